From an optimization exercise on the open Yosys and OpenROAD flow, aimed at small area; shortcuts taken in it are not production practice. At most, simulation tests tie the RTL to the original design; equivalence was not proved. Order is by start time. A run may have started before the one above it ended, and the first run may already hold edits. Not every run is shown, and edits may drop behaviour that the tests do not exercise. The RTL of run 9 was laid out without a check of its function.

==> flow/design.v <==
module control(clk, rst, finish, value, able, direc, clea, led, to_fin, state,twice_play);
input clk;
input rst;
input [3:0] value;
input finish;
output reg able;
output reg direc;
output reg clea;
output reg to_fin;
output reg twice_play;
output reg [5:0] led;
output reg [2:0] state;
parameter [7:0] initi = 8'b00000001;
parameter [7:0] recording = 8'b00000010;
parameter [7:0] record_pause = 8'b00000100;
parameter [7:0] record_finish = 8'b00001000;
parameter [7:0] playing = 8'b00010000;
parameter [7:0] play_pause = 8'b00100000;
parameter [7:0] move_forward = 8'b01000000;
parameter [7:0] move_backward = 8'b10000000;
reg [7:0] next_state;
wire [7:0] current_state = next_state;
parameter [3:0] i_on = 4'b0001; 
parameter [3:0] i_pause = 4'b0010; 
parameter [3:0] i_clear = 4'b0011; 
parameter [3:0] i_back = 4'b0100; 
reg valid_val;
always@(posedge clk) 
begin
	if(rst)
	begin
		next_state <= initi;
		valid_val = 0;
	end
	else
	begin
	if(value == 4'b1111)
		valid_val = 0; 
	case(current_state)
	initi: 
	begin
		if(value == i_on && valid_val == 0)
		begin
			next_state <= recording;
			valid_val = 1;
		end
	end
	recording: 
	begin
		if(value == i_on && valid_val == 0 )
		begin
			next_state <= record_finish;
			valid_val = 1;
		end
		else if(value == i_pause && valid_val == 0)
		begin
			next_state <= record_pause;
			valid_val = 1;
		end
	end
	record_pause: 
	begin
		if(value == i_on || value == i_pause && valid_val == 0)
		begin
			next_state <= recording;
			valid_val = 1;
		end
	end
	record_finish: 
	begin
		if(value == i_on && valid_val == 0)
		begin
			next_state <= playing;
			valid_val = 1;
		end
		else if(value == i_clear || value == i_back && valid_val == 0)
		begin
			next_state <= initi;
			valid_val = 1;
		end
	end	
	playing: 
	begin
		if(finish == 1 || value == i_on && valid_val == 0)
		begin
			next_state <= record_finish;
			valid_val = 1;
		end
		else if(value == i_pause && valid_val == 0)
		begin
			next_state <= play_pause;
			valid_val = 1;
		end
		else if(value == i_clear && valid_val == 0)
		begin
			next_state <= move_forward;
			valid_val =1;
		end
		else if(value == i_back && valid_val == 0)
		begin
			next_state <= move_backward;
			valid_val =1;
		end
	end
	play_pause: 
	begin
		if(value == i_on || value == i_pause && valid_val == 0)
		begin
			next_state <= playing;
			valid_val = 1;
		end
	end
	move_forward: 
	begin
		if(value == i_on && valid_val ==0)
		begin
			next_state <= playing;
			valid_val = 1;
		end
		else if(finish == 1 && valid_val == 0)
		begin
			next_state <= record_finish;
			valid_val =1;
		end
	end
	move_backward: 
	begin
		if(value == i_on && valid_val ==0)
		begin
			next_state <= playing;
			valid_val = 1;
		end
		else if(finish == 1 && valid_val == 0)
		begin
			next_state <= record_finish;
			valid_val =1;
		end
	end
	default:
		next_state <= initi;
	endcase
	end
end
always@(posedge clk) 
begin
	if(rst)
	begin
		state <= 3'b000;
		able <= 0;
		direc <= 0;
		clea <= 1;
		to_fin <= 0;
		twice_play <= 0;
	end
	else
	case(current_state)
	initi:
	begin
		state <= 3'b000;		 
		able <= 0;				 
		direc <= 0;				 
		clea <= 1;				 
		to_fin <= 0;				 
		twice_play <= 0;			 
	end
	recording:
	begin
		state <= 3'b001;
		able <= 1;
		direc <= 0;
		clea <= 0;
		to_fin <= 0;
		twice_play <= 0;
	end
	record_pause:
	begin
		state <= 3'b010;
		able <= 0;
		direc <= 0;
		clea <= 0;
		to_fin <= 0;
		twice_play <= 0;
	end
	record_finish:
	begin
		state <= 3'b011;
		able <= 0;
		direc <= 0;
		clea <= 0;
		to_fin <= 1;
		twice_play <= 0;
	end
	playing:
	begin
		state <= 3'b100;
		able <= 1;
		direc <= 1;
		clea <= 0;
		to_fin <= 0;
		twice_play <= 0;
	end
	play_pause:
	begin
		state <= 3'b101;
		able <= 0;
		direc <= 1;
		clea <= 0;
		to_fin <= 0;
		twice_play <= 0;
	end
	move_forward:
	begin
		state <= 3'b110;
		able <= 1;
		direc <= 1;
		clea <= 0;
		to_fin <= 0;
		twice_play <= 1;
	end
	move_backward:
	 begin
		state <= 3'b111;
		able <= 1;
		direc <= 0;
		clea <= 0;
		to_fin <= 0;
		twice_play <= 1;
	end
	default:
	begin
		state <= 3'b111;
		able <= 0;
		direc <= 0;
		clea <= 0;
		to_fin <= 0;
		twice_play <= 0;
	end
	endcase
end
always@(posedge clk)
begin
	if(rst)
		led <= 6'b000001;
	else
	case(current_state)
	initi: begin
			led <= 6'b000001;
			end
	recording: begin
			led <= 6'b000010;
			end
	record_pause:begin
			led <= 6'b000100;
			end
	record_finish:	begin
			led <= 6'b001000;
				end
	playing: begin
			led <= 6'b010000;
				end
	play_pause: begin
			led <= 6'b100000;
				end
	move_forward:begin
			led <= 6'b110000;
				end
	move_backward:begin
			led <= 6'b111000;
            end					
	default:
		begin 
			led <= 6'b111111;
		end 	
	endcase
end
endmodule
module timer(rst, tick, able, direc, clk1, clear, to_fin, play_twice, minute1, minute0, second1, second0, finish);
input able;
input direc;
input clk1;
input rst;
input tick; 
input clear;
input to_fin;
input play_twice;
output reg [3:0] minute1;
output reg [3:0] minute0;
output reg [3:0] second1;
output reg [3:0] second0;
output reg finish;
reg [7:0] minute;
reg [7:0] second;
reg [15:0] lasttime;
always@(posedge clk1)
begin	
	if(rst == 1 || tick == 1 && clear == 1)
	begin
		lasttime = 0;
		minute = 0;
		second = 0;
		finish <= 0;
	end
	else if(tick == 1)
	begin
		if(able == 0)
		begin
			finish <= 0;
			if(to_fin == 1)
			begin
				minute = lasttime/100;
				second = lasttime - minute*100;
			end
		end
		else if(able == 1 && finish == 0)
		begin
			if(direc == 0 && play_twice == 0)
			begin
				if(second < 59)
					second = second + 1;
				else if(second == 59)
				begin
					second = 0;
					minute = minute + 1;
				end
				lasttime = minute*100+second;
			end
			else if(direc == 0 && play_twice == 1)
			begin
				if(lasttime == minute*100 + second )
					finish <= 1;
				else if(second == 59)
				begin
					second = 0;
					minute = minute + 1;
				end
				else
					second = second + 1;
			end
			else if(direc == 1)
			begin
				if(minute == 0 && second == 0)
				begin
					finish <= 1;
					minute = lasttime/100;
					second = lasttime - minute*100;
				end
				else if(second == 0)
				begin
					second = 59;
					minute = minute - 1;
				end
				else 
					second = second - 1;
			end
		end
	end
end
always@(*)
begin
	minute1 = minute/10;
	minute0 = minute-10*minute1;
end
always@(*)
begin
	second1 = second/10;
	second0 = second-10*second1;
end
endmodule
module recorder(clk, rst, key, tick, state, led, able, direc, clea, to_fin,
                twice_play, finish, minute1, minute0, second1, second0);
input clk;
input rst;
input [3:0] key;
input tick;
output [2:0] state;
output [5:0] led;
output able;
output direc;
output clea;
output to_fin;
output twice_play;
output finish;
output [3:0] minute1;
output [3:0] minute0;
output [3:0] second1;
output [3:0] second0;
control u_control(.clk(clk), .rst(rst), .finish(finish), .value(key), .able(able),
                  .direc(direc), .clea(clea), .led(led), .to_fin(to_fin),
                  .state(state), .twice_play(twice_play));
timer u_timer(.rst(rst), .tick(tick), .able(able), .direc(direc), .clk1(clk),
              .clear(clea), .to_fin(to_fin), .play_twice(twice_play),
              .minute1(minute1), .minute0(minute0), .second1(second1),
              .second0(second0), .finish(finish));
endmodule
==> flow/run.sh <==
#!/bin/bash
# synth_recipe.tcl (not shown) runs the flow's synth.tcl, then flattens the netlist and writes it again
# the make line also repeats each setting of config.mk as NAME=value (left out here)
make -C /OpenROAD-flow-scripts/flow DESIGN_CONFIG=/design/flow/config.mk WORK_HOME=/design/flow/orfs CLKGATE_MAP_FILE= SYNTH_SCRIPT=/design/flow/synth_recipe.tcl finish
==> flow/config.mk <==
export PLATFORM = sky130hd
export DESIGN_NAME = recorder
export DESIGN_NICKNAME = recorder
export VERILOG_FILES = /design/flow/design.v
export SDC_FILE = /design/flow/constraint.sdc
export NUM_CORES = 4
export LEC_CHECK = 0
export CAP_MARGIN = 20
export CORE_MARGIN = 2
export CORE_UTILIZATION = 40
export SLEW_MARGIN = 20
==> flow/constraint.sdc <==
create_clock -name core_clock -period 12.0 [get_ports {clk}]
set_input_delay 2.4000 -clock core_clock [delete_from_list [all_inputs] [get_ports {clk}]]
set_output_delay 2.4000 -clock core_clock [all_outputs]
set_load 0.01 [all_outputs]
==> results.toml, run 1 <==
[status]
status = "finished clean"

[setup_path]
worstPathMaxFanout = 19
r2r-end = "u_timer.second[7]"
timing.rr.start = "u_timer.lasttime[13]"
crit_arrival_ns = 7.98
regToRegSetupSlack_ns = 2.53
crit_path_start = "u_timer.minute[4]"
worstSetupStartpointType = "register"
path_class = "register to output port"
required_ns = 9.60
worst-r2r-cell-count = 34
end_kind = "output port"

[drt]
wl_met3_mm = 1.155
drt_iter0_drc = 782
vias = 9302
ant_nets = 0
top_layer_used = "met4"
wl_per_cell_microns = 16.40
wl_met1_mm = 12.67
wl_met2_mm = 11.97
drc = 0
avgViaCountPerCell = 5.847
dr.pass1.iters = 5
routed_wl_mm = 26.09

[finish]
nets = 1394
drive_above_1_share_pct = 5.346
num_antenna_cells = 0
syn2layout_area_growth_pct = 7.318

[timing]
fin_tns_setup_ns = 0
relSlewSlack_pct = 30.43
max_freq_ghz = 0.09630
hold_viol = 0
fin_crit_ns = 10.38
fin_worst_skew_ns = 0.01174
rsz0062_at_grt = "no"
worst_pin_slew_ns = 1.034
setup_viol = 0
slew_violations = 0
period_share_pct = 86.53

[synthesis]
yosysTopAreaCellShare_pct = 13.80
syn_area_per_cell_sq_um = 7.394
syn_inst = 1288
synth_cell_types = 101
ys_warn_count = 2
yosys.area.top_type = "ha_1"
synth_edf_count = 0
ys_seq_area_share_pct = 11.77
synth-main-ff-cell = "dfxtp_1"
synth.area.top_cells = "ha_1 14%, dfxtp_1 12%, xnor2_1 7.0%"
syn-cell-area_sq_um = 9523
async_flop_share_pct = 0
synth-seq-cells = 56

[clock_tree]
postCtsHoldBufs = 0
tritoncts = "built"
clk_pin_slew_ns = 0.08
cts_sinks = 56
clock_latency_ns = 0.31
root_buffer = "clkbuf_16"
cts_buffers = 5
htreeDepth = 2
post_cts_resized = 0
postCtsSetupBuffers = 0
clock_path_buffers = 2

[worst_hold_path]
hold_end = "u_control.next_state[2]"
min_from = "u_control.next_state[2]"
whs_path_depth = 2
min_path_type = "register to register"

[global_routing]
grt_overflow = 0
grt.total_usage_pct = 21.17
grt_start_max_net_pins = 33
grt_pass1_vias = 8545
antenna_found_initial = 0
grt_pass1_wl_mm = 43.55

[placed_design]
gp_congestion = 0.9022
dpl.hpwl_mm = 20.13
port-buffer-count = 37

[floorplanning]
rows = 56
start_util_pct = 40.69
io_pins = 38
coreArea_sq_um = 23400
die_w_microns = 158.3
die_h_microns = 158.3
dieArea_sq_um = 25060

[run]
maxCapViolCount = 0
## state kept, by name (all words and copies together), names as in the netlist
name and flops:
u_timer.lasttime 16, u_control.next_state 8, u_timer.minute 8, u_timer.second 8
u_control.led 6, u_control.state 3, u_control.able 1, u_control.clea 1
u_control.direc 1, u_control.to_fin 1, u_control.twice_play 1, u_control.valid_val 1
u_timer.finish 1
## through the flow
stage          setup WS, ns  cell area [sq um]  hold slack, ns  util [%]  cells
3_5_place_dp          1.982              10030          0.4872     42.84   1583
5_1_grt              0.8375              10220          0.5183     43.67   1591
4_1_cts               1.589              10220          0.5001     43.67   1591
2_1_floorplan         3.155               9523          0.4532         -   1288
6_report              1.616              10220          0.4959     43.67   1591
3_3_place_gp          2.097              10030          0.4703     42.84   1583
## kinds of logic after synthesis
family | count (synthesis) | synth area share (%)
XOR/XNOR | 105 | 10.21
adder cells (fa/ha/maj) | 119 | 16.44
flip-flops | 56 | 11.77
multiplexers | 17 | 1.813
AND/OR/NAND/NOR | 429 | 22.09
AO/OA/AOI/OAI | 411 | 31.02
buffers and inverters | 151 | 6.661
## worst max-delay path: stages, from the launching register on
cell and delay (ns):
dfxtp_1 0.73, inv_1 0.30, ha_1 0.27, nand2b_1 0.11, o21ai_0 0.11, xnor2_1 0.71
a21oi_1 0.27, and2_1 0.27, a2111oi_0 0.66, and2_1 0.27, a21oi_1 0.14, and2_1 0.22
or2_2 0.32, a2111oi_0 0.36, and3_1 0.23, o311ai_0 0.14, or2_2 0.40, inv_1 0.11
ha_1 0.23, nand2_1 0.06, o21ai_0 0.09, nand4_1 0.17, ha_1 0.17, inv_1 0.05
fa_1 0.37, xor2_1 0.18, xnor2_1 0.18, clkdlybuf4s50_1 0.55
## per-layer routing
metal	track usage (%)	vias up
li1	-	4670
met1	30.22	4376
met2	35.11	230
met3	1.551	26
met4	4.204	0
met5	0	-
## Yosys cell counts, drive strengths merged (5+ instances only)
| cell | instances |
|---|---|
| nand4 | 11 |
| a211o | 5 |
| and2 | 15 |
| ha | 105 |
| mux2i | 15 |
| buf | 17 |
| a41oi | 5 |
| a22oi | 12 |
| o21bai | 8 |
| a21boi | 7 |
| a221oi | 8 |
| nor2 | 123 |
| o21a | 16 |
| a21oi | 94 |
| or2 | 10 |
| a2111oi | 10 |
| nor2b | 17 |
| nor3b | 5 |
| dfxtp | 56 |
| o31ai | 12 |
| nor3 | 38 |
| clkbuf | 52 |
| xnor2 | 79 |
| xor2 | 26 |
| nand2b | 18 |
| o22ai | 15 |
| nand2 | 108 |
| o311ai | 11 |
| a31oi | 14 |
| or3 | 8 |
| nand3b | 6 |
| o211ai | 12 |
| inv | 81 |
| nor4 | 10 |
| fa | 11 |
| a21o | 27 |
| o21ai | 72 |
| a211oi | 29 |
| and3 | 16 |
| nand3 | 35 |
## cells in the final DEF, fill, tap and decap left out, types with 12 or more instances in the layout
master / instances
ha_1: 105
nor2b_1: 17
xnor2_1: 76
nand2b_1: 18
and2_1: 15
dfxtp_1: 56
o21ai_0: 62
xor2_1: 25
mux2i_1: 15
a22oi_1: 12
inv_1: 81
clkdlybuf4s50_1: 37
nor3_1: 37
a31oi_1: 13
and3_1: 16
a21oi_1: 93
o21a_1: 15
a211oi_1: 27
o22ai_1: 14
a21o_1: 27
nand3_1: 33
nor2_1: 122
nand2_1: 108
## how the worst max path moves through the flow
stage          depth (start not counted)          to
2_1_floorplan                         31  minute0[3]
3_3_place_gp                          27  minute0[3]
3_5_place_dp                          27  minute0[3]
4_1_cts                               27  minute0[3]
5_1_grt                               26  minute0[3]
6_report                              27  minute0[3]
## final cells by class
class                           count  area [sq um]
Inverter                           82         307.8
Sequential cell                    56          1121
Multi-Input combinational cell   1081          7767
Tap cell                          319         399.1
Clock inverter                      3         68.82
Clock buffer                        5         125.1
Timing Repair Buffer               45         430.4
Fill cell                        2470         13180
Power of run 1 is not shown: the default activity estimate is doubtful for this run.
==> inputs of run 2 (changes only) <==
==> flow/design.v (replaced) <==
module control(clk, rst, finish, value, st);
input clk;
input rst;
input [3:0] value;
input finish;
output reg [2:0] st;
reg [2:0] cur;
reg [2:0] nxt;
reg valid_val;
reg tr;
wire v  = valid_val & (value != 4'b1111);
wire k1 = value == 4'd1;
wire k2 = value == 4'd2;
wire k3 = value == 4'd3;
wire k4 = value == 4'd4;
always @(*) begin
	nxt = cur;
	tr = 1'b0;
	case (cur)
	3'd0: if (k1 && !v) begin nxt = 3'd1; tr = 1'b1; end
	3'd1: if (k1 && !v) begin nxt = 3'd3; tr = 1'b1; end
	      else if (k2 && !v) begin nxt = 3'd2; tr = 1'b1; end
	3'd2: if (k1 || k2 && !v) begin nxt = 3'd1; tr = 1'b1; end
	3'd3: if (k1 && !v) begin nxt = 3'd4; tr = 1'b1; end
	      else if (k3 || k4 && !v) begin nxt = 3'd0; tr = 1'b1; end
	3'd4: if (finish || k1 && !v) begin nxt = 3'd3; tr = 1'b1; end
	      else if (k2 && !v) begin nxt = 3'd5; tr = 1'b1; end
	      else if (k3 && !v) begin nxt = 3'd6; tr = 1'b1; end
	      else if (k4 && !v) begin nxt = 3'd7; tr = 1'b1; end
	3'd5: if (k1 || k2 && !v) begin nxt = 3'd4; tr = 1'b1; end
	default: if (k1 && !v) begin nxt = 3'd4; tr = 1'b1; end
	         else if (finish && !v) begin nxt = 3'd3; tr = 1'b1; end
	endcase
end
always @(posedge clk) begin
	if (rst) begin
		cur <= 3'd0;
		valid_val <= 1'b0;
		st <= 3'd0;
	end else begin
		cur <= nxt;
		valid_val <= v | tr;
		st <= cur;
	end
end
endmodule
module timer(clk, rst, tick, st, minute1, minute0, second1, second0, finish);
input clk;
input rst;
input tick;
input [2:0] st;
output [3:0] minute1;
output [3:0] minute0;
output [3:0] second1;
output [3:0] second0;
output reg finish;
reg [4:0] mt;
reg [3:0] mu;
reg [2:0] st_;
reg [3:0] su;
reg [4:0] lmt;
reg [3:0] lmu;
reg [2:0] lst;
reg [3:0] lsu;
assign minute1 = mt[3:0];
assign minute0 = mu;
assign second1 = {1'b0, st_};
assign second0 = su;
wire su9 = su[3] & su[0];
wire st5 = st_[2] & st_[0];
wire mwrap = mt[4] & mt[3] & mt[0] & mu[2] & mu[0];
wire mu9 = mu[3] & mu[0];
wire [3:0] i_su = su9 ? 4'd0 : su + 4'd1;
wire [2:0] i_st = su9 ? (st5 ? 3'd0 : st_ + 3'd1) : st_;
wire cs = su9 & st5;
wire [3:0] i_mu = cs ? ((mu9 | mwrap) ? 4'd0 : mu + 4'd1) : mu;
wire [4:0] i_mt = (cs & mu9) ? mt + 5'd1 : (cs & mwrap) ? 5'd0 : mt;
wire su0 = su == 4'd0;
wire st0 = st_ == 3'd0;
wire mu0 = mu == 4'd0;
wire [3:0] d_su = su0 ? 4'd9 : su - 4'd1;
wire [2:0] d_st = su0 ? (st0 ? 3'd5 : st_ - 3'd1) : st_;
wire bs = su0 & st0;
wire [3:0] d_mu = bs ? (mu0 ? 4'd9 : mu - 4'd1) : mu;
wire [4:0] d_mt = (bs & mu0) ? mt - 5'd1 : mt;
wire zero = su0 & st0 & mu0 & (mt == 5'd0);
wire same = {mt, mu, st_, su} == {lmt, lmu, lst, lsu};
always @(posedge clk) begin
	if (rst || tick && st == 3'd0) begin
		{mt, mu, st_, su} <= 16'd0;
		{lmt, lmu, lst, lsu} <= 16'd0;
		finish <= 1'b0;
	end else if (tick) begin
		case (st)
		3'd2, 3'd5: finish <= 1'b0;
		3'd3: begin
			finish <= 1'b0;
			{mt, mu, st_, su} <= {lmt, lmu, lst, lsu};
		end
		3'd1: if (!finish) begin
			{mt, mu, st_, su} <= {i_mt, i_mu, i_st, i_su};
			{lmt, lmu, lst, lsu} <= {i_mt, i_mu, i_st, i_su};
		end
		3'd7: if (!finish) begin
			if (same)
				finish <= 1'b1;
			else
				{mt, mu, st_, su} <= {i_mt, i_mu, i_st, i_su};
		end
		default: if (!finish) begin  
			if (zero) begin
				finish <= 1'b1;
				{mt, mu, st_, su} <= {lmt, lmu, lst, lsu};
			end else
				{mt, mu, st_, su} <= {d_mt, d_mu, d_st, d_su};
		end
		endcase
	end
end
endmodule
module recorder(clk, rst, key, tick, state, led, able, direc, clea, to_fin,
                twice_play, finish, minute1, minute0, second1, second0);
input clk;
input rst;
input [3:0] key;
input tick;
output [2:0] state;
output reg [5:0] led;
output able;
output direc;
output clea;
output to_fin;
output twice_play;
output finish;
output [3:0] minute1;
output [3:0] minute0;
output [3:0] second1;
output [3:0] second0;
wire [2:0] st;
control u_control(.clk(clk), .rst(rst), .finish(finish), .value(key), .st(st));
timer u_timer(.clk(clk), .rst(rst), .tick(tick), .st(st),
              .minute1(minute1), .minute0(minute0), .second1(second1),
              .second0(second0), .finish(finish));
assign state = st;
assign able = (st == 3'd1) | st[2] & (st[1] | ~st[0]);
assign direc = st[2] & ~(st[1] & st[0]);
assign clea = st == 3'd0;
assign to_fin = st == 3'd3;
assign twice_play = st[2] & st[1];
always @(*) begin
	case (st)
	3'd0: led = 6'b000001;
	3'd1: led = 6'b000010;
	3'd2: led = 6'b000100;
	3'd3: led = 6'b001000;
	3'd4: led = 6'b010000;
	3'd5: led = 6'b100000;
	3'd6: led = 6'b110000;
	default: led = 6'b111000;
	endcase
end
endmodule
==> results.toml, run 2 <==
[setup_path]
worst-r2r-cell-count = 7
r2r-end = "u_timer.su[0]"
end_kind = "output port"
crit_path_start = "u_control.st[0]"
worstSetupEndpoint = "led[4]"
crit_arrival_ns = 2.48
worstSetupStartpointType = "register"
regToRegSetupSlack_ns = 9.06
path_cells = "nor2b_1 > ha_1 > o21ai_0 > o21a_1 > clkdlybuf4s50_1"
cpMaxStageDelayCell = "dfxtp_1"
slowest_delay_ns = 0.67
required_ns = 9.60
path_class = "register to output port"
timing.rr.start = "u_control.st[2]"
path_buf_inv = 1
critPathTopFamily = "flip-flops"
path_depth = 5
worstPathMaxFanout = 17

[synthesis]
synth_edf_count = 0
synth-seq-cells = 40
synth_common_cells = "49 x nor2_1, 42 x a21oi_1, 40 x dfxtp_1, 38 x nand2_1, 25 x o21ai_0"
syn_inst = 436
yosys.area.top_type = "dfxtp_1"
ys_seq_area_share_pct = 24.89
async_flop_share_pct = 0
yosysTopAreaCellShare_pct = 24.89
synth_cell_types = 64
syn_area_per_cell_sq_um = 7.378
ys_warn_count = 3
synth.area.top_cells = "dfxtp_1 25%, a21oi_1 6.5%, nor2_1 5.7%"
yosysMostFrequentCell = "nor2_1"
syn-cell-area_sq_um = 3217
synth-main-ff-cell = "dfxtp_1"

[timing]
setup_viol = 0
period_share_pct = 40.66
relSlewSlack_pct = 27.74
fin_tns_setup_ns = 0
worst_pin_slew_ns = 1.084
fin_crit_ns = 4.879
max_freq_ghz = 0.2049
rsz0062_at_grt = "no"
slew_violations = 0
fin_worst_skew_ns = 0.009243
hold_viol = 0

[drt]
drt_iter0_drc = 224
wl_per_cell_microns = 16.47
dr.pass1.iters = 5
drc = 0
routed_wl_mm = 9.008
avgViaCountPerCell = 5.896
vias = 3225
ant_nets = 0

[clock_tree]
postCtsHoldBufs = 0
postCtsSetupBuffers = 0
post_cts_resized = 0
tritoncts = "built"
clk_pin_slew_ns = 0.08
cts_buffers = 5
clock_latency_ns = 0.30
htreeDepth = 2
clock_path_buffers = 2
cts_sinks = 40
root_buffer = "clkbuf_8"

[floorplanning]
die_w_microns = 93.68
coreArea_sq_um = 7767
start_util_pct = 41.41
rows = 32
dieArea_sq_um = 8775
die_h_microns = 93.68
io_pins = 38

[worst_hold_path]
min_path_type = "register to register"
min_from = "u_timer.lst[1]"

[global_routing]
grt_pass1_wl_mm = 15.27
grt_pass1_vias = 3000
grt.total_usage_pct = 21.59
grt_overflow = 0
grt_start_max_net_pins = 26
antenna_found_initial = 0

[finish]
num_antenna_cells = 0
multiInputGateArea_sq_um = 2171
syn2layout_area_growth_pct = 13.81
seqCellArea_sq_um = 800.8
nets = 463
final_common_cell = "nor2_1"
drive_above_1_share_pct = 5.169
final_cell_mix = "49 x nor2_1, 42 x a21oi_1, 40 x dfxtp_1, 38 x nand2_1, 36 x clkdlybuf4s50_1"
num-fill-cells = 804

[status]
status = "finished clean"

[placed_design]
gp_congestion = 0.8254
port-buffer-count = 36
dpl.hpwl_mm = 6.322

[run]
maxCapViolCount = 0
-- run 2: cell count changes in the layout (fill, tap and decap cells not counted), moves of 16 or more --
| cell | delta |
|---|---|
| inv_1 | -65 |
| nor2_1 | -73 |
| a21o_1 | -26 |
| nor3_1 | -26 |
| dfxtp_1 | -16 |
| nand3_1 | -17 |
| a211oi_1 | -16 |
| xnor2_1 | -68 |
| o21ai_0 | -37 |
| nand2_1 | -70 |
| ha_1 | -93 |
| a21oi_1 | -51 |
-- run 2: area by class of cell --
cell class                 instances  share of cell area, %
timing repair buffer              38                  10.25
tap                              102                  3.486
inverter                          16                  1.640
clock buffer                       7                  2.632
clock inverter                     1                 0.8202
multi-input combinational        343                  59.30
sequential                        40                  21.87
-- run 2: metal layers --
layer / vias up / share of wire [%] / GRT usage, %
li1: 1606 / - / -
met1: 1511 / 49 / 31.68
met2: 97 / 44 / 32.49
met3: 11 / 5.1 / 4.013
met4: 0 / 1.3 / 5.556
met5: - / 0 / 0
-- run 2: cell families after synthesis --
family,synth area share (%)
flops,24.89
simple gates,25.17
other cells,0.1166
fa+ha+maj,4.667
buf+inv,7.623
compound gates,29.83
mux,1.711
xor+xnor,5.990
-- run 2: worst reg2reg max path, cell delays in order, from the launching register on --
cell,delay [ns]
dfxtp_1,0.65
inv_1,0.13
ha_1,0.37
nand4bb_1,0.25
a2111o_1,0.53
a21oi_1,0.56
o2111ai_1,0.20
o211a_1,0.17
-- run 2: worst min path at each step --
stage                endpoint  slack [ns]  cells past startpoint
2_1_floorplan  u_timer.lsu[2]        0.46                      2
3_3_place_gp   u_timer.lsu[2]        0.47                      2
3_5_place_dp   u_timer.lst[1]        0.48                      2
4_1_cts        u_timer.lst[1]        0.49                      2
5_1_grt        u_timer.lsu[2]        0.51                      2
6_report       u_timer.lst[1]        0.49                      2
-- run 2: per-stage QoR --
| stage | setup WS, ns | util [%] | cell area, sq um | hold slack (ns) | std cells |
|---|---|---|---|---|---|
| 2_1_floorplan | 7.839 | - | 3217 | 0.4602 | 436 |
| 4_1_cts | 7.077 | 47.13 | 3661 | 0.4868 | 547 |
| 6_report | 7.121 | 47.13 | 3661 | 0.4876 | 547 |
| 5_1_grt | 6.867 | 47.13 | 3661 | 0.5136 | 547 |
| 3_3_place_gp | 7.438 | 45.51 | 3535 | 0.4717 | 539 |
| 3_5_place_dp | 7.338 | 45.51 | 3535 | 0.4751 | 539 |
Power of run 2 is not shown: the default activity estimate is doubtful for this run.
==> inputs of run 3 (changes only) <==
--- a/flow/design.v
+++ b/flow/design.v
@@ -58,62 +58,60 @@
 reg [3:0] mu;
-reg [2:0] st_;
+reg [2:0] sd;
 reg [3:0] su;
-reg [4:0] lmt;
-reg [3:0] lmu;
-reg [2:0] lst;
-reg [3:0] lsu;
+reg [15:0] last;
+wire [15:0] cur = {mt, mu, sd, su};
 assign minute1 = mt[3:0];
 assign minute0 = mu;
-assign second1 = {1'b0, st_};
+assign second1 = {1'b0, sd};
 assign second0 = su;
-wire su9 = su[3] & su[0];
-wire st5 = st_[2] & st_[0];
-wire mwrap = mt[4] & mt[3] & mt[0] & mu[2] & mu[0];
-wire mu9 = mu[3] & mu[0];
-wire [3:0] i_su = su9 ? 4'd0 : su + 4'd1;
-wire [2:0] i_st = su9 ? (st5 ? 3'd0 : st_ + 3'd1) : st_;
-wire cs = su9 & st5;
-wire [3:0] i_mu = cs ? ((mu9 | mwrap) ? 4'd0 : mu + 4'd1) : mu;
-wire [4:0] i_mt = (cs & mu9) ? mt + 5'd1 : (cs & mwrap) ? 5'd0 : mt;
-wire su0 = su == 4'd0;
-wire st0 = st_ == 3'd0;
-wire mu0 = mu == 4'd0;
-wire [3:0] d_su = su0 ? 4'd9 : su - 4'd1;
-wire [2:0] d_st = su0 ? (st0 ? 3'd5 : st_ - 3'd1) : st_;
-wire bs = su0 & st0;
-wire [3:0] d_mu = bs ? (mu0 ? 4'd9 : mu - 4'd1) : mu;
-wire [4:0] d_mt = (bs & mu0) ? mt - 5'd1 : mt;
-wire zero = su0 & st0 & mu0 & (mt == 5'd0);
-wire same = {mt, mu, st_, su} == {lmt, lmu, lst, lsu};
+wire s0 = st == 3'd0;
+wire s1 = st == 3'd1;
+wire s3 = st == 3'd3;
+wire s7 = st == 3'd7;
+wire s46 = st[2] & ~st[0];
+wire up = st[0];
+wire su_e = up ? (su[3] & su[0]) : (su == 4'd0);
+wire sd_e = up ? (sd[2] & sd[0]) : (sd == 3'd0);
+wire mu_e = up ? (mu[3] & mu[0]) : (mu == 4'd0);
+wire zero = (cur == 16'd0);
+wire same = (cur == last);
+wire top = mt[4] & mt[3] & mt[0] & mu[2] & mu[0] & sd[2] & sd[0] & su[3] & su[0];
+wire [3:0] tsu, tmu;
+wire [2:0] tsd;
+wire [4:0] tmt;
+assign tsu[0] = 1'b1;
+assign tsu[1] = up ? (su[0] & ~su[3]) : (~su[0] & (su[1] | su[2] | su[3]));
+assign tsu[2] = up ? (su[0] & su[1]) : (~su[0] & ~su[1] & (su[2] | su[3]));
+assign tsu[3] = up ? (su[0] & (su[1] & su[2] | su[3])) : (~su[0] & ~su[1] & ~su[2]);
+assign tsd[0] = 1'b1;
+assign tsd[1] = up ? (sd[0] & ~sd[2]) : (~sd[0] & (sd[1] | sd[2]));
+assign tsd[2] = up ? sd[0] & (sd[1] | sd[2]) : (~sd[0] & ~sd[1]);
+assign tmu[0] = 1'b1;
+assign tmu[1] = up ? (mu[0] & ~mu[3]) : (~mu[0] & (mu[1] | mu[2] | mu[3]));
+assign tmu[2] = up ? (mu[0] & mu[1]) : (~mu[0] & ~mu[1] & (mu[2] | mu[3]));
+assign tmu[3] = up ? (mu[0] & (mu[1] & mu[2] | mu[3])) : (~mu[0] & ~mu[1] & ~mu[2]);
+assign tmt[0] = 1'b1;
+assign tmt[1] = up ? mt[0] : ~mt[0];
+assign tmt[2] = up ? &mt[1:0] : ~|mt[1:0];
+assign tmt[3] = up ? &mt[2:0] : ~|mt[2:0];
+assign tmt[4] = up ? &mt[3:0] : ~|mt[3:0];
+wire act = tick & ~finish;
+wire cnt = act & (s1 | s7 & ~same | s46 & ~zero);
+wire ld = tick & (s3 | ~finish & s46 & zero);
+wire clr = rst | tick & s0 | cnt & up & top;
+wire rec = act & s1;
+wire e1 = cnt & su_e;
+wire e2 = e1 & sd_e;
+wire e3 = e2 & mu_e;
+wire [15:0] tg = {{5{e3}} & tmt, {4{e2}} & tmu, {3{e1}} & tsd, {4{cnt}} & tsu};
+wire [15:0] nxt = clr ? 16'd0 : ld ? last : cur ^ tg;
 always @(posedge clk) begin
-	if (rst || tick && st == 3'd0) begin
-		{mt, mu, st_, su} <= 16'd0;
-		{lmt, lmu, lst, lsu} <= 16'd0;
+	{mt, mu, sd, su} <= nxt;
+	if (clr | rec)
+		last <= nxt;
+	if (rst | tick & s0)
 		finish <= 1'b0;
-	end else if (tick) begin
-		case (st)
-		3'd2, 3'd5: finish <= 1'b0;
-		3'd3: begin
-			finish <= 1'b0;
-			{mt, mu, st_, su} <= {lmt, lmu, lst, lsu};
-		end
-		3'd1: if (!finish) begin
-			{mt, mu, st_, su} <= {i_mt, i_mu, i_st, i_su};
-			{lmt, lmu, lst, lsu} <= {i_mt, i_mu, i_st, i_su};
-		end
-		3'd7: if (!finish) begin
-			if (same)
-				finish <= 1'b1;
-			else
-				{mt, mu, st_, su} <= {i_mt, i_mu, i_st, i_su};
-		end
-		default: if (!finish) begin  
-			if (zero) begin
-				finish <= 1'b1;
-				{mt, mu, st_, su} <= {lmt, lmu, lst, lsu};
-			end else
-				{mt, mu, st_, su} <= {d_mt, d_mu, d_st, d_su};
-		end
-		endcase
-	end
+	else if (tick)
+		finish <= (st == 3'd1 | st[2] & (st[1] | ~st[0])) &
+		          (finish | s7 & same | s46 & zero);
 end
--- a/flow/config.mk
+++ b/flow/config.mk
@@ -7,2 +7,3 @@
 export LEC_CHECK = 0
+export ABC_AREA = 1
 export CAP_MARGIN = 20
@@ -10,2 +11,3 @@
 export CORE_UTILIZATION = 40
+export GPL_TIMING_DRIVEN = 0
 export SLEW_MARGIN = 20
==> results.toml, run 3 <==
[setup_path]
worstPathMaxFanout = 10
cpMaxStageDelayCell = "clkdlybuf4s50_1"
path_class = "register to output port"
worstSetupStartpointType = "register"
slowest_delay_ns = 0.49
required_ns = 9.60
end_kind = "output port"
path_cells = "buf_2 > clkinv_1 > clkbuf_1 > nor2_1 > ha_1 > inv_1 > o211ai_1 > o21ai_0 > clkdlybuf4s50_1"
crit_arrival_ns = 2.90
worst-r2r-cell-count = 14

[placed_design]
gp_congestion = 0.9102
dpl.hpwl_mm = 5.508
dp.cells = 558
port-buffer-count = 36

[finish]
final_common_cell = "nand2_1"
num-fill-cells = 709
num_antenna_cells = 0
nets = 479
final_util_pct = 50.48
syn2layout_area_growth_pct = 21.09
fin_cells = 566
drive_above_1_share_pct = 12.77
largest_reg_flops = 16
final_cell_mix = "110 x nand2_1, 69 x inv_1, 43 x nor2_1, 36 x clkdlybuf4s50_1, 32 x nand3_1"

[synthesis]
yosysMostFrequentCell = "nand2_1"
synth_cell_types = 37
syn_inst = 425
synth-seq-cells = 40
yosysTopAreaCellShare_pct = 16.87
yosys.area.top_type = "dfxtp_1"
ys_warn_count = 3
synth.area.top_cells = "dfxtp_1 17%, edfxtp_1 17%, nand2_1 14%"
synth-main-ff-cell = "dfxtp_1"
syn_area_per_cell_sq_um = 6.701
ys_seq_area_share_pct = 33.74
syn-cell-area_sq_um = 2848
synth_common_cells = "110 x nand2_1, 69 x inv_1, 43 x nor2_1, 32 x nand3_1, 24 x dfxtp_1"
synth_edf_count = 16
async_flop_share_pct = 0

[timing]
slew_violations = 0
fin_tns_setup_ns = 0
rsz0062_at_grt = "no"
worst_pin_slew_ns = 0.6002
fin_worst_skew_ns = 0.006888
period_share_pct = 44.18
hold_viol = 0
fin_crit_ns = 5.302
max_freq_ghz = 0.1886
setup_viol = 0
relSlewSlack_pct = 59.68

[clock_tree]
post_cts_resized = 0
cts_buffers = 5
htreeDepth = 2
root_buffer = "clkbuf_8"
postCtsSetupBuffers = 0
postCtsHoldBufs = 0
clk_pin_slew_ns = 0.08
clock_latency_ns = 0.30
tritoncts = "built"
clock_path_buffers = 2
cts_sinks = 40

[drt]
wl_met3_microns = 362
ant_nets = 0
wl_met1_mm = 3.419
drt_iter0_drc = 94
vias = 2782
top_layer_used = "met4"
drc = 0
dr.pass1.iters = 4
routed_wl_mm = 7.229
wl_per_cell_microns = 12.77
wl_met2_mm = 3.309
avgViaCountPerCell = 4.915

[global_routing]
grt_start_max_net_pins = 14
grt_pass1_wl_mm = 12.06
grt_overflow = 0
grt_pass1_vias = 2640
antenna_found_initial = 0
grt.total_usage_pct = 19.74

[worst_hold_path]
min_path_type = "register to register"
whs_path_depth = 2

[floorplanning]
die_w_microns = 88.38
io_pins = 38
start_util_pct = 41.68
die_h_microns = 88.38
dieArea_sq_um = 7810
coreArea_sq_um = 6832
rows = 30

[status]
status = "finished clean"

[run]
maxCapViolCount = 0
## run 3: cell types whose count changed after synthesis, moves of 11 or more
cell | before | now
nor2b_1 | 11 | 0
a21oi_2 | 0 | 11
nand3_1 | 16 | 32
clkbuf_1 | 20 | 1
a21oi_1 | 42 | 15
inv_1 | 16 | 69
dfxtp_1 | 40 | 24
nand2_1 | 38 | 110
edfxtp_1 | 0 | 16
## run 3: cells by family after synthesis
group                    synth area share [%]
AO/OA/AOI/OAI                           15.07
XOR/XNOR                                1.230
adder cells (fa/ha/maj)                 1.318
buffers and inverters                   16.30
flip-flops                              33.74
other                                  0.1317
AND/OR/NAND/NOR                         32.21
## run 3: cell type report
class,count,area (sq um),area share [%]
Buffer,24,176.4,5.116
Clock buffer,6,93.84,2.721
Clock inverter,2,11.26,0.3266
Inverter,76,287.8,8.345
Multi-Input combinational cell,285,1426,41.36
Sequential cell,40,960.9,27.87
Tap cell,96,120.1,3.483
Timing Repair Buffer,37,371.6,10.78
## run 3: worst max-delay path: cells and delay by family (launching register included)
kind                       cells  cell delay (ns)
buffers and inverters          5             1.44
DFF                            1             0.33
and+or+nand+nor                1             0.31
AOI/OAI and AO/OA              2             0.26
adders and majority gates      1             0.25
## run 3: final timing paths
| path | slack, ns | endpoint | from |
|---|---|---|---|
| max | 6.70 | led[4] | u_control.st[0] |
| min | 0.52 | u_control.st[2] | u_control.cur[2] |
| max reg2reg | 8.87 | u_timer.last[15] | u_control.st[0] |
| min reg2reg | 0.52 | u_control.st[2] | u_control.cur[2] |
## run 3: stage by stage
| stage | hold WS (ns) | cell area, sq um | setup WS, ns |
|---|---|---|---|
| 2_1_floorplan | 0.4728 | 2848 | 7.582 |
| 3_3_place_gp | 0.5043 | 3328 | 6.067 |
| 3_5_place_dp | 0.5062 | 3343 | 7.046 |
| 4_1_cts | 0.5193 | 3448 | 6.691 |
| 5_1_grt | 0.5412 | 3448 | 6.458 |
| 6_report | 0.5187 | 3448 | 6.698 |
## run 3: routing by layer
metal,GRT usage [%],up-vias
met4,6.887,0
met1,25.14,1245
met5,0,-
met3,3.638,12
met2,33.56,87
li1,-,1438
Power of run 3 is not shown: the default activity estimate is doubtful for this run.
==> inputs of run 4 (changes only) <==
==> flow/flow/run.sh (new file) <==
#!/bin/bash
# Standard ORFS layout, with the port buffers made with the smallest buffer
# and a clock tree without dummy loads. Each tool's output is logged here.
set -euo pipefail
export BUFFER_PORTS_ARGS="-buffer_cell sky130_fd_sc_hd__buf_1"
export CTS_ARGS="-sink_clustering_enable -repair_clock_nets -dont_use_dummy_load -buf_list {sky130_fd_sc_hd__clkbuf_2 sky130_fd_sc_hd__clkbuf_4 sky130_fd_sc_hd__clkbuf_8}"
bash standard.sh > standard_flow.log 2>&1
cp -r orfs/logs orfs_logs || true
==> flow/standard.sh (new file) <==
#!/bin/bash
# synth_recipe.tcl (not shown) runs the flow's synth.tcl, then flattens the netlist and writes it again
# the make line also repeats each setting of config.mk as NAME=value (left out here)
make -C /OpenROAD-flow-scripts/flow DESIGN_CONFIG=/design/flow/config.mk WORK_HOME=/design/flow/orfs CLKGATE_MAP_FILE= SYNTH_SCRIPT=/design/flow/synth_recipe.tcl "${@:-finish}"
removed: flow/run.sh
==> results.toml, run 4 <==
[global_routing]
grt.total_usage_pct = 19.16
grt_overflow = 0
grt_start_max_net_pins = 12
antenna_found_initial = 0
grt_pass1_wl_mm = 11.81
grt_pass1_vias = 2592

[synthesis]
yosysTopAreaCellShare_pct = 16.87
synthSimpleGateAreaFrac_pct = 32.21
synthAdderAreaFrac_pct = 1.318
synth-seq-cells = 40
ys_seq_area_share_pct = 33.74
synth_top_family_by_area = "simple AND/OR/NAND/NOR gates"
synthXorXnorAreaFrac_pct = 1.230
synth_cell_types = 37
yosysMostFrequentCell = "nand2_1"
yosys.area.top_type = "dfxtp_1"
ys_warn_count = 3
synth.area.top_cells = "dfxtp_1 17%, edfxtp_1 17%, nand2_1 14%"
syn_area_per_cell_sq_um = 6.701
synth_common_cells = "110 x nand2_1, 69 x inv_1, 43 x nor2_1, 32 x nand3_1, 24 x dfxtp_1"
synth-main-ff-cell = "dfxtp_1"
synth_edf_count = 16
synth-compound-area-share_pct = 15.07
synth_mux_area_share_pct = 0
syn_inst = 425
syn-cell-area_sq_um = 2848
async_flop_share_pct = 0

[setup_path]
worst-r2r-cell-count = 14
worstSetupStartpointType = "register"
end_kind = "output port"
worstPathMaxFanout = 10
crit_arrival_ns = 2.60
required_ns = 9.60
timing.rr.start = "u_control.st[0]"
r2r-end = "u_timer.last[2]"
regToRegSetupSlack_ns = 8.86
path_class = "register to output port"

[worst_hold_path]
min_from = "u_control.cur[2]"
min_path_type = "register to register"
whs_path_depth = 2
hold_end = "u_control.cur[2]"

[floorplanning]
io_pins = 38
dieArea_sq_um = 7810
die_w_microns = 88.38
coreArea_sq_um = 6832
rows = 30
start_util_pct = 41.68
die_h_microns = 88.38

[timing]
setup_viol = 0
period_share_pct = 41.63
hold_viol = 0
worst_pin_slew_ns = 0.6738
slew_violations = 0
fin_tns_setup_ns = 0
max_freq_ghz = 0.2002
relSlewSlack_pct = 54.73
fin_worst_skew_ns = 0.006971
fin_crit_ns = 4.995
rsz0062_at_grt = "no"

[placed_design]
port-buffer-count = 36
dpl.hpwl_mm = 5.332
gp_congestion = 0.9190

[finish]
seqCellArea_sq_um = 960.9
drive_above_1_share_pct = 12.21
final_cell_mix = "110 x nand2_1, 69 x inv_1, 43 x nor2_1, 36 x buf_1, 32 x nand3_1"
syn2layout_area_growth_pct = 12.04
final_util_pct = 46.70
num_antenna_cells = 0
nets = 479
multiInputGateArea_sq_um = 1426
largest_reg_flops = 16
num-fill-cells = 746
final_common_cell = "nand2_1"

[status]
status = "finished clean"

[drt]
vias = 2752
wl_per_cell_microns = 12.41
avgViaCountPerCell = 4.888
routed_wl_mm = 6.989
drt_iter0_drc = 162
drc = 0
dr.pass1.iters = 5
ant_nets = 0

[clock_tree]
clock_path_buffers = 2
postCtsHoldBufs = 0
htreeDepth = 2
cts_buffers = 5
tritoncts = "built"
root_buffer = "clkbuf_8"
clk_pin_slew_ns = 0.07
clock_latency_ns = 0.29
cts_sinks = 40
post_cts_resized = 0
postCtsSetupBuffers = 0

[run]
maxCapViolCount = 0
==> run 4: layer usage <==
metal | wire length (microns) | up-vias | share of wire (%) | global-route usage (%)
met1 | 3389 | 1241 | 48 | 26.18
met2 | 3240 | 72 | 46 | 31.44
li1 | - | 1434 | - | -
met4 | 55 | 0 | 0.79 | 5.096
met3 | 303 | 5 | 4.3 | 3.265
met5 | 0 | - | 0 | 0
==> run 4: stage by stage <==
stage | cell area, sq um | hold slack [ns] | instances | worst slack (ns)
finish | 3191 | 0.5203 | 563 | 7.005
CTS | 3191 | 0.5238 | 563 | 7.017
global placement | 3103 | 0.5072 | 557 | 6.461
global route | 3191 | 0.5553 | 563 | 6.829
detailed placement | 3122 | 0.5112 | 558 | 7.353
floorplan | 2848 | 0.4728 | 425 | 7.582
==> run 4: cells by family (layout without fill, tap and decap cells) <==
group,count (synthesis),after routing
AO/OA/AOI/OAI,67,67
XOR/XNOR,4,4
adder cells (fa/ha/maj),3,3
buffers and inverters,100,142
flip-flops,40,40
other,1,1
AND/OR/NAND/NOR,210,210
==> run 4: critical path, stage by stage, from the launching register on <==
cell	delay [ns]
dfxtp_1	0.33
buf_2	0.22
clkinv_1	0.32
clkbuf_1	0.35
nor2_1	0.32
ha_1	0.26
inv_1	0.08
o211ai_1	0.14
o21ai_0	0.13
buf_1	0.15
==> run 4: worst max-delay path by stage <==
stage	start	to	slack [ns]	depth (start not counted)
after floorplan	tick	u_timer.last[0]	7.58	4
after global placement	tick	u_timer.last[13]	6.46	5
after detailed placement	u_control.st[0]	led[4]	7.35	9
after CTS	u_control.st[0]	led[4]	7.02	9
after global routing	u_control.st[0]	led[4]	6.83	9
final	u_control.st[0]	led[4]	7.00	9
==> run 4: final cells by class <==
type	count	area share [%]
Timing Repair Buffer	37	4.706
Sequential cell	40	30.12
Inverter	76	9.020
Buffer	24	5.529
Tap cell	96	3.765
Multi-Input combinational cell	285	44.71
Clock buffer	5	2.157
Power of run 4 is not shown: the default activity estimate is doubtful for this run.
==> inputs of run 5 (changes only) <==
==> flow/flow/run.sh (replaced) <==
#!/bin/bash
# Standard ORFS synthesis; its combinational logic re-mapped for area (the
# registers are kept); then the standard layout, with the port buffers made
# with the smallest buffer and a clock tree without dummy loads.
# Each tool's output is logged in this folder.
set -euo pipefail
W=$(pwd)
R=$W/orfs/results/$FLOW_PLATFORM/recorder/base
export BUFFER_PORTS_ARGS="-buffer_cell sky130_fd_sc_hd__buf_1"
export CTS_ARGS="-sink_clustering_enable -repair_clock_nets -dont_use_dummy_load -sink_clustering_size 50 -sink_clustering_max_diameter 400 -buf_list {sky130_fd_sc_hd__clkbuf_2 sky130_fd_sc_hd__clkbuf_4 sky130_fd_sc_hd__clkbuf_8}"
bash standard.sh synth > synth.log 2>&1
cp $R/1_2_yosys.v $W/standard_synth.v
export LIB=$FLOW_HOME/platforms/$FLOW_PLATFORM/lib/sky130_fd_sc_hd__tt_025C_1v80.lib
export NETLIST=$W/standard_synth.v
export TOP=$FLOW_TOP
export ABC_SCRIPT=$W/flow/remap.abc
export OUT=$W/remapped.v
export STAT=$W/remap_stat.txt
export DONT_USE="$(sed -n '/^export DONT_USE_CELLS/,/^$/p' $FLOW_HOME/platforms/$FLOW_PLATFORM/config.mk | tr -d '\\' | tr ' ' '\n' | grep sky130 | tr '\n' ' ')"
yosys -c $W/flow/remap.tcl > remap.log 2>&1
cp $OUT $R/1_2_yosys.v
rm -f $R/1_synth.odb
bash standard.sh synth > synth_odb.log 2>&1
bash standard.sh > layout.log 2>&1
cp -r orfs/logs orfs_logs || true
==> flow/flow/remap.abc (new file) <==
strash
balance; rewrite; refactor; balance; rewrite; rewrite -z; balance; refactor -z; rewrite -z; balance
balance -l; resub -K 6 -l; rewrite -l; resub -K 6 -N 2 -l; refactor -l; resub -K 8 -l; balance -l; resub -K 8 -N 2 -l; rewrite -l; resub -K 10 -l; rewrite -z -l; resub -K 10 -N 2 -l; balance -l; resub -K 12 -l; refactor -z -l; resub -K 12 -N 2 -l; rewrite -z -l; balance -l
dch -f
amap
mfs2 -a
strash
dch -f
amap
==> flow/flow/remap.tcl (new file) <==
# Re-map the combinational logic of the standard synthesis netlist for area.
# Registers (every *df* cell) are kept as they are, with their names.
yosys -import
set lib $::env(LIB)
set net $::env(NETLIST)
read_liberty -ignore_miss_func $lib
read_verilog $net
hierarchy -top $::env(TOP)
setattr -mod -set keep_hierarchy 1 sky130_fd_sc_hd__*df*
flatten
opt_clean -purge
set du {}
foreach c $::env(DONT_USE) { lappend du -dont_use $c }
abc -script $::env(ABC_SCRIPT) -liberty $lib {*}$du -D 12000
opt_clean -purge
hilomap -singleton -hicell sky130_fd_sc_hd__conb_1 HI -locell sky130_fd_sc_hd__conb_1 LO
insbuf -buf sky130_fd_sc_hd__buf_1 A X
opt_clean -purge
yosys tee -q -o $::env(STAT) stat -liberty $lib
yosys select $::env(TOP)
write_verilog -noattr -noexpr -nohex -nodec -selected $::env(OUT)
==> results.toml, run 5 <==
[status]
status = "finished clean"

[drt]
drc = 0
wl_per_cell_microns = 13.77
drt_iter0_drc = 68
ant_nets = 0
vias = 2191
dr.pass1.iters = 4
avgViaCountPerCell = 5.318
routed_wl_mm = 5.674

[floorplanning]
coreArea_sq_um = 5473
die_w_microns = 78.85
start_util_pct = 40.95
die_h_microns = 78.85
rows = 27
io_pins = 38
dieArea_sq_um = 6217

[placed_design]
dpl_worst_slack_ns = 6.453
dp.cells = 407
dpl.hpwl_mm = 4.303
port-buffer-count = 36
gp_congestion = 0.8450

[synthesis]
ys_warn_count = 3
syn_inst = 298
syn-cell-area_sq_um = 2241
syn_area_per_cell_sq_um = 7.520

[setup_path]
required_ns = 12.12
worstSetupStartpointType = "input port"
worstSetupEndpoint = "u_timer.last[15]"
cpMaxStageDelayCell = "nor3_1"
worstPathMaxFanout = 5
path_class = "input port to register"
path_cells = "buf_1 > clkinv_1 > nor3_1 > clkinv_1 > nor2_1 > nand2_1 > clkinv_1 > o21ai_0 > nor2_1 > o21ai_0 > nor2_1 > o221ai_1 > clkinv_1 > o21ai_0 > or2_0 > a31oi_1"
critPathTopFamily = "simple AND/OR/NAND/NOR gates"
worst-r2r-cell-count = 17
end_kind = "register"
slowest_delay_ns = 0.35
crit_path_start = "tick"
critPathMostFrequentCell = "clkinv_1"
path_buf_inv = 5
timing.rr.start = "u_control.st[0]"
crit_arrival_ns = 5.40
regToRegSetupSlack_ns = 7.36
r2r-end = "u_timer.last[15]"
path_depth = 16

[finish]
num-fill-cells = 582
syn2layout_area_growth_pct = 14.13
num_antenna_cells = 0
final_cell_mix = "56 x buf_1, 43 x nor2_1, 37 x clkinv_1, 30 x nand2_1, 28 x o21ai_0"
fin_cells = 412
largest_reg_flops = 16
final_common_cell = "buf_1"
nets = 349
drive_above_1_share_pct = 2.059

[clock_tree]
clock_path_buffers = 2
postCtsHoldBufs = 0
clock_latency_ns = 0.29
cts_sinks = 40
post_cts_resized = 0
root_buffer = "clkbuf_8"
clk_pin_slew_ns = 0.06
postCtsSetupBuffers = 0
htreeDepth = 2
tritoncts = "built"
cts_buffers = 5

[timing]
fin_worst_skew_ns = 0.009624
fin_crit_ns = 5.285
fin_tns_setup_ns = 0
rsz0062_at_grt = "no"
setup_slack_ns = 6.715
relSlewSlack_pct = 27.83
holdWs_ns = 0.5221
period_share_pct = 44.04
slew_violations = 0
hold_viol = 0
max_freq_ghz = 0.1892
setup_viol = 0
worst_pin_slew_ns = 1.077

[global_routing]
grt_pass1_wl_mm = 9.549
grt_overflow = 0
grt_pass1_vias = 2047
grt.total_usage_pct = 19.36
antenna_found_initial = 0
grt_start_max_net_pins = 17

[worst_hold_path]
min_path_type = "register to register"

[run]
maxCapViolCount = 0
run 5: worst min-delay path by stage:
stage / depth (start not counted) / slack [ns] / end / start
global route: 2 / 0.56 / u_timer.mt[4] / u_timer.mt[4]
finish: 2 / 0.52 / u_timer.mt[4] / u_timer.mt[4]
detailed placement: 2 / 0.52 / u_timer.mt[4] / u_timer.mt[4]
global placement: 2 / 0.50 / u_timer.mt[4] / u_timer.mt[4]
CTS: 2 / 0.52 / u_timer.mt[4] / u_timer.mt[4]
floorplan: 2 / 0.48 / u_timer.mt[4] / u_timer.mt[4]
run 5: through the flow:
step	area [sq um]	util [%]
detailed placement	2489	45.47
finish	2557	46.73
global route	2557	46.73
CTS	2557	46.73
floorplan	2241	-
global placement	2466	45.06
run 5: layer usage:
| metal | GRT usage [%] | share of wire [%] | vias to the layer above |
|---|---|---|---|
| met5 | 0 | 0 | - |
| met4 | 5.862 | 1.3 | 0 |
| met3 | 3.636 | 3.4 | 9 |
| met2 | 31.11 | 46 | 49 |
| met1 | 26.56 | 50 | 988 |
| li1 | - | - | 1145 |
run 5: tightest hold or removal path: cells and delay by family (launching register included):
family / cells / cell delay, ns
and+or+nand+nor: 1 / 0.06
AOI/OAI and AO/OA: 1 / 0.09
DFF: 1 / 0.33
run 5: area by class of cell:
class	count	area [sq um]	area share [%]
sequential	40	960.9	37.57
clock buffer	5	68.82	2.691
multi-input combinational	201	1074	41.98
inverter	37	138.9	5.431
timing repair buffer	37	150.1	5.871
tap	72	90.09	3.523
buffer	20	75.07	2.935
Power of run 5 is not shown: the default activity estimate is doubtful for this run.
==> inputs of run 6 (changes only) <==
--- a/flow/flow/run.sh
+++ b/flow/flow/run.sh
@@ -9,3 +9,4 @@
 export BUFFER_PORTS_ARGS="-buffer_cell sky130_fd_sc_hd__buf_1"
-export CTS_ARGS="-sink_clustering_enable -repair_clock_nets -dont_use_dummy_load -sink_clustering_size 50 -sink_clustering_max_diameter 400 -buf_list {sky130_fd_sc_hd__clkbuf_2 sky130_fd_sc_hd__clkbuf_4 sky130_fd_sc_hd__clkbuf_8}"
+export REMOVE_ABC_BUFFERS=1
+export CTS_ARGS="-sink_clustering_enable -repair_clock_nets -dont_use_dummy_load -root_buf sky130_fd_sc_hd__clkbuf_4 -buf_list {sky130_fd_sc_hd__clkbuf_2 sky130_fd_sc_hd__clkbuf_4}"
 bash standard.sh synth > synth.log 2>&1
==> results.toml, run 6 <==
[setup_path]
required_ns = 12.17
regToRegSetupSlack_ns = 7.29
critPathMostFrequentCell = "clkinv_1"
path_class = "input port to register"
path_depth = 16
path_cells = "buf_1 > clkinv_1 > nor3_1 > clkinv_1 > nor2_1 > nand2_1 > clkinv_1 > o21ai_0 > nor2_1 > o21ai_0 > nor2_1 > o221ai_1 > clkinv_1 > o21ai_0 > or2_0 > a31oi_1"
r2r-end = "u_timer.last[15]"
worst-r2r-cell-count = 17
worstSetupStartpointType = "input port"
slowest_delay_ns = 0.38
end_kind = "register"
crit_path_start = "tick"
crit_arrival_ns = 5.43
worstPathMaxFanout = 5
cpMaxStageDelayCell = "nor3_1"
worstSetupEndpoint = "u_timer.last[15]"
path_buf_inv = 5
critPathTopFamily = "simple AND/OR/NAND/NOR gates"
timing.rr.start = "u_control.st[0]"

[clock_tree]
clk_pin_slew_ns = 0.10
postCtsHoldBufs = 0
post_cts_resized = 0
htreeDepth = 2
cts_sinks = 40
cts_buffers = 5
clock_path_buffers = 2
root_buffer = "clkbuf_4"
tritoncts = "built"
clock_latency_ns = 0.34
postCtsSetupBuffers = 0

[timing]
worst_pin_slew_ns = 0.7823
fin_worst_skew_ns = 0.01961
fin_tns_setup_ns = 0
setup_viol = 0
hold_viol = 0
relSlewSlack_pct = 47.72
max_freq_ghz = 0.1902
rsz0062_at_grt = "no"
fin_crit_ns = 5.258
slew_violations = 0
period_share_pct = 43.82

[global_routing]
grt_pass1_vias = 1938
grt_overflow = 0
grt_start_max_net_pins = 17
grt_pass1_wl_mm = 9.197
antenna_found_initial = 0
grt.total_usage_pct = 18.61

[run]
maxCapViolCount = 0

[floorplanning]
rows = 27
die_h_microns = 78.85
io_pins = 38
start_util_pct = 40.95
dieArea_sq_um = 6217
coreArea_sq_um = 5473
die_w_microns = 78.85

[placed_design]
port-buffer-count = 36
gp_congestion = 0.9036
dpl.hpwl_mm = 4.197

[synthesis]
syn-cell-area_sq_um = 2241
syn_area_per_cell_sq_um = 7.520
ys_warn_count = 3
syn_inst = 298

[finish]
num_antenna_cells = 0
largest_reg_flops = 16
nets = 329
final_cell_mix = "43 x nor2_1, 37 x clkinv_1, 36 x buf_1, 30 x nand2_1, 28 x o21ai_0"
syn2layout_area_growth_pct = 9.492
drive_above_1_share_pct = 2.500
final_common_cell = "nor2_1"

[status]
status = "finished clean"

[drt]
drc = 0
avgViaCountPerCell = 5.492
ant_nets = 0
wl_per_cell_microns = 14.17
vias = 2153
dr.pass1.iters = 4
drt_iter0_drc = 117
routed_wl_mm = 5.553

[worst_hold_path]
min_path_type = "register to register"
-- run 6: worst min path at each step --
stage / end / start / cells after the start
floorplan: u_timer.mt[4] / u_timer.mt[4] / 2
global placement: u_timer.mt[4] / u_timer.mt[4] / 2
detailed placement: u_timer.mt[4] / u_timer.mt[4] / 2
CTS: u_timer.mt[4] / u_timer.mt[4] / 2
global route: u_timer.mt[4] / u_timer.mt[4] / 2
finish: u_timer.mt[4] / u_timer.mt[4] / 2
-- run 6: final cells by class --
| class | instances | area, sq um |
|---|---|---|
| clock buffer | 5 | 37.54 |
| fill | 584 | 3019 |
| inverter | 37 | 138.9 |
| multi-input combinational | 201 | 1080 |
| sequential | 40 | 960.9 |
| tap | 72 | 90.09 |
| timing repair buffer | 37 | 146.4 |
-- run 6: stage by stage --
stage	util (%)	hold WS (ns)	instances	worst slack, ns	cell area [sq um]
final	44.83	0.5234	392	6.742	2454
after global routing	44.83	0.5620	392	6.371	2454
after CTS	44.72	0.5301	392	6.832	2447
after detailed placement	44.03	0.5088	387	6.500	2410
after global placement	43.69	0.5077	386	6.269	2391
after floorplan	-	0.4757	278	7.280	2166
-- run 6: worst min-delay path: cells and delay by family (launching register included) --
family	cells	cell delay (ns)
DFF	1	0.34
AOI/OAI and AO/OA	1	0.09
and+or+nand+nor	1	0.06
-- run 6: routing by layer --
metal,track usage [%],routed length [microns]
met2,29.06,2449
met5,0,0
met4,6.724,90
met3,3.750,278
met1,25.63,2734
Power of run 6 is not shown: the default activity estimate is doubtful for this run.
==> inputs of run 7 (changes only) <==
==> flow/flow/run.sh (replaced) <==
#!/bin/bash
# Standard ORFS synthesis; its combinational logic re-mapped for area with a
# few ABC scripts, keeping the smallest (the registers are kept as they are);
# then the standard layout, with the port buffers made with the smallest
# buffer and a clock tree of small buffers without dummy loads.
# Each tool's output is logged in this folder.
set -euo pipefail
W=$(pwd)
R=$W/orfs/results/$FLOW_PLATFORM/recorder/base
export BUFFER_PORTS_ARGS="-buffer_cell sky130_fd_sc_hd__buf_1"
export REMOVE_ABC_BUFFERS=1
export CTS_ARGS="-sink_clustering_enable -repair_clock_nets -dont_use_dummy_load -root_buf sky130_fd_sc_hd__clkbuf_4 -buf_list {sky130_fd_sc_hd__clkbuf_4}"
bash standard.sh synth > synth.log 2>&1
cp $R/1_2_yosys.v $W/standard_synth.v
export LIB=$FLOW_HOME/platforms/$FLOW_PLATFORM/lib/sky130_fd_sc_hd__tt_025C_1v80.lib
export NETLIST=$W/standard_synth.v
export TOP=$FLOW_TOP
export DONT_USE="$(sed -n '/^export DONT_USE_CELLS/,/^$/p' $FLOW_HOME/platforms/$FLOW_PLATFORM/config.mk | tr -d '\\' | tr ' ' '\n' | grep sky130 | tr '\n' ' ')"
best=""; best_area=""
for s in a b c d; do
  export ABC_SCRIPT=$W/flow/remap_$s.abc OUT=$W/remapped_$s.v STAT=$W/remap_stat_$s.txt
  if yosys -c $W/flow/remap.tcl > remap_$s.log 2>&1; then
    a=$(grep "Chip area for top module" $STAT | awk '{print $NF}')
    echo "remap $s: $a" >> remap_choice.log
    if [[ -n "$a" ]] && { [[ -z "$best_area" ]] || awk -v x="$a" -v y="$best_area" 'BEGIN{exit !(x<y)}'; }; then
      best=$s; best_area=$a
    fi
  else
    echo "remap $s: failed" >> remap_choice.log
  fi
done
echo "chosen: $best $best_area" >> remap_choice.log
if [[ -n "$best" ]]; then
  cp $W/remapped_$best.v $R/1_2_yosys.v
  rm -f $R/1_synth.odb
  bash standard.sh synth > synth_odb.log 2>&1
fi
bash standard.sh > layout.log 2>&1
cp -r orfs/logs orfs_logs || true
==> flow/flow/remap_a.abc (new file) <==
strash
balance; rewrite; refactor; balance; rewrite; rewrite -z; balance; refactor -z; rewrite -z; balance
balance -l; resub -K 6 -l; rewrite -l; resub -K 6 -N 2 -l; refactor -l; resub -K 8 -l; balance -l; resub -K 8 -N 2 -l; rewrite -l; resub -K 10 -l; rewrite -z -l; resub -K 10 -N 2 -l; balance -l; resub -K 12 -l; refactor -z -l; resub -K 12 -N 2 -l; rewrite -z -l; balance -l
dch -f
amap
mfs2 -a
strash
dch -f
amap
==> flow/flow/remap_b.abc (new file) <==
strash
&get -n
&deepsyn -T 20
&put
balance -l; resub -K 6 -l; rewrite -l; resub -K 6 -N 2 -l; refactor -l; resub -K 8 -l; balance -l; resub -K 8 -N 2 -l; rewrite -l; resub -K 10 -l; rewrite -z -l; resub -K 10 -N 2 -l; balance -l; resub -K 12 -l; refactor -z -l; resub -K 12 -N 2 -l; rewrite -z -l; balance -l
dch -f
amap
==> flow/flow/remap_c.abc (new file) <==
strash
&get -n
&deepsyn -T 60
&put
dch -f
amap
==> flow/flow/remap_d.abc (new file) <==
strash
balance -l; resub -K 6 -l; rewrite -l; resub -K 6 -N 2 -l; refactor -l; resub -K 8 -l; balance -l; resub -K 8 -N 2 -l; rewrite -l; resub -K 10 -l; rewrite -z -l; resub -K 10 -N 2 -l; balance -l; resub -K 12 -l; refactor -z -l; resub -K 12 -N 2 -l; rewrite -z -l; balance -l
balance -l; resub -K 6 -l; rewrite -l; resub -K 6 -N 2 -l; refactor -l; resub -K 8 -l; balance -l; resub -K 8 -N 2 -l; rewrite -l; resub -K 10 -l; rewrite -z -l; resub -K 10 -N 2 -l; balance -l; resub -K 12 -l; refactor -z -l; resub -K 12 -N 2 -l; rewrite -z -l; balance -l
dch -f
amap
removed: flow/flow/remap.abc
==> results.toml, run 7 <==
[status]
status = "finished clean"

[finish]
num_antenna_cells = 0
num-fill-cells = 560
largest_reg_flops = 16
drive_above_1_share_pct = 1.623
final_cell_mix = "50 x clkinv_1, 49 x nor2_1, 36 x buf_1, 24 x dfxtp_1, 23 x nand2_1"
syn2layout_area_growth_pct = 8.443
final_common_cell = "clkinv_1"
multiInputGateArea_sq_um = 969.7
seqCellArea_sq_um = 960.9
nets = 317

[timing]
relSlewSlack_pct = 47.95
fin_worst_skew_ns = 0.02683
setup_viol = 0
rsz0062_at_grt = "no"
fin_tns_setup_ns = 0
period_share_pct = 45.55
fin_crit_ns = 5.465
holdWs_ns = 0.5208
hold_viol = 0
worst_pin_slew_ns = 0.7808
slew_violations = 0
max_freq_ghz = 0.1830

[clock_tree]
cts_buffers = 5
clk_pin_slew_ns = 0.09
tritoncts = "built"
root_buffer = "clkbuf_4"
postCtsHoldBufs = 0
postCtsSetupBuffers = 0
cts_sinks = 40
clock_latency_ns = 0.34
clock_path_buffers = 2
htreeDepth = 2
post_cts_resized = 0

[floorplanning]
start_util_pct = 42.14
die_h_microns = 78.05
dieArea_sq_um = 6092
rows = 26
coreArea_sq_um = 5205
die_w_microns = 78.05
io_pins = 38

[global_routing]
antenna_found_initial = 0
grt_pass1_vias = 1832
grt.total_usage_pct = 18.19
grt_start_max_net_pins = 17
grt_overflow = 0
grt_pass1_wl_mm = 8.901

[placed_design]
port-buffer-count = 36
dpl.hpwl_mm = 4.184
gp_congestion = 0.8542

[drt]
wl_met1_mm = 2.700
routed_wl_mm = 5.300
wl_met3_microns = 225
top_layer_used = "met4"
avgViaCountPerCell = 5.402
dr.pass1.iters = 7
wl_per_cell_microns = 14.02
drt_iter0_drc = 119
wl_met2_mm = 2.344
drc = 0
vias = 2042
ant_nets = 0

[synthesis]
syn_area_per_cell_sq_um = 7.642
syn_inst = 287
syn-cell-area_sq_um = 2193
ys_warn_count = 3

[setup_path]
required_ns = 12.11
end_kind = "register"
worstSetupStartpointType = "input port"
worstPathMaxFanout = 5
worst-r2r-cell-count = 19
crit_arrival_ns = 5.58
path_class = "input port to register"

[run]
maxCapViolCount = 0

[worst_hold_path]
whs_path_depth = 2
min_path_type = "register to register"
-- run 7: routing by layer --
layer / up-vias / global-route usage [%]
li1: 1054 / -
met1: 944 / 26.52
met2: 42 / 27.67
met3: 2 / 3.908
met4: 0 / 4.211
met5: - / 0
-- run 7: layout make-up --
type                    count  area share (%)
well taps                  70           3.682
clock buffers               5           1.578
multi-input cells         177           40.77
repair buffers             36           5.681
inverters                  50           7.891
flip-flops and latches     40           40.40
-- run 7: final timing paths --
| path | from | to | slack [ns] |
|---|---|---|---|
| worst max register to register | u_control.st[0] | u_timer.last[14] | 7.20 |
| worst max-delay path | tick | u_timer.last[15] | 6.53 |
| worst min-delay path | u_control.cur[0] | u_control.st[0] | 0.52 |
| worst min register to register | u_control.cur[0] | u_control.st[0] | 0.52 |
-- run 7: through the flow --
stage / area [sq um] / worst slack, ns / instances / utilization, %
2_1_floorplan: 2118 / 7.108 / 267 / -
3_3_place_gp: 2341 / 6.252 / 373 / 44.98
3_5_place_dp: 2341 / 6.218 / 373 / 44.98
4_1_cts: 2379 / 6.563 / 378 / 45.70
5_1_grt: 2379 / 6.026 / 378 / 45.70
6_report: 2379 / 6.535 / 378 / 45.70
-- run 7: worst max-delay path, stage by stage --
cell      delay, ns
buf_1          0.18
clkinv_1       0.11
nor4_1         0.50
clkinv_1       0.16
nor3_1         0.23
nand2_1        0.12
nor3_1         0.31
nand2_1        0.14
nor2_1         0.16
nand2_1        0.10
nor2_1         0.12
o21ai_0        0.18
a21oi_1        0.23
clkinv_1       0.13
nor2_1         0.12
nor2_1         0.05
o32ai_1        0.32
Power of run 7 is not shown: the default activity estimate is doubtful for this run.
==> inputs of run 8 (changes only) <==
--- a/flow/config.mk
+++ b/flow/config.mk
@@ -10,4 +10,5 @@
 export CORE_MARGIN = 2
-export CORE_UTILIZATION = 40
+export CORE_UTILIZATION = 75
 export GPL_TIMING_DRIVEN = 0
+export PLACE_DENSITY = 0.85
 export SLEW_MARGIN = 20
==> results.toml, run 8 <==
[status]
status = "finished clean"

[floorplanning]
start_util_pct = 79.54
die_h_microns = 58.08
die_w_microns = 58.08
io_pins = 38
dieArea_sq_um = 3373
rows = 19
coreArea_sq_um = 2758

[timing]
slew_violations = 0
period_share_pct = 44.92
worst_pin_slew_ns = 0.7636
relSlewSlack_pct = 49.10
hold_viol = 0
rsz0062_at_grt = "no"
fin_tns_setup_ns = 0
setup_slack_ns = 6.610
max_freq_ghz = 0.1855
setup_viol = 0
fin_worst_skew_ns = 0.02079
fin_crit_ns = 5.390

[global_routing]
grt_start_max_net_pins = 17
grt.total_usage_pct = 34.09
antenna_found_initial = 0
grt_pass1_wl_mm = 8.749
grt_pass1_vias = 2010
grt_overflow = 0

[placed_design]
gp_congestion = 0.9373
dp.cells = 334
dpl_worst_slack_ns = 6.357
dpl.hpwl_mm = 4.081
port-buffer-count = 36

[setup_path]
path_class = "input port to register"
required_ns = 12.15
path_buf_inv = 4
cpMaxStageDelayCell = "nor4_1"
critPathMostFrequentCell = "nor2_1"
end_kind = "register"
worstPathMaxFanout = 5
regToRegSetupSlack_ns = 7.07
crit_arrival_ns = 5.54
path_cells = "buf_1 > clkinv_1 > nor4_1 > clkinv_1 > nor3_1 > nand2_1 > nor3_1 > nand2_1 > nor2_1 > nand2_1 > nor2_1 > o21ai_0 > a21oi_1 > clkinv_1 > nor2_1 > nor2_1 > o32ai_1"
worst-r2r-cell-count = 19
timing.rr.start = "u_control.st[0]"
worstSetupStartpointType = "input port"
critPathTopFamily = "simple AND/OR/NAND/NOR gates"
r2r-end = "u_timer.last[12]"
slowest_delay_ns = 0.41

[finish]
fin_cells = 339
drive_above_1_share_pct = 1.623
num-fill-cells = 185
num_antenna_cells = 0
final_cell_mix = "50 x clkinv_1, 49 x nor2_1, 36 x buf_1, 24 x dfxtp_1, 23 x nand2_1"
syn2layout_area_growth_pct = 6.218
nets = 317
final_util_pct = 84.48
largest_reg_flops = 16
multiInputGateArea_sq_um = 969.7
final_common_cell = "clkinv_1"
seqCellArea_sq_um = 960.9

[synthesis]
syn-cell-area_sq_um = 2193
syn_inst = 287
ys_warn_count = 3
syn_area_per_cell_sq_um = 7.642

[drt]
dr.pass1.iters = 6
avgViaCountPerCell = 6.475
drc = 0
drt_iter0_drc = 229
ant_nets = 0
wl_per_cell_microns = 15.82
vias = 2195
routed_wl_mm = 5.362

[clock_tree]
root_buffer = "clkbuf_4"
postCtsHoldBufs = 0
postCtsSetupBuffers = 0
post_cts_resized = 0
clock_latency_ns = 0.34
tritoncts = "built"
cts_buffers = 5
htreeDepth = 2
cts_sinks = 40
clock_path_buffers = 2
clk_pin_slew_ns = 0.10

[worst_hold_path]
whs_path_depth = 2
min_from = "u_control.cur[0]"
min_path_type = "register to register"
hold_end = "u_control.st[0]"

[run]
maxCapViolCount = 0
==> run 8: worst max path at each step <==
stage | endpoint | start | cells past startpoint
after floorplan | u_timer.last[15] | tick | 16
after global placement | u_timer.last[15] | tick | 17
after detailed placement | u_timer.last[15] | tick | 17
after CTS | u_timer.last[15] | tick | 17
after global routing | u_timer.last[15] | tick | 17
final | u_timer.last[15] | tick | 17
==> run 8: final cells by class <==
| cell class | count | share of cell area, % |
|---|---|---|
| clock buffer | 5 | 1.611 |
| multi-input combinational | 177 | 41.62 |
| timing repair buffer | 36 | 5.800 |
| inverter | 50 | 8.056 |
| tap | 31 | 1.665 |
| sequential | 40 | 41.25 |
==> run 8: per-layer routing <==
layer  vias up  track usage, %  wire [microns]
met5         -               0               0
met4         0           18.27             180
met3        28           7.366             444
met2       135           55.68            2611
met1       992           42.17            2125
li1       1040               -               -
==> run 8: stage by stage <==
step | hold slack (ns) | area [sq um]
floorplan | 0.4595 | 2118
global placement | 0.4924 | 2292
detailed placement | 0.5155 | 2292
CTS | 0.5272 | 2330
global route | 0.5511 | 2330
finish | 0.5392 | 2330
==> run 8: worst min-delay path: cells and delay by family (launching register included) <==
kind                   cells  cell delay (ns)
DFF                        1             0.36
buffers and inverters      1             0.08
and+or+nand+nor            1             0.06
Power of run 8 is not shown: the default activity estimate is doubtful for this run.
==> inputs of run 9 (changes only) <==
--- a/flow/design.v
+++ b/flow/design.v
@@ -7,27 +7,24 @@
 reg [2:0] cur;
-reg [2:0] nxt;
 reg valid_val;
+wire kf = &value;
+wire lo = ~value[3] & ~(value[2] & (value[1] | value[0]));   
+wire k1 = lo & ~value[2] & ~value[1] & value[0];
+wire k2 = lo & ~value[2] & value[1] & ~value[0];
+wire k3 = lo & ~value[2] & value[1] & value[0];
+wire k4 = lo & value[2];
+wire nv = ~valid_val;
+wire K1 = k1 & nv, K2 = k2 & nv, K3 = k3 & nv, K4 = k4 & nv;
+wire F = finish & (nv | kf);
+reg [2:0] n;
 reg tr;
-wire v  = valid_val & (value != 4'b1111);
-wire k1 = value == 4'd1;
-wire k2 = value == 4'd2;
-wire k3 = value == 4'd3;
-wire k4 = value == 4'd4;
 always @(*) begin
-	nxt = cur;
-	tr = 1'b0;
 	case (cur)
-	3'd0: if (k1 && !v) begin nxt = 3'd1; tr = 1'b1; end
-	3'd1: if (k1 && !v) begin nxt = 3'd3; tr = 1'b1; end
-	      else if (k2 && !v) begin nxt = 3'd2; tr = 1'b1; end
-	3'd2: if (k1 || k2 && !v) begin nxt = 3'd1; tr = 1'b1; end
-	3'd3: if (k1 && !v) begin nxt = 3'd4; tr = 1'b1; end
-	      else if (k3 || k4 && !v) begin nxt = 3'd0; tr = 1'b1; end
-	3'd4: if (finish || k1 && !v) begin nxt = 3'd3; tr = 1'b1; end
-	      else if (k2 && !v) begin nxt = 3'd5; tr = 1'b1; end
-	      else if (k3 && !v) begin nxt = 3'd6; tr = 1'b1; end
-	      else if (k4 && !v) begin nxt = 3'd7; tr = 1'b1; end
-	3'd5: if (k1 || k2 && !v) begin nxt = 3'd4; tr = 1'b1; end
-	default: if (k1 && !v) begin nxt = 3'd4; tr = 1'b1; end
-	         else if (finish && !v) begin nxt = 3'd3; tr = 1'b1; end
+	3'd0: begin n = {2'b00, K1}; tr = K1; end
+	3'd1: begin n = {1'b0, K1 | K2, ~K2}; tr = K1 | K2; end
+	3'd2: begin n = {1'b0, ~(k1 | K2), k1 | K2}; tr = k1 | K2; end
+	3'd3: begin n = {K1, {2{~(K1 | k3 | K4)}}}; tr = K1 | k3 | K4; end
+	3'd4: begin n = {~(finish | K1), finish | K1 | K3 | K4, finish | K1 | K2 | K4}; tr = finish | K1 | K2 | K3 | K4; end
+	3'd5: begin n = {1'b1, 1'b0, ~(k1 | K2)}; tr = k1 | K2; end
+	3'd6: begin n = {K1 | ~F, ~K1, ~K1 & F}; tr = K1 | F; end
+	default: begin n = {K1 | ~F, ~K1, ~K1}; tr = K1 | F; end
 	endcase
@@ -40,4 +37,4 @@
 	end else begin
-		cur <= nxt;
-		valid_val <= v | tr;
+		cur <= n;
+		valid_val <= valid_val & ~kf | tr;
 		st <= cur;
--- a/flow/flow/run.sh
+++ b/flow/flow/run.sh
@@ -2,6 +2,7 @@
 # Standard ORFS synthesis; its combinational logic re-mapped for area with a
-# few ABC scripts, keeping the smallest (the registers are kept as they are);
-# then the standard layout, with the port buffers made with the smallest
-# buffer and a clock tree of small buffers without dummy loads.
-# Each tool's output is logged in this folder.
+# few ABC scripts (the registers are kept as they are, with their names); each
+# re-mapped netlist is compared with the standard one in a random simulation
+# and the smallest that matches is kept. Then the standard layout, with the
+# port buffers made with the smallest buffer and a clock tree of small
+# buffers without dummy loads. Each tool's output is logged in this folder.
 set -euo pipefail
@@ -18,13 +19,23 @@
 export DONT_USE="$(sed -n '/^export DONT_USE_CELLS/,/^$/p' $FLOW_HOME/platforms/$FLOW_PLATFORM/config.mk | tr -d '\\' | tr ' ' '\n' | grep sky130 | tr '\n' ' ')"
+# simulation model of a netlist, with the top renamed
+simmodel() {
+  yosys -p "read_liberty -ignore_miss_func $LIB; read_verilog $1; hierarchy -top $TOP; flatten; opt_clean; rename $TOP $2; select $2; write_verilog -noattr -selected $3" > $3.log 2>&1
+}
+simmodel $W/standard_synth.v gold_net $W/sim_gold.v
 best=""; best_area=""
-for s in a b c d; do
+for s in a b c d s1 s2; do
   export ABC_SCRIPT=$W/flow/remap_$s.abc OUT=$W/remapped_$s.v STAT=$W/remap_stat_$s.txt
-  if yosys -c $W/flow/remap.tcl > remap_$s.log 2>&1; then
-    a=$(grep "Chip area for top module" $STAT | awk '{print $NF}')
-    echo "remap $s: $a" >> remap_choice.log
-    if [[ -n "$a" ]] && { [[ -z "$best_area" ]] || awk -v x="$a" -v y="$best_area" 'BEGIN{exit !(x<y)}'; }; then
-      best=$s; best_area=$a
-    fi
-  else
-    echo "remap $s: failed" >> remap_choice.log
+  if ! yosys -c $W/flow/remap.tcl > remap_$s.log 2>&1; then
+    echo "remap $s: failed" >> remap_choice.log; continue
+  fi
+  a=$(grep "Chip area for top module" $STAT | awk '{print $NF}')
+  simmodel $OUT gate_net $W/sim_gate_$s.v
+  iverilog -g2012 -o $W/eqsim_$s $W/flow/eqsim.sv $W/sim_gold.v $W/sim_gate_$s.v > eqsim_$s.log 2>&1
+  vvp -n $W/eqsim_$s >> eqsim_$s.log 2>&1 || true
+  if ! grep -q "EQSIM errors 0$" eqsim_$s.log; then
+    echo "remap $s: $a differs in simulation" >> remap_choice.log; continue
+  fi
+  echo "remap $s: $a" >> remap_choice.log
+  if [[ -n "$a" ]] && { [[ -z "$best_area" ]] || awk -v x="$a" -v y="$best_area" 'BEGIN{exit !(x<y)}'; }; then
+    best=$s; best_area=$a
   fi
==> flow/flow/eqsim.sv (new file) <==
// Random-stimulus comparison of two netlists of recorder (gold_net, gate_net)
// from reset, every cycle.
`timescale 1ns/1ps
module eqsim;
  reg clk = 0; reg rst = 1; reg [3:0] key = 4'hf; reg tick = 0;
  wire [38:0] a, b;
  gold_net g(.clk(clk), .rst(rst), .key(key), .tick(tick),
    .state(a[38:36]), .led(a[35:30]), .able(a[29]), .direc(a[28]), .clea(a[27]),
    .to_fin(a[26]), .twice_play(a[25]), .finish(a[24]),
    .minute1(a[23:20]), .minute0(a[19:16]), .second1(a[15:12]), .second0(a[11:8]));
  gate_net d(.clk(clk), .rst(rst), .key(key), .tick(tick),
    .state(b[38:36]), .led(b[35:30]), .able(b[29]), .direc(b[28]), .clea(b[27]),
    .to_fin(b[26]), .twice_play(b[25]), .finish(b[24]),
    .minute1(b[23:20]), .minute0(b[19:16]), .second1(b[15:12]), .second0(b[11:8]));
  assign a[7:0] = 0; assign b[7:0] = 0;
  always #5 clk = ~clk;
  integer i, errors = 0, seed = 7, mode = 0, r;
  initial begin
    @(posedge clk); #1 rst = 0;
    for (i = 0; i < 150000; i = i + 1) begin
      if (i % 5000 == 0) mode = $urandom(seed) % 4;
      r = $urandom(seed);
      key = (mode == 0 || r % 3 == 0) ? (r[7] ? 4'hf : r[11:8]) : 4'hf;
      if (mode == 1 && r % 50 == 0) key = 1 + r[13:12];
      tick = (mode == 3) ? 1'b1 : r[20];
      rst = (r % 30011) == 0;
      @(negedge clk);
      if (a !== b) begin errors = errors + 1; if (errors < 5) $display("DIFF %0d %h %h", i, a, b); end
      @(posedge clk); #1;
    end
    $display("EQSIM errors %0d", errors);
    $finish;
  end
endmodule
==> flow/flow/remap_d.abc (replaced) <==
strash
&get -n
&deepsyn -T 20
&put
balance -l; resub -K 6 -l; rewrite -l; resub -K 6 -N 2 -l; refactor -l; resub -K 8 -l; balance -l; resub -K 8 -N 2 -l; rewrite -l; resub -K 10 -l; rewrite -z -l; resub -K 10 -N 2 -l; balance -l; resub -K 12 -l; refactor -z -l; resub -K 12 -N 2 -l; rewrite -z -l; balance -l
dch -f
map -a
strash
dch -f
amap
==> flow/flow/remap_s1.abc (new file) <==
strash
&get -n
&deepsyn -T 20 -S 1
&put
balance -l; resub -K 6 -l; rewrite -l; resub -K 6 -N 2 -l; refactor -l; resub -K 8 -l; balance -l; resub -K 8 -N 2 -l; rewrite -l; resub -K 10 -l; rewrite -z -l; resub -K 10 -N 2 -l; balance -l; resub -K 12 -l; refactor -z -l; resub -K 12 -N 2 -l; rewrite -z -l; balance -l
dch -f
amap
==> flow/flow/remap_s2.abc (new file) <==
strash
&get -n
&deepsyn -T 20 -S 2
&put
balance -l; resub -K 6 -l; rewrite -l; resub -K 6 -N 2 -l; refactor -l; resub -K 8 -l; balance -l; resub -K 8 -N 2 -l; rewrite -l; resub -K 10 -l; rewrite -z -l; resub -K 10 -N 2 -l; balance -l; resub -K 12 -l; refactor -z -l; resub -K 12 -N 2 -l; rewrite -z -l; balance -l
dch -f
amap
==> results.toml, run 9 <==
[status]
status = "finished clean"

[floorplanning]
coreArea_sq_um = 2758
io_pins = 38
die_h_microns = 57.77
dieArea_sq_um = 3337
start_util_pct = 78.63
rows = 19
die_w_microns = 57.77

[drt]
wl_met3_microns = 395
drc = 0
wl_met1_mm = 2.087
vias = 2079
dr.pass1.iters = 7
wl_met2_mm = 2.302
routed_wl_mm = 4.851
wl_per_cell_microns = 14.70
avgViaCountPerCell = 6.300
drt_iter0_drc = 207
top_layer_used = "met4"
ant_nets = 0

[setup_path]
worstPathMaxFanout = 16
crit_path_start = "tick"
timing.rr.start = "u_control.st[0]"
end_kind = "register"
path_class = "input port to register"
required_ns = 12.07
crit_arrival_ns = 5.58
worstSetupStartpointType = "input port"

[timing]
hold_viol = 0
period_share_pct = 45.91
rsz0062_at_grt = "no"
relSlewSlack_pct = 50.53
max_freq_ghz = 0.1815
slew_violations = 0
setup_viol = 0
fin_crit_ns = 5.509
worst_pin_slew_ns = 0.7420
fin_tns_setup_ns = 0
fin_worst_skew_ns = 0.01445

[worst_hold_path]
min_from = "u_control.cur[1]"
min_path_type = "register to register"

[clock_tree]
htreeDepth = 2
cts_buffers = 5
clk_pin_slew_ns = 0.10
post_cts_resized = 0
postCtsSetupBuffers = 0
clock_latency_ns = 0.34
postCtsHoldBufs = 0
clock_path_buffers = 2
tritoncts = "built"
cts_sinks = 40
root_buffer = "clkbuf_4"

[global_routing]
grt_pass1_vias = 1746
antenna_found_initial = 0
grt_overflow = 0
grt_pass1_wl_mm = 7.817
grt.total_usage_pct = 30.83
grt_start_max_net_pins = 17

[finish]
num-fill-cells = 182
fin_cells = 330
syn2layout_area_growth_pct = 6.290
drive_above_1_share_pct = 1.672
final_util_pct = 83.58
largest_reg_flops = 16
num_antenna_cells = 0
final_common_cell = "nor2_1"
final_cell_mix = "51 x nor2_1, 49 x clkinv_1, 36 x buf_1, 24 x dfxtp_1, 16 x edfxtp_1"
nets = 308

[synthesis]
syn_area_per_cell_sq_um = 7.800
ys_warn_count = 3
syn-cell-area_sq_um = 2168
syn_inst = 278

[placed_design]
port-buffer-count = 36
dpl.hpwl_mm = 3.651
gp_congestion = 0.9485
dp.cells = 325

[run]
maxCapViolCount = 0
## run 9: cell types whose count changed in the layout (fill, tap and decap cells not counted), sizes merged, moves of 3 or more
cell   before  now
nor3       15   11
nand2      23   10
nor2b       3    7
or2         3    0
o21ai      16   13
a22oi       4    9
## run 9: critical path, stage by stage
cell      delay [ns]
buf_1           0.19
clkinv_1        0.12
nor4_1          0.44
clkinv_1        0.18
nor2_1          0.15
nand2_1         0.13
nor2_1          0.21
nand2_1         0.13
nor2_1          0.18
nand2_1         0.14
o41ai_1         0.50
or3_1           0.58
o21ai_0         0.20
## run 9: per-layer routing
layer	vias to the layer above	global-route usage [%]
met5	-	0
met4	0	9.967
met3	8	6.473
met2	99	48.38
met1	941	43.09
li1	1031	-
## run 9: path summary, 6_finish.rpt
check,end,slack (ns),cells past startpoint
max,u_timer.last[11],6.49,13
min,u_control.st[1],0.54,2
max reg2reg,u_timer.last[9],7.56,21
min reg2reg,u_control.st[1],0.54,2
## run 9: layout make-up
class | instances | area, sq um | share of cell area, %
well taps | 31 | 38.79 | 1.683
repair buffers | 36 | 135.1 | 5.863
multi-input cells | 169 | 948.4 | 41.15
clock buffers | 5 | 37.54 | 1.629
inverters | 49 | 183.9 | 7.980
flip-flops and latches | 40 | 960.9 | 41.69
## run 9: per-stage QoR
stage	area [sq um]	hold WS, ns	worst slack, ns
global placement	2267	0.5130	6.344
CTS	2305	0.5384	6.552
global route	2305	0.5877	6.197
finish	2305	0.5449	6.491
detailed placement	2267	0.5189	6.206
floorplan	2093	0.4744	7.098
Power of run 9 is not shown: the default activity estimate is doubtful for this run.
==> inputs of run 10 (changes only) <==
--- a/flow/design.v
+++ b/flow/design.v
@@ -7,24 +7,27 @@
 reg [2:0] cur;
+reg [2:0] nxt;
 reg valid_val;
-wire kf = &value;
-wire lo = ~value[3] & ~(value[2] & (value[1] | value[0]));   
-wire k1 = lo & ~value[2] & ~value[1] & value[0];
-wire k2 = lo & ~value[2] & value[1] & ~value[0];
-wire k3 = lo & ~value[2] & value[1] & value[0];
-wire k4 = lo & value[2];
-wire nv = ~valid_val;
-wire K1 = k1 & nv, K2 = k2 & nv, K3 = k3 & nv, K4 = k4 & nv;
-wire F = finish & (nv | kf);
-reg [2:0] n;
 reg tr;
+wire v  = valid_val & (value != 4'b1111);
+wire k1 = value == 4'd1;
+wire k2 = value == 4'd2;
+wire k3 = value == 4'd3;
+wire k4 = value == 4'd4;
 always @(*) begin
+	nxt = cur;
+	tr = 1'b0;
 	case (cur)
-	3'd0: begin n = {2'b00, K1}; tr = K1; end
-	3'd1: begin n = {1'b0, K1 | K2, ~K2}; tr = K1 | K2; end
-	3'd2: begin n = {1'b0, ~(k1 | K2), k1 | K2}; tr = k1 | K2; end
-	3'd3: begin n = {K1, {2{~(K1 | k3 | K4)}}}; tr = K1 | k3 | K4; end
-	3'd4: begin n = {~(finish | K1), finish | K1 | K3 | K4, finish | K1 | K2 | K4}; tr = finish | K1 | K2 | K3 | K4; end
-	3'd5: begin n = {1'b1, 1'b0, ~(k1 | K2)}; tr = k1 | K2; end
-	3'd6: begin n = {K1 | ~F, ~K1, ~K1 & F}; tr = K1 | F; end
-	default: begin n = {K1 | ~F, ~K1, ~K1}; tr = K1 | F; end
+	3'd0: if (k1 && !v) begin nxt = 3'd1; tr = 1'b1; end
+	3'd1: if (k1 && !v) begin nxt = 3'd3; tr = 1'b1; end
+	      else if (k2 && !v) begin nxt = 3'd2; tr = 1'b1; end
+	3'd2: if (k1 || k2 && !v) begin nxt = 3'd1; tr = 1'b1; end
+	3'd3: if (k1 && !v) begin nxt = 3'd4; tr = 1'b1; end
+	      else if (k3 || k4 && !v) begin nxt = 3'd0; tr = 1'b1; end
+	3'd4: if (finish || k1 && !v) begin nxt = 3'd3; tr = 1'b1; end
+	      else if (k2 && !v) begin nxt = 3'd5; tr = 1'b1; end
+	      else if (k3 && !v) begin nxt = 3'd6; tr = 1'b1; end
+	      else if (k4 && !v) begin nxt = 3'd7; tr = 1'b1; end
+	3'd5: if (k1 || k2 && !v) begin nxt = 3'd4; tr = 1'b1; end
+	default: if (k1 && !v) begin nxt = 3'd4; tr = 1'b1; end
+	         else if (finish && !v) begin nxt = 3'd3; tr = 1'b1; end
 	endcase
@@ -37,4 +40,4 @@
 	end else begin
-		cur <= n;
-		valid_val <= valid_val & ~kf | tr;
+		cur <= nxt;
+		valid_val <= v | tr;
 		st <= cur;
--- a/flow/flow/run.sh
+++ b/flow/flow/run.sh
@@ -12,3 +12,3 @@
 export REMOVE_ABC_BUFFERS=1
-export CTS_ARGS="-sink_clustering_enable -repair_clock_nets -dont_use_dummy_load -root_buf sky130_fd_sc_hd__clkbuf_4 -buf_list {sky130_fd_sc_hd__clkbuf_4}"
+export CTS_ARGS="-sink_clustering_enable -repair_clock_nets -dont_use_dummy_load -root_buf sky130_fd_sc_hd__clkbuf_4 -buf_list {sky130_fd_sc_hd__clkbuf_8}"
 bash standard.sh synth > synth.log 2>&1
--- a/flow/config.mk
+++ b/flow/config.mk
@@ -10,5 +10,4 @@
 export CORE_MARGIN = 2
-export CORE_UTILIZATION = 75
+export CORE_UTILIZATION = 50
 export GPL_TIMING_DRIVEN = 0
-export PLACE_DENSITY = 0.85
 export SLEW_MARGIN = 20
==> results.toml, run 10 <==
[status]
status = "finished clean"

[global_routing]
grt_start_max_net_pins = 17
grt.total_usage_pct = 23.43
antenna_found_initial = 0
grt_pass1_vias = 1946
grt_overflow = 0
grt_pass1_wl_mm = 9.052

[timing]
setup_viol = 0
setup_slack_ns = 5.839
slew_violations = 0
hold_viol = 0
fin_tns_setup_ns = 0
worst_pin_slew_ns = 1.074
fin_crit_ns = 6.161
period_share_pct = 51.34
max_freq_ghz = 0.1623
rsz0062_at_grt = "no"
relSlewSlack_pct = 28.39
fin_worst_skew_ns = 0.02373

[clock_tree]
clock_path_buffers = 2
postCtsSetupBuffers = 0
cts_buffers = 5
tritoncts = "built"
root_buffer = "clkbuf_4"
clk_pin_slew_ns = 0.09
clock_latency_ns = 0.35
post_cts_resized = 0
cts_sinks = 40
htreeDepth = 2
postCtsHoldBufs = 0

[drt]
drt_iter0_drc = 221
vias = 2084
avgViaCountPerCell = 5.838
drc = 0
ant_nets = 0
routed_wl_mm = 5.568
dr.pass1.iters = 4
wl_per_cell_microns = 15.60

[setup_path]
crit_arrival_ns = 6.19
required_ns = 12.03
path_cells = "buf_1 > clkinv_1 > nor3_1 > o21ai_0 > nor3_1 > clkinv_1 > o21ai_0 > clkinv_1 > nor3_1 > clkinv_1 > o21ai_0 > or2_0 > o22ai_1"
worstSetupStartpointType = "input port"
path_class = "input port to register"
slowest_delay_ns = 0.86
critPathMostFrequentCell = "clkinv_1"
end_kind = "register"
cpMaxStageDelayCell = "or2_0"
worstPathMaxFanout = 16

[floorplanning]
die_h_microns = 69.86
die_w_microns = 69.86
io_pins = 38
coreArea_sq_um = 4086
start_util_pct = 53.06
dieArea_sq_um = 4880
rows = 23

[placed_design]
place_area_sq_um = 2291
dpl_worst_slack_ns = 5.569
dpl.hpwl_mm = 4.252
gp_congestion = 0.8830
port-buffer-count = 36

[synthesis]
syn-cell-area_sq_um = 2168
ys_warn_count = 3
syn_inst = 286
syn_area_per_cell_sq_um = 7.582

[finish]
multiInputGateArea_sq_um = 922.1
num-fill-cells = 422
final_cell_mix = "56 x clkinv_1, 40 x nor2_1, 36 x buf_1, 25 x o22ai_1, 24 x dfxtp_1"
seqCellArea_sq_um = 960.9
nets = 316
stdcell_area_sq_um = 2328
drive_above_1_share_pct = 1.629
num_antenna_cells = 0
largest_reg_flops = 16
syn2layout_area_growth_pct = 7.386
final_common_cell = "clkinv_1"

[run]
maxCapViolCount = 0

[worst_hold_path]
min_path_type = "register to register"
[run 10: layout make-up]
cell class,instances,share of cell area [%]
Sequential cell,40,41.27
Multi-Input combinational cell,170,39.60
Inverter,56,9.027
Timing Repair Buffer,36,5.803
Tap cell,50,2.687
Clock buffer,5,1.612
[run 10: final timing paths]
kind	from	to	cells past startpoint	slack, ns
max	tick	u_timer.last[7]	13	5.84
min	u_control.cur[2]	u_control.st[2]	2	0.54
max reg2reg	u_control.st[0]	u_timer.last[7]	14	6.81
min reg2reg	u_control.cur[2]	u_control.st[2]	2	0.54
[run 10: critical path, delay by kind of cell]
| family | cells | cell delay [ns] |
|---|---|---|
| and+or+nand+nor | 4 | 1.93 |
| AOI/OAI and AO/OA | 4 | 1.03 |
| buffers and inverters | 5 | 0.83 |
[run 10: routing by layer]
metal  up-vias  track usage [%]  part of all wire (%)
li1       1046                -                     -
met1       964            31.30                    47
met2        67            37.35                    47
met3         7            5.628                   4.9
met4         0            7.692                   1.1
met5         -                0                     0
[run 10: metrics by stage]
step           hold slack [ns]  std cells  utilization [%]
2_1_floorplan           0.4728        266                -
3_3_place_gp            0.5196        352            56.06
3_5_place_dp            0.5268        352            56.06
4_1_cts                 0.5344        357            56.98
5_1_grt                 0.5623        357            56.98
6_report                0.5373        357            56.98
Power of run 10 is not shown: the default activity estimate is doubtful for this run.
==> inputs of run 11 (changes only) <==
--- a/flow/flow/run.sh
+++ b/flow/flow/run.sh
@@ -12,3 +12,3 @@
 export REMOVE_ABC_BUFFERS=1
-export CTS_ARGS="-sink_clustering_enable -repair_clock_nets -dont_use_dummy_load -root_buf sky130_fd_sc_hd__clkbuf_4 -buf_list {sky130_fd_sc_hd__clkbuf_8}"
+export CTS_ARGS="-sink_clustering_enable -repair_clock_nets -dont_use_dummy_load -root_buf sky130_fd_sc_hd__clkbuf_4 -buf_list {sky130_fd_sc_hd__clkbuf_4}"
 bash standard.sh synth > synth.log 2>&1
==> results.toml, run 11 <==
[finish]
final_common_cell = "clkinv_1"
drive_above_1_share_pct = 1.629
num_antenna_cells = 0
largest_reg_flops = 16
final_cell_mix = "56 x clkinv_1, 40 x nor2_1, 36 x buf_1, 25 x o22ai_1, 24 x dfxtp_1"
syn2layout_area_growth_pct = 7.386
nets = 316

[timing]
slew_violations = 0
hold_viol = 0
rsz0062_at_grt = "no"
fin_worst_skew_ns = 0.02373
max_freq_ghz = 0.1623
period_share_pct = 51.34
setup_viol = 0
worst_pin_slew_ns = 1.074
fin_crit_ns = 6.161
relSlewSlack_pct = 28.39
fin_tns_setup_ns = 0

[drt]
vias = 2084
drc = 0
avgViaCountPerCell = 5.838
ant_nets = 0
wl_per_cell_microns = 15.60
dr.pass1.iters = 4
routed_wl_mm = 5.568
drt_iter0_drc = 221

[clock_tree]
clock_latency_ns = 0.35
clock_path_buffers = 2
tritoncts = "built"
postCtsSetupBuffers = 0
cts_sinks = 40
cts_buffers = 5
htreeDepth = 2
root_buffer = "clkbuf_4"
clk_pin_slew_ns = 0.09
post_cts_resized = 0
postCtsHoldBufs = 0

[global_routing]
grt_overflow = 0
antenna_found_initial = 0
grt_pass1_wl_mm = 9.052
grt_start_max_net_pins = 17
grt_pass1_vias = 1946
grt.total_usage_pct = 23.43

[setup_path]
required_ns = 12.03
path_class = "input port to register"
crit_arrival_ns = 6.19
worstPathMaxFanout = 16
regToRegSetupSlack_ns = 6.81
timing.rr.start = "u_control.st[0]"
worstSetupStartpointType = "input port"
worst-r2r-cell-count = 14
end_kind = "register"
r2r-end = "u_timer.last[7]"

[floorplanning]
io_pins = 38
coreArea_sq_um = 4086
die_h_microns = 69.86
rows = 23
start_util_pct = 53.06
die_w_microns = 69.86
dieArea_sq_um = 4880

[worst_hold_path]
whs_path_depth = 2
hold_end = "u_control.st[2]"
min_path_type = "register to register"
min_from = "u_control.cur[2]"

[placed_design]
port-buffer-count = 36
gp_congestion = 0.8830
dpl.hpwl_mm = 4.252

[status]
status = "finished clean"

[synthesis]
syn-cell-area_sq_um = 2168
syn_inst = 286
ys_warn_count = 3
syn_area_per_cell_sq_um = 7.582

[run]
maxCapViolCount = 0
==> run 11: stage by stage <==
stage	setup slack (ns)	hold WS (ns)	utilization [%]	instance area [sq um]	cells
2_1_floorplan	6.711	0.4728	-	2093	266
3_3_place_gp	5.518	0.5196	56.06	2291	352
3_5_place_dp	5.569	0.5268	56.06	2291	352
4_1_cts	5.942	0.5344	56.98	2328	357
5_1_grt	5.352	0.5623	56.98	2328	357
6_report	5.839	0.5373	56.98	2328	357
==> run 11: cell type report <==
| cell class | count | area [sq um] |
|---|---|---|
| Clock buffer | 5 | 37.54 |
| Fill cell | 422 | 1758 |
| Inverter | 56 | 210.2 |
| Multi-Input combinational cell | 170 | 922.1 |
| Sequential cell | 40 | 960.9 |
| Tap cell | 50 | 62.56 |
| Timing Repair Buffer | 36 | 135.1 |
==> run 11: worst max-delay path by stage <==
stage | from | endpoint | slack, ns | cells past startpoint
after floorplan | tick | u_timer.last[2] | 6.71 | 12
after global placement | tick | u_timer.last[2] | 5.52 | 13
after detailed placement | tick | u_timer.last[2] | 5.57 | 13
after CTS | tick | u_timer.last[13] | 5.94 | 13
after global routing | tick | u_timer.last[15] | 5.35 | 13
final | tick | u_timer.last[7] | 5.84 | 13
==> run 11: critical path, stage by stage <==
cell and delay, ns:
buf_1 0.21, clkinv_1 0.15, nor3_1 0.41, o21ai_0 0.29, nor3_1 0.38, clkinv_1 0.13, o21ai_0 0.23, clkinv_1 0.15
nor3_1 0.28, clkinv_1 0.19, o21ai_0 0.27, or2_0 0.86, o22ai_1 0.24
==> run 11: per-layer routing <==
layer / vias up / GRT usage, % / share of wire [%]
met5: - / 0 / 0
met4: 0 / 7.692 / 1.1
met3: 7 / 5.628 / 4.9
met2: 67 / 37.35 / 47
met1: 964 / 31.30 / 47
li1: 1046 / - / -
Power of run 11 is not shown: the default activity estimate is doubtful for this run.
==> inputs of run 12 (changes only) <==
==> flow/flow/run.sh (replaced) <==
#!/bin/bash
# Standard ORFS synthesis; its combinational logic re-mapped for area, in a few
# rounds, with a few ABC scripts (the registers are kept as they are, with
# their names); each re-mapped netlist is compared with the standard one in
# a random simulation and the smallest that matches is kept. Then the standard layout, with the
# port buffers made with the smallest buffer and a clock tree of small
# buffers without dummy loads. Each tool's output is logged in this folder.
set -euo pipefail
W=$(pwd)
R=$W/orfs/results/$FLOW_PLATFORM/recorder/base
export BUFFER_PORTS_ARGS="-buffer_cell sky130_fd_sc_hd__buf_1"
export REMOVE_ABC_BUFFERS=1
export CTS_ARGS="-sink_clustering_enable -repair_clock_nets -dont_use_dummy_load -root_buf sky130_fd_sc_hd__clkbuf_4 -buf_list {sky130_fd_sc_hd__clkbuf_4}"
bash standard.sh synth > synth.log 2>&1
cp $R/1_2_yosys.v $W/standard_synth.v
export LIB=$FLOW_HOME/platforms/$FLOW_PLATFORM/lib/sky130_fd_sc_hd__tt_025C_1v80.lib
export NETLIST=$W/standard_synth.v
export TOP=$FLOW_TOP
export DONT_USE="$(sed -n '/^export DONT_USE_CELLS/,/^$/p' $FLOW_HOME/platforms/$FLOW_PLATFORM/config.mk | tr -d '\\' | tr ' ' '\n' | grep sky130 | tr '\n' ' ')"
# simulation model of a netlist, with the top renamed
simmodel() {
  yosys -p "read_liberty -ignore_miss_func $LIB; read_verilog $1; hierarchy -top $TOP; flatten; opt_clean; rename $TOP $2; select $2; write_verilog -noattr -selected $3" > $3.log 2>&1
  # registers start at 0 in both netlists, so that X-pessimism in the gate
  # models does not hide or fake a difference; reset comes first anyway
  sed -i -E "/=/!s/^(\s*reg .*[^ ]) ?;$/\1 = 1'b0;/" $3
}
simmodel $W/standard_synth.v gold_net $W/sim_gold.v
# one candidate: re-map netlist $2 with flow/remap_$1.abc into remapped_$1_$3.v,
# then compare it with the standard netlist in simulation
candidate() {
  local s=$1 tag=$1_$3
  export NETLIST=$2 ABC_SCRIPT=$W/flow/remap_$s.abc OUT=$W/remapped_$tag.v STAT=$W/remap_stat_$tag.txt
  if ! yosys -c $W/flow/remap.tcl > remap_$tag.log 2>&1; then
    echo "remap $tag: failed" > remap_result_$tag.txt; return
  fi
  local a=$(grep "Chip area for top module" $STAT | awk '{print $NF}')
  simmodel $OUT gate_net $W/sim_gate_$tag.v
  iverilog -g2012 -o $W/eqsim_$tag $W/flow/eqsim.sv $W/sim_gold.v $W/sim_gate_$tag.v > eqsim_$tag.log 2>&1
  vvp -n $W/eqsim_$tag >> eqsim_$tag.log 2>&1 || true
  if grep -q "EQSIM errors 0$" eqsim_$tag.log && [[ -n "$a" ]]; then
    echo "remap $tag: $a ok" > remap_result_$tag.txt
  else
    echo "remap $tag: $a differs in simulation" > remap_result_$tag.txt
  fi
}
cands=$(ls $W/flow/remap_*.abc | sed 's#.*/remap_##; s#\.abc$##')
best=""; best_area=""
# up to three rounds: each re-maps the best netlist so far, until none is smaller
src=$W/standard_synth.v
for round in 1 2 3; do
  prev=$best
  n=0
  for s in $cands; do
    candidate $s $src $round &
    n=$((n + 1))
    if (( n % ${NUM_CORES:-4} == 0 )); then wait; fi
  done
  wait
  cat remap_result_*_$round.txt >> remap_choice.log || true
  while read -r _ t a ok; do
    [[ "$ok" == "ok" ]] || continue
    t=${t%:}
    if [[ -z "$best_area" ]] || awk -v x="$a" -v y="$best_area" 'BEGIN{exit !(x<y)}'; then
      best=$t; best_area=$a
    fi
  done < <(cat remap_result_*_$round.txt)
  [[ -n "$best" && "$best" != "$prev" ]] || break
  src=$W/remapped_$best.v
done
echo "chosen: $best $best_area" >> remap_choice.log
if [[ -n "$best" ]]; then
  cp $W/remapped_$best.v $R/1_2_yosys.v
  rm -f $R/1_synth.odb
  bash standard.sh synth > synth_odb.log 2>&1
fi
bash standard.sh > layout.log 2>&1
cp -r orfs/logs orfs_logs || true
==> flow/flow/remap_e.abc (new file) <==
strash
&get -n
&deepsyn -T 20
&put
balance -l; resub -K 6 -l; rewrite -l; resub -K 6 -N 2 -l; refactor -l; resub -K 8 -l; balance -l; resub -K 8 -N 2 -l; rewrite -l; resub -K 10 -l; rewrite -z -l; resub -K 10 -N 2 -l; balance -l; resub -K 12 -l; refactor -z -l; resub -K 12 -N 2 -l; rewrite -z -l; balance -l
&get -n
&dch -f
&nf -R 1000
&put
removed: flow/flow/remap_a.abc
removed: flow/flow/remap_c.abc
==> results.toml, run 12 <==
[timing]
fin_worst_skew_ns = 0.02282
worst_pin_slew_ns = 0.9388
fin_tns_setup_ns = 0
period_share_pct = 48.80
max_freq_ghz = 0.1708
setup_viol = 0
relSlewSlack_pct = 36.99
hold_viol = 0
rsz0062_at_grt = "no"
fin_crit_ns = 5.856
slew_violations = 0

[floorplanning]
dieArea_sq_um = 4858
die_h_microns = 69.70
start_util_pct = 52.82
io_pins = 38
rows = 23
coreArea_sq_um = 4086
die_w_microns = 69.70

[placed_design]
port-buffer-count = 36
gp_congestion = 0.9249
dpl.hpwl_mm = 4.121
dp.cells = 348

[global_routing]
grt_start_max_net_pins = 16
grt.total_usage_pct = 22.60
grt_pass1_wl_mm = 8.866
antenna_found_initial = 0
grt_pass1_vias = 1848
grt_overflow = 0

[clock_tree]
cts_sinks = 40
cts_buffers = 5
postCtsHoldBufs = 0
post_cts_resized = 0
clock_path_buffers = 2
clock_latency_ns = 0.34
clk_pin_slew_ns = 0.12
htreeDepth = 2
postCtsSetupBuffers = 0
root_buffer = "clkbuf_4"
tritoncts = "built"

[drt]
ant_nets = 0
avgViaCountPerCell = 5.748
wl_per_cell_microns = 14.84
drt_iter0_drc = 175
dr.pass1.iters = 5
drc = 0
vias = 2029
routed_wl_mm = 5.239

[setup_path]
worstPathMaxFanout = 11
path_class = "input port to register"
crit_arrival_ns = 5.94
end_kind = "register"
required_ns = 12.08
worstSetupStartpointType = "input port"

[synthesis]
syn_area_per_cell_sq_um = 7.681
syn_inst = 281
syn-cell-area_sq_um = 2158
ys_warn_count = 3

[run]
maxCapViolCount = 0

[worst_hold_path]
min_path_type = "register to register"

[finish]
num-fill-cells = 404
syn2layout_area_growth_pct = 8.116
largest_reg_flops = 16
final_common_cell = "clkinv_1"
final_cell_mix = "54 x clkinv_1, 36 x buf_1, 35 x nor2_1, 24 x dfxtp_1, 21 x o21ai_0"
drive_above_1_share_pct = 2.310
num_antenna_cells = 0
fin_cells = 353
nets = 312

[status]
status = "finished clean"
## run 12: cell type report
type	count	area, sq um	share of cell area, %
tap	50	62.56	2.681
multi-input combinational	167	923.4	39.57
timing repair buffer	37	146.4	6.273
clock buffer	5	37.54	1.609
inverter	54	202.7	8.686
sequential	40	960.9	41.18
## run 12: through the flow
stage	worst slack (ns)	area (sq um)	utilization, %	hold slack, ns
floorplan	6.794	2083	-	0.4577
global placement	5.559	2281	55.82	0.5023
detailed placement	5.742	2296	56.18	0.5065
CTS	6.137	2333	57.10	0.5205
global route	5.846	2333	57.10	0.5629
finish	6.144	2333	57.10	0.5224
## run 12: critical path, stage by stage
cell      delay [ns]
buf_1           0.15
nand2_1         0.10
or3_1           0.46
nor3_1          0.33
clkinv_1        0.20
nor4_1          0.37
nand2_1         0.20
nor2_1          0.19
a221oi_1        0.17
o21ai_1         0.55
clkinv_1        0.43
o21ai_0         0.24
o22ai_1         0.16
## run 12: routing by layer
| metal | global-route usage, % | share of wire [%] | up-vias |
|---|---|---|---|
| met3 | 5.669 | 6.4 | 4 |
| met1 | 31.02 | 46 | 904 |
| met2 | 35.90 | 47 | 83 |
| li1 | - | - | 1038 |
| met4 | 5.556 | 0.55 | 0 |
| met5 | 0 | 0 | - |
## run 12: path summary, 6_finish.rpt
path | startpoint | endpoint | slack (ns) | cells past startpoint
worst max-delay path | tick | u_timer.last[9] | 6.14 | 13
worst min-delay path | u_control.cur[1] | u_control.st[1] | 0.52 | 2
worst max register to register | u_timer.sd[2] | u_timer.last[9] | 7.11 | 19
worst min register to register | u_control.cur[1] | u_control.st[1] | 0.52 | 2
Power of run 12 is not shown: the default activity estimate is doubtful for this run.

[re-timing with driven ports]
The results above use ideal ports. As a check the final layouts listed here were re-extracted and re-timed, cells and wires unchanged. Step 1 assumes that a clkbuf_16 drives the clock port and a buf_2 every other input. Step 2 times the ports against the registers' clock, not the clock port: input delays grow and output delays shrink by t, the midpoint of the rising clock arrivals with the driver on. a / b / c = ideal / step 1 / step 2; a / b = the first two.
run	shift t [ns]	setup slack, ns	hold WS [ns]	worst setup path at the end
run 1	0.352	1.616 / 1.572 / 1.924	0.496 / 0.496 / 0.496	register to output
run 2	0.326	7.121 / 7.092 / 7.255	0.488 / 0.488 / 0.488	input to register
run 3	0.331	6.698 / 6.667 / 6.998	0.519 / 0.519 / 0.519	register to output
run 4	0.312	7.005 / 6.976 / 7.289	0.520 / 0.520 / 0.520	register to output
run 5	0.312	6.715 / 6.715 / 6.403	0.522 / 0.522 / 0.522	input to register
run 6	0.355	6.742 / 6.741 / 6.385	0.523 / 0.523 / 0.523	input to register
run 7	0.351	6.535 / 6.526 / 6.175	0.521 / 0.521 / 0.521	input to register
run 8	0.351	6.610 / 6.609 / 6.259	0.539 / 0.539 / 0.539	input to register
run 9	0.360	6.491 / 6.493 / 6.133	0.545 / 0.545 / 0.545	input to register
run 10	0.361	5.839 / 5.841 / 5.480	0.537 / 0.537 / 0.537	input to register
run 11	0.361	5.839 / 5.841 / 5.480	0.537 / 0.537 / 0.537	input to register
run 12	0.353	6.144 / 6.139 / 5.786	0.522 / 0.522 / 0.522	input to register
After both steps every run listed still meets setup and hold. The setup slack of run 7, which loses most, moves by -0.009 ns with the drivers and by -0.360 ns with both steps.
